This is an optimization exercise on Yosys and OpenROAD, whose aim is small area, not a production implementation. Where RTL was checked, it was by simulation tests only, not by an equivalence proof against the original. Runs are listed by start time; runs that overlapped did not see each other's results, and the first one shown may already differ from the original design. The series may have gaps, and a smaller design here may also do less where the tests do not look. For runs 2 to 6, only the layout was checked, not whether the RTL still works. The clock cells of runs 10 to 12 come from the design's own scripts or RTL, not from TritonCTS. The clock input has no modelled driver; a real chip could not lean on it and would need a root buffer or a full tree.

## flow/design.v

```verilog
module uart_1r1w(
	input clk,
	input [2:0] ram_radr,
	output [7:0] ram_rdata,
	input [2:0] ram_wadr,
	input [7:0] ram_wdata,
	input ram_wen
	);
reg[7:0] ram[0:7];
always @ (posedge clk) begin
	if (ram_wen)
		ram[ram_wadr] <= ram_wdata;
end
assign ram_rdata = ram[ram_radr];
endmodule
module uart_if(
	input clk,
	input rst_n,
	input rx,
	output tx,
	input rx_rden,
	output [7:0] rx_rdata,
	output rx_fifo_full,
	output rx_fifo_dvalid,
	output rx_fifo_overrun,
	output rx_fifo_underrun,
	input [7:0] tx_wdata,
	input tx_wten,
	output tx_fifo_full,
	output tx_fifo_overrun,
	output tx_fifo_underrun
	);
reg rx1;
reg rx2;
reg s0;
reg s1;
reg s2;
reg s3;
reg s4;
always @ (posedge clk or negedge rst_n) begin
	if (~rst_n) begin
		rx1 <= 1'b1;
		rx2 <= 1'b1;
		s0 <= 1'b1;
		s1 <= 1'b1;
		s2 <= 1'b1;
		s3 <= 1'b1;
		s4 <= 1'b1;
	end
	else begin
		rx1 <= rx;
		rx2 <= rx1;
		s0 <= rx2;
		s1 <= s0;
		s2 <= s1;
		s3 <= s2;
		s4 <= s3;
	end
end
wire edge_rx = ~rx2 & s0;
wire sample_trg;
reg [3:0] rx_state;
wire [3:0] bit_cnt = {2'd0, s0} +  {2'd0, s1} +  {2'd0, s2} +  {2'd0, s3} +  {2'd0, s4}; 
wire bit_data = (bit_cnt >= 3'd3);
wire start_ok = ~bit_data & sample_trg & (rx_state == 4'd1);
wire start_ng =  bit_data & sample_trg & (rx_state == 4'd1);
wire end_ok   =  bit_data & sample_trg & (rx_state == 4'd10);
wire end_ng   = ~bit_data & sample_trg & (rx_state == 4'd10);
wire get_bit =  sample_trg & (rx_state != 4'd10) & sample_trg & (rx_state != 4'd10);
wire start_trg = edge_rx & (rx_state == 4'd0);
reg [12:0] sample_cntr;
always @ (posedge clk or negedge rst_n) begin
	if (~rst_n)
		sample_cntr <= 13'd0;
	else if (start_trg)
		sample_cntr <= 2500;
	else if (start_ok | get_bit)
		sample_cntr <= 5000;
	else if (sample_cntr == 13'd0)
		sample_cntr <= 13'd0;
	else
		sample_cntr <= sample_cntr - 13'd1;
end
assign sample_trg = (sample_cntr == 13'd1);
function [3:0] rx_state_machine;
input [3:0] rx_state;
input edge_rx;
input start_ok;
input start_ng;
input get_bit;
input end_ok;
input end_ng;
begin
	case(rx_state)
		4'd0: if (edge_rx) rx_state_machine = 4'd1;
				  else rx_state_machine = 4'd0;
		4'd1: if (start_ok)  rx_state_machine = 4'd2;
		          else if (start_ng) rx_state_machine = 4'd0;
				  else rx_state_machine = 4'd1;
		4'd2: if (get_bit) rx_state_machine = 4'd3;
				  else  rx_state_machine = 4'd2;
		4'd3: if (get_bit) rx_state_machine = 4'd4;
				  else  rx_state_machine = 4'd3;
		4'd4: if (get_bit) rx_state_machine = 4'd5;
				  else  rx_state_machine = 4'd4;
		4'd5: if (get_bit) rx_state_machine = 4'd6;
				  else  rx_state_machine = 4'd5;
		4'd6: if (get_bit) rx_state_machine = 4'd7;
				  else  rx_state_machine = 4'd6;
		4'd7: if (get_bit) rx_state_machine = 4'd8;
				  else  rx_state_machine = 4'd7;
		4'd8: if (get_bit) rx_state_machine = 4'd9;
				  else  rx_state_machine = 4'd8;
		4'd9: if (get_bit) rx_state_machine = 4'd10;
				  else  rx_state_machine = 4'd9;
		4'd10: if (end_ok)  rx_state_machine = 4'd0;
		          else if (end_ng) rx_state_machine = 4'd0;
				  else rx_state_machine = 4'd10;
		default : rx_state_machine = 4'd0;
	endcase
end
endfunction
wire [3:0] next_rx_state = rx_state_machine( rx_state,
											 edge_rx,
											 start_ok,
											 start_ng,
											 get_bit,
											 end_ok,
											 end_ng);
always @ (posedge clk or negedge rst_n) begin
	if (~rst_n)
		rx_state <= 4'd0;
	else
		rx_state <= next_rx_state;
end
reg [7:0] byte_data;
always @ (posedge clk or negedge rst_n) begin
	if (~rst_n)
		byte_data <= 8'd0;
	else if (start_ok)
		byte_data <= 8'd0;
	else if (get_bit)
		byte_data <= { byte_data[6:0], bit_data } ;
end
reg [2:0] rx_fifo_wcntr;
reg [2:0] rx_fifo_rcntr;
reg [3:0] rx_fifo_dcntr;
always @ (posedge clk or negedge rst_n) begin
	if (~rst_n)
		rx_fifo_wcntr <= 3'd0;
	else if (end_ok)
		rx_fifo_wcntr <= rx_fifo_wcntr + 3'd1;
end
always @ (posedge clk or negedge rst_n) begin
	if (~rst_n)
		rx_fifo_rcntr <= 3'd0;
	else if (rx_rden)
		rx_fifo_rcntr <= rx_fifo_rcntr + 3'd1;
end
always @ (posedge clk or negedge rst_n) begin
	if (~rst_n)
		rx_fifo_dcntr <= 4'd0;
	else if (end_ok & rx_rden)
		rx_fifo_dcntr <= rx_fifo_dcntr;		
	else if (end_ok)
		rx_fifo_dcntr <= rx_fifo_dcntr + 4'd1;
	else if (rx_rden)
		rx_fifo_dcntr <= rx_fifo_dcntr - 4'd1;
end
assign rx_fifo_full = (rx_fifo_dcntr == 4'd8);
assign rx_fifo_dvalid = ~(rx_fifo_dcntr == 4'd0);
assign rx_fifo_overrun = rx_fifo_full & end_ok;
assign rx_fifo_underrun = ~rx_fifo_dvalid & rx_rden;
uart_1r1w rx_fifo (
	.clk(clk),
	.ram_radr(rx_fifo_rcntr),
	.ram_rdata(rx_rdata),
	.ram_wadr(rx_fifo_wcntr),
	.ram_wdata(byte_data),
	.ram_wen(end_ok)
	);
reg [2:0] tx_fifo_wcntr;
reg [2:0] tx_fifo_rcntr;
reg [3:0] tx_fifo_dcntr;
wire tx_rden;
wire tx_wr = tx_wten & ~tx_fifo_full;
always @ (posedge clk or negedge rst_n) begin
	if (~rst_n)
		tx_fifo_wcntr <= 3'd0;
	else if (tx_wr)
		tx_fifo_wcntr <= tx_fifo_wcntr + 3'd1;
end
always @ (posedge clk or negedge rst_n) begin
	if (~rst_n)
		tx_fifo_rcntr <= 3'd0;
	else if (tx_rden)
		tx_fifo_rcntr <= tx_fifo_rcntr + 3'd1;
end
always @ (posedge clk or negedge rst_n) begin
	if (~rst_n)
		tx_fifo_dcntr <= 4'd0;
	else if (tx_wr & tx_rden)
		tx_fifo_dcntr <= tx_fifo_dcntr;		
	else if (tx_wr)
		tx_fifo_dcntr <= tx_fifo_dcntr + 4'd1;
	else if (tx_rden)
		tx_fifo_dcntr <= tx_fifo_dcntr - 4'd1;
end
assign tx_fifo_full = (tx_fifo_dcntr == 4'd8);
wire   tx_fifo_dvalid = ~(tx_fifo_dcntr == 4'd0);
assign tx_fifo_overrun = tx_fifo_full & tx_wten;
assign tx_fifo_underrun = ~tx_fifo_dvalid & tx_rden;
wire [7:0] tx_rdata;
 uart_1r1w tx_fifo(
	.clk(clk),
	.ram_radr(tx_fifo_rcntr),
	.ram_rdata(tx_rdata),
	.ram_wadr(tx_fifo_wcntr),
	.ram_wdata(tx_wdata),
	.ram_wen(tx_wr)
	);
reg [3:0] tx_out_cntr;
wire tx_cycle_end;
reg tx_state;
wire tx_cntr_start = tx_fifo_dvalid & (tx_state == 1'b0);
always @ (posedge clk or negedge rst_n) begin
	if (~rst_n)
		tx_out_cntr <= 4'd0;
	else if (tx_cntr_start)
		tx_out_cntr <= 4'd10;
	else if (tx_out_cntr == 4'd0)
		tx_out_cntr <= 4'd0;
	else if (tx_cycle_end)
		tx_out_cntr <= tx_out_cntr - 4'd1;
end
reg [12:0] tx_cycle_cntr;
wire tx_cntr_next;
wire tx_start_cycle = tx_cntr_start | tx_cntr_next;
always @ (posedge clk or negedge rst_n) begin
	if (~rst_n)
		tx_cycle_cntr <= 13'd0;
	else if (tx_start_cycle)
		tx_cycle_cntr <= 5000;
	else if (tx_cycle_cntr == 13'd0)
		tx_cycle_cntr <= 13'd0;
	else
		tx_cycle_cntr <= tx_cycle_cntr - 13'd1;
end
assign tx_cycle_end = (tx_cycle_cntr == 13'd1);
assign tx_cntr_next = tx_cycle_end & (tx_out_cntr != 4'd0);
wire tx_cntr_finish = tx_cycle_end & (tx_out_cntr == 4'd0);
assign tx_rden = tx_cntr_finish;
function tx_state_machine;
input tx_state;
input tx_fifo_dvalid;
input tx_cntr_finish;
begin
	case(tx_state)
		1'b0: if (tx_fifo_dvalid) tx_state_machine = 1'b1;
				  else tx_state_machine = 1'b0;
		1'b1: if (tx_cntr_finish) tx_state_machine = 1'b0;
				  else tx_state_machine = 1'b1;
		default : tx_state_machine = 1'b0;
	endcase
end
endfunction
wire next_tx_state = tx_state_machine( tx_state, tx_fifo_dvalid, tx_cntr_finish);
always @ (posedge clk or negedge rst_n) begin
	if (~rst_n)
		tx_state <= 1'b0;
	else
		tx_state <= next_tx_state;
end
reg [9:0] tx_out_data;
always @ (posedge clk or negedge rst_n) begin
	if (~rst_n)
		tx_out_data <= 9'd1;
	else if (tx_cntr_start)
		tx_out_data <= { 1'b0, tx_rdata, 1'b1 };
	else if (tx_cntr_next)
		tx_out_data <= { tx_out_data[8:0], 1'b1 };
end
assign tx = tx_out_data[9] | (tx_state == 1'b0);
endmodule
module uart_loop (
    input clk,
    input rst_n,
	output rx_rden,
	input [7:0] rx_rdata,
	input rx_fifo_full,
	input rx_fifo_dvalid,
	input rx_fifo_overrun,
	input rx_fifo_underrun,
	output [7:0] tx_wdata,
	output reg tx_wten,
	input tx_fifo_full,
	input tx_fifo_overrun,
	input tx_fifo_underrun
);
assign rx_rden = rx_fifo_dvalid;
reg [7:0] rx_data_l;
always @ (posedge clk or negedge rst_n) begin
    if (~rst_n)
        rx_data_l <= 8'd0 ;
    else if (rx_fifo_dvalid)
        rx_data_l <= rx_rdata ;
end
always @ (posedge clk or negedge rst_n) begin
    if (~rst_n)
        tx_wten <= 1'b0 ;
    else
        tx_wten <= rx_fifo_dvalid ;
end
assign tx_wdata = rx_data_l;
endmodule
module led
	(
		input clk,
		input rst_n,
		input next,
		output [2:0]rgb_led
	);
reg [2:0] led_value;
always @ (posedge clk or negedge rst_n) begin
    if (~rst_n)
        led_value <= 3'd0 ;
	else if ( next )
		led_value <= led_value + 3'd1 ;
end
assign rgb_led = led_value;
endmodule
module uart_top (
	input clkin,
	input rst_n,
	input rx,
	output tx,
	output [2:0] rgb_led
	);
wire rx_fifo_dvalid;
wire rx_fifo_full;
wire rx_fifo_overrun;
wire rx_fifo_underrun;
wire rx_rden;
wire tx_fifo_full;
wire tx_fifo_overrun;
wire tx_fifo_underrun;
wire tx_wten;
wire [7:0] rx_rdata;
wire [7:0] tx_wdata;
wire clk = clkin;
led led (
	.clk(clk),
	.rst_n(rst_n),
	.next(tx_wten),
	.rgb_led(rgb_led)
	);
uart_if uart_if (
	.clk(clk),
	.rst_n(rst_n),
	.rx(rx),
	.tx(tx),
	.rx_rden(rx_rden),
	.rx_rdata(rx_rdata),
	.rx_fifo_full(rx_fifo_full),
	.rx_fifo_dvalid(rx_fifo_dvalid),
	.rx_fifo_overrun(rx_fifo_overrun),
	.rx_fifo_underrun(rx_fifo_underrun),
	.tx_wdata(tx_wdata),
	.tx_wten(tx_wten),
	.tx_fifo_full(tx_fifo_full),
	.tx_fifo_overrun(tx_fifo_overrun),
	.tx_fifo_underrun(tx_fifo_underrun)
	);
uart_loop uart_loop (
	.clk(clk),
	.rst_n(rst_n),
	.rx_rden(rx_rden),
	.rx_rdata(rx_rdata),
	.rx_fifo_full(rx_fifo_full),
	.rx_fifo_dvalid(rx_fifo_dvalid),
	.rx_fifo_overrun(rx_fifo_overrun),
	.rx_fifo_underrun(rx_fifo_underrun),
	.tx_wdata(tx_wdata),
	.tx_wten(tx_wten),
	.tx_fifo_full(tx_fifo_full),
	.tx_fifo_overrun(tx_fifo_overrun),
	.tx_fifo_underrun(tx_fifo_underrun)
	);
endmodule
```

## flow/run.sh

```bash
#!/bin/bash
# synth_recipe.tcl (not shown) runs the flow's synth.tcl, then flattens the netlist and writes it again
# the make line also repeats each setting of config.mk as NAME=value (left out here)
make -C /OpenROAD-flow-scripts/flow DESIGN_CONFIG=/design/flow/config.mk WORK_HOME=/design/flow/orfs CLKGATE_MAP_FILE= SYNTH_SCRIPT=/design/flow/synth_recipe.tcl finish
```

## flow/config.mk

```make
export PLATFORM = sky130hd
export DESIGN_NAME = uart_top
export DESIGN_NICKNAME = uart_top
export VERILOG_FILES = /design/flow/design.v
export SDC_FILE = /design/flow/constraint.sdc
export NUM_CORES = 4
export LEC_CHECK = 0
export CAP_MARGIN = 20
export CORE_MARGIN = 2
export CORE_UTILIZATION = 40
export SLEW_MARGIN = 20
```

## flow/constraint.sdc

```tcl
create_clock -name core_clock -period 20.8 [get_ports {clkin}]
set_input_delay 4.1600 -clock core_clock [delete_from_list [all_inputs] [get_ports {clkin}]]
set_output_delay 4.1600 -clock core_clock [all_outputs]
set_load 0.01 [all_outputs]
```

==> flow_summary.rst, run 1 <==
.. list-table::
   :header-rows: 1

   * - Metric
     - Value
   * - Run status
     - timing/DRC/antenna clean
   * - CP max FO
     - 4
   * - Yosys top cell area share
     - 41.1%
   * - GR Overflow Total
     - 0
   * - Cell count after synthesis
     - 637
   * - Top delay family on crit path
     - buffers and inverters
   * - Root Driver
     - clkbuf_16
   * - Category of the most critical setup path
     - flip-flop to primary output
   * - Vias per Instance
     - 5.24
   * - Violation count after the first detailed-routing iteration
     - 328
   * - Most common cell after layout, fill and taps aside
     - edfxtp_1
   * - Via count of the routed design
     - 5155
   * - Worst path slowest cell
     - clkdlybuf4s50_1
   * - Combined buffer and inverter count along the critical path
     - 1
   * - Clock Skews
     - 0.00983 ns
   * - Synthesized cell area
     - 9350 um^2
   * - TritonRoute pass-1 iters
     - 5
   * - Largest registers ranked by flip-flop count
     - uart_if.rx_fifo.ram: 64 flops, uart_if.tx_fifo.ram: 64 flops
   * - Syn Area/Cell
     - 14.7 um^2
   * - Cell type with the highest aggregate area in the netlist
     - edfxtp_1
   * - Quantity of I/O buffers inserted on ports
     - 6
   * - Number of DRC violations after detailed routing
     - 0
   * - Final HPWL from detailed placement
     - 11.2 mm
   * - Total die area
     - 24600 um^2
   * - Final WS setup
     - 15.08 ns
   * - CTS max path bufs
     - 3
   * - Crit path launch type
     - flip-flop
   * - Detailed-route wire length per cell
     - 17.2 um
   * - Worst-Skew Late Latency
     - 0.50 ns
   * - Post-synthesis cell type count
     - 66
   * - Warning count from the yosys run
     - 4
   * - Pre-CTS setup slack
     - 15.52 ns
   * - Setup TNS after final layout
     - 0 ns
   * - Critical path, cell by cell
     - nand2b_1 > clkdlybuf4s50_1
   * - Least-Margin Pin Slew
     - 1.01 ns
   * - Most used flip-flop cell after synthesis
     - edfxtp_1
   * - Sequential cell area fraction in the yosys report
     - 65.6%
   * - Crit. Startpoint
     - uart_if.tx_state
   * - Mapped Nets
     - 659
   * - # placed instances
     - 942
   * - Fmax
     - 0.175 GHz
   * - Count of flip-flops with a built-in enable after synthesis
     - 128
   * - Minimum period implied by the final worst setup slack
     - 5.72 ns
   * - Count of antenna-violating nets left after detailed routing
     - 0
   * - Setup fix buffers added after clock tree synthesis
     - 0
   * - Count of H-tree levels built during CTS
     - 1
   * - Part of the cycle the worst path needs
     - 27.5%
   * - Number of ports placed on the die boundary
     - 7
   * - DRT Wirelength
     - 16.9 mm
   * - Setup-violating endpoint count in the final report
     - 0
   * - Number of global-route vias before repair
     - 5093
   * - Hold path start
     - uart_if.rx1
   * - Gp weighted congestion
     - 0.834
   * - Area of the multi-input gates
     - 3070 um^2
   * - Relative slew slack
     - 32.2%
   * - CTS hold repair buffers
     - 0
   * - Worst hold path type
     - flip-flop to flip-flop
   * - Share of async-settable or async-resettable flops after synthesis
     - 41.6%
   * - FP Rows
     - 55
   * - Total Routing Usage GR
     - 14.2%
   * - FILL cells
     - 1953
   * - Die Width
     - 157 um
   * - TritonCTS clock tree
     - built
   * - Synth-to-layout area growth
     - 12.2%
   * - Final Hold Viols
     - 0
   * - Max incr delay on CP
     - 0.53 ns
   * - Critical Path AT
     - 1.56 ns
   * - First-pass GRT wire length
     - 27.4 mm
   * - Post-cts gate resize count
     - 0
   * - Final slew viol count
     - 0
   * - Max Cap Violations
     - 0
   * - Clock transition at the registers of the reported paths
     - 0.06 ns
   * - Critical R2R Launch
     - uart_if.s0
   * - Initial antenna violation count
     - 0
   * - Setup crit end kind
     - primary output
   * - Non-filler cells, final
     - 984
   * - Core region area
     - 22800 um^2
   * - Setup repair after global routing missed its margin
     - false
   * - Required time worst endpoint
     - 16.64 ns
   * - Area contributors post-synth
     - edfxtp_1, dfrtp_1, mux4_2
   * - Pin count of the biggest net entering global routing
     - 59
   * - # nets final
     - 676
   * - Number of clock buffers inserted by TritonCTS
     - 23
   * - Share of layout cells above drive strength 1
     - 16.7%
   * - Flip-flop and latch area
     - 6130 um^2
   * - Yosys reg bits
     - 219
   * - Count of inserted antenna diode cells
     - 0
   * - Commonest cells after routing, fill and taps aside
     - edfxtp_1, dfrtp_1, nand2_1
   * - Die span in y
     - 157 um
   * - Clk sinks
     - 219
   * - Fraction of the core area covered by cells at the end of the flow
     - 46.0%
   * - Starting utilization of the core area
     - 41.0%
[worst register-to-register path, cell delays in order (launching register included)]
cell	delay (ns)
dfstp_2	0.54
ha_1	0.22
inv_1	0.07
fa_1	0.40
inv_1	0.06
ha_1	0.13
inv_1	0.05
fa_1	0.43
nand2b_1	0.22
a21o_1	0.26
nor2_4	0.21
inv_2	0.18
nor4b_2	0.86
[cell usage after synthesis, types with 6 or more instances]
| master | instances |
|---|---|
| inv_1 | 15 |
| o21ai_0 | 39 |
| clkbuf_1 | 11 |
| ha_1 | 16 |
| a21oi_1 | 18 |
| nor4_1 | 6 |
| or3_1 | 6 |
| dfstp_2 | 7 |
| nor3_1 | 18 |
| buf_2 | 6 |
| mux2i_1 | 18 |
| xnor2_1 | 20 |
| edfxtp_1 | 128 |
| nand2b_1 | 6 |
| mux4_2 | 32 |
| xor2_1 | 14 |
| nand2_1 | 77 |
| nor3b_1 | 7 |
| dfrtp_1 | 84 |
| nand3_1 | 6 |
| nor2_1 | 35 |
[worst paths after layout]
kind | to | slack (ns) | depth (start not counted)
setup / recovery | tx | 15.08 | 2
hold / removal | uart_if.rx2 | 0.35 | 0
setup reg to reg | uart_if.rx_fifo.ram[4][6] | 16.76 | 12
hold reg to reg | uart_if.rx2 | 0.35 | 0
max in group asynchronous | uart_if.rx_state[0] | 16.11 | 2
min in group asynchronous | uart_if.tx_cycle_cntr[12] | 3.59 | 1
[cell type report]
cell class / count / share of cell area, %
Multi-Input combinational cell: 376 / 29.3
Tap cell: 313 / 3.73
Clock inverter: 9 / 0.668
Inverter: 17 / 0.608
Sequential cell: 219 / 58.5
Clock buffer: 33 / 5.94
Timing Repair Buffer: 17 / 1.34
[stage by stage]
step / instance area [um^2] / hold slack (ns)
3_3_place_gp: 9770 / 0.346
6_report: 10500 / 0.354
2_1_floorplan: 9350 / 0.345
3_5_place_dp: 9790 / 0.347
4_1_cts: 10500 / 0.355
5_1_grt: 10500 / 0.362
[per-layer routing]
| layer | wire length [um] | GRT usage, % | vias to the layer above |
|---|---|---|---|
| li1 | - | - | 2403 |
| met5 | 0 | 0 | - |
| met1 | 7700 | 19.3 | 2639 |
| met2 | 8280 | 24.0 | 90 |
| met4 | 319 | 3.76 | 0 |
| met3 | 581 | 2.24 | 23 |
[cell families (layout without fill, tap and decap cells)]
family	Yosys count	after routing	synth area share, %
buffers and inverters	42	76	1.93
AND/OR/NAND/NOR	186	186	10.9
AO/OA/AOI/OAI	82	82	5.29
XOR/XNOR	35	35	3.36
multiplexers	54	54	10.1
adder cells (fa/ha/maj)	19	19	2.78
flip-flops	219	219	65.6
Power of run 1 is not shown: the default activity estimate is doubtful for this run.
==> run 2: changes to the inputs <==
==> flow/design.v (replaced) <==
module uart_top (
	input clkin,
	input rst_n,
	input rx,
	output tx,
	output [2:0] rgb_led
	);
wire clk = clkin;
localparam T_END  = 13'b1111100011011;
localparam T_HARF = 13'b0101101101100;
localparam T_TERM = 13'b0101100101100;
reg rx1, rx2;
reg s0, s1, s2, s3, s4;
always @(posedge clk or negedge rst_n) begin
	if (~rst_n) begin
		rx1 <= 1'b1;
		rx2 <= 1'b1;
	end else begin
		rx1 <= rx;
		rx2 <= rx1;
	end
end
always @(posedge clk) begin
	s0 <= rx2;
	s1 <= s0;
	s2 <= s1;
	s3 <= s2;
	s4 <= s3;
end
wire edge_rx = ~rx2 & s0;
wire [2:0] bit_cnt = s0 + s1 + s2 + s3 + s4;
wire bit_data = (bit_cnt >= 3'd3);
localparam RX_IDLE = 2'd0;
localparam RX_ACPT = 2'd1;    
localparam RX_STAR = 2'd2;
localparam RX_DATA = 2'd3;    
reg [1:0] rx_state;
reg [12:0] sample_cntr;
reg [8:0] rb;                 
wire sample_trg = (sample_cntr == T_END);
wire rx_idle = ~rx_state[1];
wire start_trg = edge_rx & rx_idle;
wire in_stop = rb[8];
always @(posedge clk) begin
	if (start_trg)
		sample_cntr <= T_HARF;
	else if (sample_trg)
		sample_cntr <= T_TERM;
	else
		sample_cntr <= {sample_cntr[11:0], sample_cntr[12] ^ sample_cntr[2]};
end
always @(posedge clk or negedge rst_n) begin
	if (~rst_n)
		rx_state <= RX_IDLE;
	else case (rx_state)
		RX_IDLE, RX_ACPT:
			rx_state <= edge_rx ? RX_STAR : RX_IDLE;
		RX_STAR:
			if (sample_trg) rx_state <= bit_data ? RX_IDLE : RX_DATA;
		RX_DATA:
			if (sample_trg & in_stop) rx_state <= bit_data ? RX_ACPT : RX_IDLE;
	endcase
end
always @(posedge clk) begin
	if (sample_trg & (rx_state == RX_STAR))
		rb <= 9'd1;
	else if (sample_trg & (rx_state == RX_DATA) & ~in_stop)
		rb <= {rb[7:0], bit_data};
end
reg tx_wten;
reg [2:0] led_value;
always @(posedge clk or negedge rst_n) begin
	if (~rst_n) begin
		tx_wten <= 1'b0;
		led_value <= 3'd0;
	end else begin
		tx_wten <= (rx_state == RX_ACPT);
		if (tx_wten)
			led_value <= led_value + 3'd1;
	end
end
assign rgb_led = led_value;
reg [3:0] wp, rp;
wire empty = (wp == rp);
wire full = (wp[2:0] == rp[2:0]) & (wp[3] ^ rp[3]);
wire tx_wr = tx_wten & ~full;
reg [5:0] ph;
reg [63:0] ring;
reg pend;
always @(posedge clk)
	ph <= ph + 6'd1;
wire [2:0] wbit = ph[2:0] - 3'd3;
wire wen = pend & (ph[5:3] == wp[2:0]);
always @(posedge clk)
	ring <= {ring[62:0], wen ? rb[wbit] : ring[63]};
always @(posedge clk) begin
	if (tx_wr)
		pend <= 1'b1;
	else if (sample_trg)
		pend <= 1'b0;
end
reg busy;
reg [3:0] bc;
reg [12:0] tx_cycle_cntr;
reg nxt;
reg tx_reg;
wire cycle_end = (tx_cycle_cntr == T_END);
wire tx_start = ~busy & ~empty;
wire tx_next = busy & cycle_end & (bc != 4'd0);
wire tx_finish = busy & cycle_end & (bc == 4'd0);
always @(posedge clk) begin
	if (tx_start | tx_next)
		tx_cycle_cntr <= T_TERM;
	else
		tx_cycle_cntr <= {tx_cycle_cntr[11:0], tx_cycle_cntr[12] ^ tx_cycle_cntr[2]};
end
always @(posedge clk) begin
	if (ph == {rp[2:0], bc[2:0]})
		nxt <= ring[55];
end
always @(posedge clk or negedge rst_n) begin
	if (~rst_n) begin
		wp <= 4'd0;
		rp <= 4'd0;
		busy <= 1'b0;
		bc <= 4'd0;
		tx_reg <= 1'b1;
	end else begin
		if (tx_wr)
			wp <= wp + 4'd1;
		if (tx_finish)
			rp <= rp + 4'd1;
		if (tx_start)
			busy <= 1'b1;
		else if (tx_finish)
			busy <= 1'b0;
		if (tx_start)
			bc <= 4'd10;
		else if (tx_next)
			bc <= bc - 4'd1;
		if (tx_start)
			tx_reg <= 1'b0;
		else if (tx_next)
			tx_reg <= (bc >= 4'd3) ? nxt : 1'b1;
	end
end
assign tx = tx_reg;
endmodule
==> run 2 against run 1 <==
- critical path type unchanged
- sequential share of layout area up 0.38 points
- largest cell class unchanged
- highest routed layer unchanged
- final cell count down 52%
- global-route usage down 2.4 points
- via count down 59%
- first-iteration DRC count down 75%
- cell area down 55%
- clock skew down 0.0061 ns
- maximum frequency up 0.15%
- critical path depth down 1
==> flow_summary.rst, run 2 <==
.. list-table::
   :header-rows: 1

   * - Metric
     - Value
   * - GR Overflow Total
     - 0
   * - CTS max path bufs
     - 2
   * - CTS hold repair buffers
     - 0
   * - Post-synthesis cell type count
     - 41
   * - First-pass GRT wire length
     - 9.94 mm
   * - Number of flip-flops under the largest register name
     - 64
   * - Part of the cycle the worst path needs
     - 27.5%
   * - CP max FO
     - 2
   * - Number of ports placed on the die boundary
     - 7
   * - Setup repair after global routing missed its margin
     - false
   * - Synth-to-layout area growth
     - 18.4%
   * - DRT Wirelength
     - 5.67 mm
   * - Pin count of the biggest net entering global routing
     - 23
   * - Critical Path AT
     - 1.55 ns
   * - Most frequent cells after synthesis
     - dfxtp_1, dfrtp_1, xnor2_1
   * - Initial antenna violation count
     - 0
   * - Required time worst endpoint
     - 16.64 ns
   * - Synthesized cell area
     - 4030 um^2
   * - FILL cells
     - 876
   * - Core region area
     - 9770 um^2
   * - Warning count from the yosys run
     - 1
   * - Share of async-settable or async-resettable flops after synthesis
     - 16.4%
   * - Crit path launch type
     - flip-flop
   * - Max Cap Violations
     - 0
   * - Most instantiated library cell after synthesis
     - dfxtp_1
   * - Quantity of I/O buffers inserted on ports
     - 6
   * - Flop2flop setup slack
     - 18.53 ns
   * - Clk sinks
     - 134
   * - Detailed-route wire length per cell
     - 12.0 um
   * - Most flops, register
     - ring
   * - Sequential cell area fraction in the yosys report
     - 69.7%
   * - Fraction of the core area covered by cells at the end of the flow
     - 48.8%
   * - Max incr delay on CP
     - 0.52 ns
   * - Die Width
     - 104 um
   * - # nets final
     - 342
   * - Die span in y
     - 104 um
   * - Worst hold path type
     - flip-flop to flip-flop
   * - Clock transition at the registers of the reported paths
     - 0.06 ns
   * - Via count of the routed design
     - 2126
   * - Pre-CTS setup slack
     - 15.39 ns
   * - Total Routing Usage GR
     - 11.9%
   * - Post-cts gate resize count
     - 0
   * - Critical R2R Launch
     - s0
   * - Final HPWL from detailed placement
     - 3.39 mm
   * - Count of flip-flops with a built-in enable after synthesis
     - 1
   * - Minimum period implied by the final worst setup slack
     - 5.71 ns
   * - Combined buffer and inverter count along the critical path
     - 1
   * - Flip-flop and latch area
     - 2810 um^2
   * - Run status
     - timing/DRC/antenna clean
   * - Crit. Startpoint
     - tx_reg
   * - TritonCTS clock tree
     - built
   * - Number of global-route vias before repair
     - 2127
   * - Setup-violating endpoint count in the final report
     - 0
   * - Count of H-tree levels built during CTS
     - 4
   * - Relative slew slack
     - 48.4%
   * - Final slew viol count
     - 0
   * - Final Hold Viols
     - 0
   * - Critical path, cell by cell
     - clkdlybuf4s50_1
   * - Mapped Nets
     - 321
   * - Violation count after the first detailed-routing iteration
     - 82
   * - Setup fix buffers added after clock tree synthesis
     - 0
   * - Setup TNS after final layout
     - 0 ns
   * - Worst-Skew Late Latency
     - 0.51 ns
   * - Cell count after synthesis
     - 307
   * - Area contributors post-synth
     - dfxtp_1, dfrtp_1, xnor2_1
   * - Starting utilization of the core area
     - 41.2%
   * - Final WS setup
     - 15.09 ns
   * - Number of clock buffers inserted by TritonCTS
     - 17
   * - Least-Margin Pin Slew
     - 0.773 ns
   * - Worst path slowest cell
     - dfstp_2
   * - Most used flip-flop cell after synthesis
     - dfxtp_1
   * - Gp weighted congestion
     - 0.787
   * - Fmax
     - 0.175 GHz
   * - TritonRoute pass-1 iters
     - 4
   * - Share of layout cells above drive strength 1
     - 12.9%
   * - Vias per Instance
     - 4.49
   * - Worst reg2reg path depth
     - 8
   * - Yosys reg bits
     - 134
   * - Root Driver
     - clkbuf_8
   * - Commonest cells after routing, fill and taps aside
     - dfxtp_1, dfrtp_1, xnor2_1
   * - Cells on Worst Hold Path
     - 0
   * - Endpoint of the worst register-to-register path
     - rx_state[1]
   * - Most common cell after layout, fill and taps aside
     - dfxtp_1
   * - Number of DRC violations after detailed routing
     - 0
   * - Yosys top cell area share
     - 55.2%
   * - Largest registers ranked by flip-flop count
     - ring: 64 flops, sample_cntr: 13 flops, tx_cycle_cntr: 13 flops
   * - Syn Area/Cell
     - 13.1 um^2
   * - Area of the multi-input gates
     - 1150 um^2
   * - Setup crit end kind
     - primary output
   * - Count of inserted antenna diode cells
     - 0
   * - FP Rows
     - 36
   * - Cell type with the highest aggregate area in the netlist
     - dfxtp_1
   * - Crit path depth
     - 1
   * - Count of antenna-violating nets left after detailed routing
     - 0
   * - Clock Skews
     - 0.00371 ns
   * - Top delay family on crit path
     - flip-flops
   * - Termination of the worst setup path
     - tx
   * - Category of the most critical setup path
     - flip-flop to primary output
   * - Total die area
     - 10900 um^2
==> run 2: stage by stage <==
step                cell area [um^2]  cells  hold slack (ns)
CTS                             4770    473            0.323
floorplan                       4030    307            0.310
global route                    4770    473            0.325
global placement                4250    442            0.312
detailed placement              4250    442            0.312
finish                          4770    473            0.321
==> run 2: per-layer routing <==
layer / vias to the layer above / GRT usage, % / part of all wire [%]
li1: 1076 / - / -
met1: 1002 / 15.2 / 51
met2: 33 / 16.2 / 42
met3: 15 / 5.51 / 4.0
met4: 0 / 6.76 / 2.6
met5: - / 0 / 0
==> run 2: logic make-up (layout without fill, tap and decap cells) <==
family,after synthesis,count (layout),share of synthesized area [%]
DFF,134,134,69.7
and+or+nand+nor,81,81,11.7
xor gates and xnor gates,28,28,6.09
AOI/OAI and AO/OA,27,27,4.63
buffers and inverters,20,53,1.89
adders and majority gates,11,11,3.79
muxes,6,6,2.20
==> run 2: worst min path at each step <==
| stage | startpoint | to | slack [ns] |
|---|---|---|---|
| after floorplan | ring[9] | ring[10] | 0.31 |
| after global placement | ring[22] | ring[23] | 0.31 |
| after detailed placement | ring[13] | ring[14] | 0.31 |
| after CTS | ring[1] | ring[2] | 0.32 |
| after global routing | ring[1] | ring[2] | 0.32 |
| final | ring[34] | ring[35] | 0.32 |
==> run 2: final cells by class <==
| type | instances | area share [%] |
|---|---|---|
| timing repair buffer | 8 | 1.47 |
| inverter | 14 | 1.10 |
| sequential | 134 | 58.8 |
| clock buffer | 24 | 10.1 |
| multi-input combinational | 153 | 24.0 |
| clock inverter | 7 | 0.971 |
| tap | 133 | 3.49 |
Power of run 2 is not shown: the default activity estimate is doubtful for this run.
==> run 3: changes to the inputs <==
--- a/flow/config.mk
+++ b/flow/config.mk
@@ -8,4 +8,5 @@
 export CAP_MARGIN = 20
 export CORE_MARGIN = 2
 export CORE_UTILIZATION = 40
+export CTS_BUF_LIST = sky130_fd_sc_hd__clkbuf_4 sky130_fd_sc_hd__clkbuf_2
 export SLEW_MARGIN = 20
==> run 3 against run 2 <==
- non-clock buffer count stayed put
- sequential cell count stayed put
- global-route usage is 0.26 points lower
==> flow_summary.rst, run 3 <==
.. list-table::
   :header-rows: 1

   * - Metric
     - Value
   * - Run status
     - timing/DRC/antenna clean
   * - Yosys reg bits
     - 134
   * - Clock Skews
     - 0.0140 ns
   * - Setup crit end kind
     - primary output
   * - Count of flip-flops with a built-in enable after synthesis
     - 1
   * - Met1 Usage GRT
     - 15.1%
   * - Total die area
     - 10900 um^2
   * - Fmax
     - 0.175 GHz
   * - Critical Path AT
     - 1.56 ns
   * - TritonCTS clock tree
     - built
   * - Quantity of I/O buffers inserted on ports
     - 6
   * - Part of the cycle the worst path needs
     - 27.5%
   * - Final Hold Viols
     - 0
   * - Synth-to-layout area growth
     - 11.3%
   * - Vias per Instance
     - 4.48
   * - CTS hold repair buffers
     - 0
   * - Top delay family on crit path
     - flip-flops
   * - Count of antenna-violating nets left after detailed routing
     - 0
   * - CTS max path bufs
     - 2
   * - Xor-xnor portion of the synthesized cell area
     - 6.09%
   * - Worst-Skew Late Latency
     - 0.50 ns
   * - First-pass GRT wire length
     - 9.74 mm
   * - Arithmetic-cell share of the synthesized area counting full adders, half adders and majority gates
     - 3.79%
   * - Core region area
     - 9770 um^2
   * - TritonRoute pass-1 iters
     - 4
   * - Worst reg2reg path depth
     - 8
   * - Max incr delay on CP
     - 0.54 ns
   * - Setup fix buffers added after clock tree synthesis
     - 0
   * - CP max FO
     - 2
   * - Most frequent cells after synthesis
     - dfxtp_1, dfrtp_1, xnor2_1
   * - Syn Area/Cell
     - 13.1 um^2
   * - Mapped Nets
     - 321
   * - Combined buffer and inverter count along the critical path
     - 1
   * - Critical R2R Launch
     - s0
   * - Pin count of the biggest net entering global routing
     - 23
   * - Root Driver
     - clkbuf_4
   * - Setup TNS after final layout
     - 0 ns
   * - Synthesized cell area
     - 4030 um^2
   * - Final slew viol count
     - 0
   * - Global Route met3 Usage
     - 5.89%
   * - Flop2flop setup slack
     - 18.53 ns
   * - Share of async-settable or async-resettable flops after synthesis
     - 16.4%
   * - Fraction of synthesized area in multiplexers
     - 2.20%
   * - Compound-gate portion of the synthesized area
     - 4.63%
   * - Number of flip-flops under the largest register name
     - 64
   * - Detailed-route wire length per cell
     - 11.5 um
   * - Count of inserted antenna diode cells
     - 0
   * - Number of clock buffers inserted by TritonCTS
     - 17
   * - Warning count from the yosys run
     - 1
   * - Sequential cell area fraction in the yosys report
     - 69.7%
   * - Critical path, cell by cell
     - clkdlybuf4s50_1
   * - Total Routing Usage GR
     - 11.6%
   * - DRT Wirelength
     - 5.46 mm
   * - Worst path slowest cell
     - dfstp_2
   * - Number of global-route vias before repair
     - 2106
   * - Number of DRC violations after detailed routing
     - 0
   * - Die span in y
     - 104 um
   * - Crit path depth
     - 1
   * - Yosys top cell area share
     - 55.2%
   * - Number of ports placed on the die boundary
     - 7
   * - Area contributors post-synth
     - dfxtp_1, dfrtp_1, xnor2_1
   * - Commonest cells after routing, fill and taps aside
     - dfxtp_1, clkbuf_4, dfrtp_1
   * - Clock transition at the registers of the reported paths
     - 0.10 ns
   * - Endpoint of the worst register-to-register path
     - rx_state[1]
   * - GR Overflow Total
     - 0
   * - Count of H-tree levels built during CTS
     - 4
   * - Relative slew slack
     - 47.9%
   * - Violation count after the first detailed-routing iteration
     - 59
   * - GR Layer Usage met2
     - 15.5%
   * - Max Cap Violations
     - 0
   * - Post-synthesis cell type count
     - 41
   * - Most used flip-flop cell after synthesis
     - dfxtp_1
   * - Clk sinks
     - 134
   * - Die Width
     - 104 um
   * - Final HPWL from detailed placement
     - 3.39 mm
   * - Dominant combinational cell family by area after synthesis
     - simple AND/OR/NAND/NOR gates
   * - Post-cts gate resize count
     - 0
   * - # nets final
     - 342
   * - Setup-violating endpoint count in the final report
     - 0
   * - Crit path launch type
     - flip-flop
   * - Worst hold path type
     - flip-flop to flip-flop
   * - Destination of the worst hold path
     - ring[2]
   * - FP Rows
     - 36
   * - Post-synthesis share of cell area spent on and, or, nand and nor gates
     - 11.7%
   * - Largest registers ranked by flip-flop count
     - ring: 64 flops, sample_cntr: 13 flops, tx_cycle_cntr: 13 flops
   * - Minimum period implied by the final worst setup slack
     - 5.72 ns
   * - Required time worst endpoint
     - 16.64 ns
   * - Share of layout cells above drive strength 1
     - 13.5%
   * - Most flops, register
     - ring
   * - Initial antenna violation count
     - 0
   * - Cells on Worst Hold Path
     - 0
   * - Most instantiated library cell after synthesis
     - dfxtp_1
   * - Least-Margin Pin Slew
     - 0.781 ns
   * - Setup repair after global routing missed its margin
     - false
   * - Category of the most critical setup path
     - flip-flop to primary output
   * - Cell type with the highest aggregate area in the netlist
     - dfxtp_1
   * - Busiest metal layer after global routing
     - met2
   * - Hold path start
     - ring[1]
   * - Cell count after synthesis
     - 307
   * - Gp weighted congestion
     - 0.787
   * - Starting utilization of the core area
     - 41.2%
   * - Via count of the routed design
     - 2119
   * - Most common cell after layout, fill and taps aside
     - dfxtp_1
==> run 3: logic make-up (layout without fill, tap and decap cells) <==
kind of cell	count (synthesis)	count (layout)
AO/OA/AOI/OAI	27	27
buffers and inverters	20	53
multiplexers	6	6
AND/OR/NAND/NOR	81	81
adder cells (fa/ha/maj)	11	11
XOR/XNOR	28	28
flip-flops	134	134
==> run 3: how the worst max path moves through the flow <==
stage / to / from / slack, ns
after floorplan: tx / tx_reg / 16.11
after global placement: led_value[0] / rst_n / 15.42
after detailed placement: bc[0] / rst_n / 15.39
after CTS: tx / tx_reg / 15.03
after global routing: tx / tx_reg / 14.98
final: tx / tx_reg / 15.08
==> run 3: routing by layer <==
| metal | wire (um) | share of wire (%) |
|---|---|---|
| met1 | 2870 | 53 |
| met2 | 2260 | 41 |
| met3 | 242 | 4.4 |
| met4 | 89 | 1.6 |
| met5 | 0 | 0 |
==> run 3: cell type report <==
type,count,area (um^2)
fill,911,5290
sequential,134,2810
multi-input combinational,153,1150
tap,133,166
clock buffer,21,158
clock inverter,10,83.8
timing repair buffer,8,70.1
inverter,14,52.6
==> run 3: through the flow <==
step | area [um^2] | hold WS [ns] | cells | setup slack [ns] | util [%]
2_1_floorplan | 4030 | 0.310 | 307 | 16.11 | -
3_3_place_gp | 4250 | 0.312 | 442 | 15.42 | 43.4
3_5_place_dp | 4250 | 0.312 | 442 | 15.39 | 43.4
4_1_cts | 4490 | 0.326 | 473 | 15.03 | 45.9
5_1_grt | 4480 | 0.322 | 473 | 14.98 | 45.9
6_report | 4480 | 0.324 | 473 | 15.08 | 45.9
Power of run 3 is not shown: the default activity estimate is doubtful for this run.
==> run 4: changes to the inputs <==
--- a/flow/config.mk
+++ b/flow/config.mk
@@ -5,8 +5,9 @@
 export SDC_FILE = /design/flow/constraint.sdc
 export NUM_CORES = 4
 export LEC_CHECK = 0
+export ABC_AREA = 1
 export CAP_MARGIN = 20
 export CORE_MARGIN = 2
-export CORE_UTILIZATION = 40
+export CORE_UTILIZATION = 70
 export CTS_BUF_LIST = sky130_fd_sc_hd__clkbuf_4 sky130_fd_sc_hd__clkbuf_2
 export SLEW_MARGIN = 20
==> run 4 against run 3 <==
- maximum frequency is essentially flat
- clock skew is essentially flat
- setup slack is essentially flat
- register-to-register slack gained 0.15 ns
- global-route usage grew 11 points
- critical path depth is the same
- non-clock buffer count shrank 2
- critical endpoint unchanged
- still clean on timing, DRC and antenna
- clock-buffer cell count shrank 3
==> flow_summary.rst, run 4 <==
.. list-table::
   :header-rows: 1

   * - Metric
     - Value
   * - Global Route met3 Usage
     - 8.15%
   * - Met1 Usage GRT
     - 27.8%
   * - Minimum period implied by the final worst setup slack
     - 5.72 ns
   * - Most flops, register
     - ring
   * - Post-detailed-placement cell area
     - 4520 um^2
   * - Endpoint of the worst register-to-register path
     - rx_state[0]
   * - Setup repair after global routing missed its margin
     - false
   * - Setup-violating endpoint count in the final report
     - 0
   * - TritonRoute pass-1 iters
     - 4
   * - Initial antenna violation count
     - 0
   * - FP Rows
     - 28
   * - Combined buffer and inverter count along the critical path
     - 1
   * - TritonCTS clock tree
     - built
   * - Via count of the routed design
     - 2787
   * - Die span in y
     - 83.3 um
   * - Share of layout cells above drive strength 1
     - 9.65%
   * - Most common cell after layout, fill and taps aside
     - dfxtp_1
   * - Vias per Instance
     - 4.96
   * - CP max FO
     - 2
   * - Critical Path AT
     - 1.56 ns
   * - Setup fix buffers added after clock tree synthesis
     - 0
   * - Fraction of the core area covered by cells at the end of the flow
     - 80.7%
   * - Syn Area/Cell
     - 9.66 um^2
   * - Worst hold path type
     - flip-flop to flip-flop
   * - Starting utilization of the core area
     - 73.6%
   * - Clock transition at the registers of the reported paths
     - 0.11 ns
   * - Category of the most critical setup path
     - flip-flop to primary output
   * - Count of inserted antenna diode cells
     - 0
   * - Least-Margin Pin Slew
     - 0.525 ns
   * - Most frequent cells after synthesis
     - dfxtp_1, nand2_1, inv_1
   * - Area contributors post-synth
     - dfxtp_1, dfrtp_1, nand2_1
   * - Worst-Skew Late Latency
     - 0.49 ns
   * - Die Width
     - 83.3 um
   * - Destination of the worst hold path
     - ring[44]
   * - Detailed-route wire length per cell
     - 11.9 um
   * - Final slew viol count
     - 0
   * - Clk sinks
     - 134
   * - Post-cts gate resize count
     - 0
   * - Violation count after the first detailed-routing iteration
     - 135
   * - Flop2flop setup slack
     - 18.68 ns
   * - Final HPWL from detailed placement
     - 4.42 mm
   * - Setup crit end kind
     - primary output
   * - Part of the cycle the worst path needs
     - 27.5%
   * - Count of H-tree levels built during CTS
     - 4
   * - Clock Skews
     - 0.0141 ns
   * - Final Hold Viols
     - 0
   * - # nets final
     - 490
   * - Required time worst endpoint
     - 16.64 ns
   * - Gp weighted congestion
     - 0.774
   * - Count of flip-flops with a built-in enable after synthesis
     - 1
   * - Crit path launch type
     - flip-flop
   * - Cell type with the highest aggregate area in the netlist
     - dfxtp_1
   * - Count of antenna-violating nets left after detailed routing
     - 0
   * - Synth-to-layout area growth
     - 9.65%
   * - Hold path start
     - ring[43]
   * - Cells on Worst Hold Path
     - 0
   * - Number of global-route vias before repair
     - 2716
   * - Number of clock buffers inserted by TritonCTS
     - 17
   * - Core region area
     - 5990 um^2
   * - CTS max path bufs
     - 2
   * - Top delay family on crit path
     - flip-flops
   * - Critical R2R Launch
     - s0
   * - Post-synthesis cell type count
     - 35
   * - Run status
     - timing/DRC/antenna clean
   * - Relative slew slack
     - 65.0%
   * - GR Layer Usage met2
     - 34.6%
   * - Worst path slowest cell
     - dfstp_2
   * - Commonest cells after routing, fill and taps aside
     - dfxtp_1, nand2_1, inv_1
   * - Busiest metal layer after global routing
     - met2
   * - DRT Wirelength
     - 6.70 mm
   * - Most instantiated library cell after synthesis
     - dfxtp_1
   * - Number of flip-flops under the largest register name
     - 64
   * - Max Cap Violations
     - 0
   * - Max incr delay on CP
     - 0.55 ns
   * - Fmax
     - 0.175 GHz
   * - Quantity of I/O buffers inserted on ports
     - 6
   * - Largest registers ranked by flip-flop count
     - ring: 64 flops, sample_cntr: 13 flops, tx_cycle_cntr: 13 flops
   * - Cell count after synthesis
     - 456
   * - Number of DRC violations after detailed routing
     - 0
   * - Pin count of the biggest net entering global routing
     - 23
   * - Total Routing Usage GR
     - 22.1%
   * - Share of async-settable or async-resettable flops after synthesis
     - 16.4%
   * - Yosys reg bits
     - 134
   * - Root Driver
     - clkbuf_4
   * - Most used flip-flop cell after synthesis
     - dfxtp_1
   * - Critical path, cell by cell
     - clkdlybuf4s50_1
   * - Setup TNS after final layout
     - 0 ns
   * - CTS hold repair buffers
     - 0
   * - First-pass GRT wire length
     - 12.0 mm
   * - Warning count from the yosys run
     - 1
   * - Worst reg2reg path depth
     - 11
   * - Number of ports placed on the die boundary
     - 7
   * - GR Overflow Total
     - 0
   * - Synthesized cell area
     - 4410 um^2
   * - Post-route cell area
     - 4830 um^2
   * - Total die area
     - 6950 um^2
   * - Mapped Nets
     - 470
   * - Yosys top cell area share
     - 50.4%
   * - Sequential cell area fraction in the yosys report
     - 63.7%
-- run 4: cell count changes in the layout (fill, tap and decap cells not counted), sizes merged, moves of 5 or more --
cell / delta
inv: +57
nand4: +5
and2: -12
a22o: -7
nand2b: -9
or3: -5
nand3: +26
nand2: +96
nor2: +39
xnor2: -15
-- run 4: final cells by class --
type | count | area [um^2]
tap | 75 | 93.8
inverter | 70 | 263
clock inverter | 12 | 178
sequential | 134 | 2810
multi-input combinational | 247 | 1300
clock buffer | 18 | 135
fill | 372 | 1160
timing repair buffer | 6 | 55.1
-- run 4: cell families after synthesis --
family          count (synthesis)  synth area share [%]
compound gates                 12                  1.68
xor+xnor                       14                  2.78
fa+ha+maj                      11                  3.46
buf+inv                        75                  6.79
flops                         134                  63.7
mux                             1                 0.256
simple gates                  209                  21.4
-- run 4: worst max-delay path by stage --
stage,start,end,cells after the start
after floorplan,tx_reg,tx,0
after global placement,rst_n,bc[0],1
after detailed placement,rst_n,bc[2],1
after CTS,tx_reg,tx,1
after global routing,tx_reg,tx,1
final,tx_reg,tx,1
-- run 4: metal layers --
layer	share of wire (%)	wire, um
met1	48	3190
met2	48	3230
met3	3.1	206
met4	1.2	79
met5	0	0
-- run 4: stage by stage --
stage                     instances  hold WS [ns]  setup WS [ns]
after detailed placement        532         0.312          15.36
after global routing            562         0.335          14.97
final                           562         0.329          15.08
after CTS                       562         0.332          15.01
after floorplan                 456         0.310          16.11
after global placement          532         0.313          15.40
Power of run 4 is not shown: the default activity estimate is doubtful for this run.
==> run 5: changes to the inputs <==
--- a/flow/config.mk
+++ b/flow/config.mk
@@ -8,6 +8,8 @@
 export ABC_AREA = 1
 export CAP_MARGIN = 20
 export CORE_MARGIN = 2
-export CORE_UTILIZATION = 70
-export CTS_BUF_LIST = sky130_fd_sc_hd__clkbuf_4 sky130_fd_sc_hd__clkbuf_2
+export CORE_UTILIZATION = 40
+export CTS_BUF_LIST = sky130_fd_sc_hd__clkbuf_8
+export CTS_CLUSTER_DIAMETER = 200
+export CTS_CLUSTER_SIZE = 50
 export SLEW_MARGIN = 20
==> run 5 against run 4 <==
- die area is 71% higher
- area after synthesis unchanged
- clock-buffer cell count up 1
- setup slack better by 0.046 ns
- register-to-register slack improved by 0.02 ns
- final cell count increased by 12%
- hold slack lost 0.0086 ns
- maximum frequency rose by 0.82%
- non-clock buffer count did not move
==> flow_summary.rst, run 5 <==
.. list-table::
   :header-rows: 1

   * - Metric
     - Value
   * - Clock Skews
     - 0.0134 ns
   * - Share of layout cells above drive strength 1
     - 10.0%
   * - Setup fix buffers added after clock tree synthesis
     - 0
   * - Fraction of the core area covered by cells at the end of the flow
     - 46.9%
   * - Area of the multi-input gates
     - 1300 um^2
   * - Cells on Worst Hold Path
     - 0
   * - Cell type with the highest aggregate area in the netlist
     - dfxtp_1
   * - Most flops, register
     - ring
   * - Destination of the worst hold path
     - ring[29]
   * - Fmax
     - 0.176 GHz
   * - Final HPWL from detailed placement
     - 4.24 mm
   * - Cell count after synthesis
     - 456
   * - Hold path start
     - ring[28]
   * - Yosys reg bits
     - 134
   * - Required time worst endpoint
     - 16.64 ns
   * - TritonCTS clock tree
     - built
   * - Worst path slowest cell
     - clkdlybuf4s50_1
   * - Largest registers ranked by flip-flop count
     - ring: 64 flops, sample_cntr: 13 flops, tx_cycle_cntr: 13 flops
   * - Post-synthesis cell type count
     - 35
   * - Number of clock buffers inserted by TritonCTS
     - 17
   * - FP Rows
     - 38
   * - Number of ports placed on the die boundary
     - 7
   * - Post-cts gate resize count
     - 0
   * - Setup crit end kind
     - primary output
   * - Max incr delay on CP
     - 0.55 ns
   * - Synth-to-layout area growth
     - 14.8%
   * - TritonRoute pass-1 iters
     - 4
   * - Worst hold path type
     - flip-flop to flip-flop
   * - Most used flip-flop cell after synthesis
     - dfxtp_1
   * - Vias per Instance
     - 4.29
   * - Area contributors post-synth
     - dfxtp_1, dfrtp_1, nand2_1
   * - Quantity of I/O buffers inserted on ports
     - 6
   * - Yosys top cell area share
     - 50.4%
   * - Die span in y
     - 109 um
   * - Part of the cycle the worst path needs
     - 27.3%
   * - Relative slew slack
     - 67.1%
   * - Final Hold Viols
     - 0
   * - Clk sinks
     - 134
   * - Initial antenna violation count
     - 0
   * - Root Driver
     - clkbuf_8
   * - Flop2flop setup slack
     - 18.70 ns
   * - Combined buffer and inverter count along the critical path
     - 1
   * - Critical R2R Launch
     - s0
   * - Count of antenna-violating nets left after detailed routing
     - 0
   * - CTS max path bufs
     - 2
   * - Category of the most critical setup path
     - flip-flop to primary output
   * - # nets final
     - 490
   * - Count of flip-flops with a built-in enable after synthesis
     - 1
   * - Mapped Nets
     - 470
   * - Syn Area/Cell
     - 9.66 um^2
   * - Sequential cell area fraction in the yosys report
     - 63.7%
   * - Most instantiated library cell after synthesis
     - dfxtp_1
   * - Setup repair after global routing missed its margin
     - false
   * - Endpoint of the worst register-to-register path
     - rx_state[0]
   * - DRT Wirelength
     - 6.50 mm
   * - First-pass GRT wire length
     - 11.4 mm
   * - Setup-violating endpoint count in the final report
     - 0
   * - Top delay family on crit path
     - buffers and inverters
   * - Setup TNS after final layout
     - 0 ns
   * - Total die area
     - 11900 um^2
   * - Die Width
     - 109 um
   * - Critical path, cell by cell
     - clkdlybuf4s50_1
   * - Violation count after the first detailed-routing iteration
     - 146
   * - Worst reg2reg path depth
     - 11
   * - Number of flip-flops under the largest register name
     - 64
   * - Count of H-tree levels built during CTS
     - 4
   * - Most common cell after layout, fill and taps aside
     - dfxtp_1
   * - Starting utilization of the core area
     - 40.8%
   * - Max Cap Violations
     - 0
   * - Total Routing Usage GR
     - 12.9%
   * - Least-Margin Pin Slew
     - 0.494 ns
   * - Gp weighted congestion
     - 0.766
   * - Core region area
     - 10800 um^2
   * - CP max FO
     - 2
   * - Pre-CTS setup slack
     - 15.38 ns
   * - Worst hold slack
     - 0.321 ns
   * - FILL cells
     - 1017
   * - Flip-flop and latch area
     - 2810 um^2
   * - Crit path launch type
     - flip-flop
   * - Number of DRC violations after detailed routing
     - 0
   * - Pin count of the biggest net entering global routing
     - 23
   * - Share of async-settable or async-resettable flops after synthesis
     - 16.4%
   * - Critical Path AT
     - 1.52 ns
   * - Number of global-route vias before repair
     - 2570
   * - Clock transition at the registers of the reported paths
     - 0.08 ns
   * - Final WS setup
     - 15.12 ns
   * - Minimum period implied by the final worst setup slack
     - 5.68 ns
   * - Worst-Skew Late Latency
     - 0.44 ns
   * - Final slew viol count
     - 0
   * - GR Overflow Total
     - 0
   * - Synthesized cell area
     - 4410 um^2
   * - Most frequent cells after synthesis
     - dfxtp_1, nand2_1, inv_1
   * - CTS hold repair buffers
     - 0
   * - Detailed-route wire length per cell
     - 10.3 um
   * - Warning count from the yosys run
     - 1
   * - Via count of the routed design
     - 2697
   * - Commonest cells after routing, fill and taps aside
     - dfxtp_1, nand2_1, inv_1
   * - Count of inserted antenna diode cells
     - 0
   * - Run status
     - timing/DRC/antenna clean
## run 5: cell counts after synthesis
Identical to the previous run, type by type.
## run 5: metal layers
metal  global-route usage, %  vias to the layer above  part of all wire, %
met5                       0                        -                    0
li1                        -                     1442                    -
met4                    8.24                        0                  2.3
met3                    4.84                       12                  3.2
met1                    16.1                     1219                   53
met2                    18.6                       24                   42
## run 5: cell families (layout without fill, tap and decap cells)
| logic type | count (synthesis) | in the layout | synth area share [%] |
|---|---|---|---|
| flip-flops | 134 | 134 | 63.7 |
| buffers and inverters | 75 | 108 | 6.79 |
| multiplexers | 1 | 1 | 0.256 |
| AND/OR/NAND/NOR | 209 | 209 | 21.4 |
| AO/OA/AOI/OAI | 12 | 12 | 1.68 |
| adder cells (fa/ha/maj) | 11 | 11 | 3.46 |
| XOR/XNOR | 14 | 14 | 2.78 |
## run 5: metrics by stage
step           cells  area (um^2)
5_1_grt          629         5060
2_1_floorplan    456         4410
4_1_cts          629         5060
3_5_place_dp     597         4610
3_3_place_gp     597         4610
6_report         629         5060
## run 5: worst reg2reg max path: stages, from the launching register on
cell and delay, ns:
dfxtp_1 0.33, inv_1 0.07, fa_1 0.50, fa_1 0.37, inv_1 0.08, ha_1 0.22
nand3b_1 0.10, nand2_1 0.08, nand2_1 0.06, nand2_1 0.04, nand3_1 0.07, nand2_1 0.06
## run 5: how the worst max path moves through the flow
| stage | end | startpoint | cells after the start |
|---|---|---|---|
| after floorplan | tx | tx_reg | 0 |
| after global placement | bc[0] | rst_n | 1 |
| after detailed placement | bc[0] | rst_n | 1 |
| after CTS | tx | tx_reg | 1 |
| after global routing | tx | tx_reg | 1 |
| final | tx | tx_reg | 1 |
## run 5: layout make-up
class,count,share of cell area [%]
timing repair buffer,6,1.09
inverter,70,5.20
multi-input combinational,247,25.7
tap,140,3.46
clock inverter,13,3.86
sequential,134,55.5
clock buffer,19,5.17
Power of run 5 is not shown: the default activity estimate is doubtful for this run.
==> run 6: changes to the inputs <==
==> flow/config.mk (replaced) <==
export PLATFORM = sky130hd
export DESIGN_NAME = uart_top
export DESIGN_NICKNAME = uart_top
export VERILOG_FILES = /design/flow/design.v
export SDC_FILE = /design/flow/constraint.sdc
export NUM_CORES = 4
export LEC_CHECK = 0
export CAP_MARGIN = 20
export CORE_MARGIN = 2
export CORE_UTILIZATION = 40
export CTS_BUF_LIST = sky130_fd_sc_hd__clkbuf_4 sky130_fd_sc_hd__clkbuf_2
export CTS_CLUSTER_DIAMETER = 100
export CTS_CLUSTER_SIZE = 30
export SLEW_MARGIN = 20
==> run 6 against run 5 <==
- still clean
- non-clock buffer count grew 2
- core utilization shrank 0.99 points
- cell area shrank 11%
- critical path type unchanged
- critical endpoint unchanged
- largest cell class unchanged
- highest routed layer unchanged
==> flow_summary.rst, run 6 <==
.. list-table::
   :header-rows: 1

   * - Metric
     - Value
   * - Count of flip-flops with a built-in enable after synthesis
     - 1
   * - Starting utilization of the core area
     - 41.2%
   * - Worst hold slack
     - 0.324 ns
   * - Most frequent cells after synthesis
     - dfxtp_1, dfrtp_1, xnor2_1
   * - Die span in y
     - 104 um
   * - Crit path depth
     - 1
   * - Top delay family on crit path
     - flip-flops
   * - First-pass GRT wire length
     - 9.74 mm
   * - Root Driver
     - clkbuf_4
   * - # nets final
     - 342
   * - Post-cts gate resize count
     - 0
   * - Clock transition at the registers of the reported paths
     - 0.10 ns
   * - TritonCTS clock tree
     - built
   * - Max incr delay on CP
     - 0.54 ns
   * - Worst-Skew Late Latency
     - 0.50 ns
   * - Most flops, register
     - ring
   * - Part of the cycle the worst path needs
     - 27.5%
   * - Violation count after the first detailed-routing iteration
     - 59
   * - Post-detailed-placement cell area
     - 4250 um^2
   * - Category of the most critical setup path
     - flip-flop to primary output
   * - Crit path launch type
     - flip-flop
   * - Mapped Nets
     - 321
   * - CTS max path bufs
     - 2
   * - Share of async-settable or async-resettable flops after synthesis
     - 16.4%
   * - Via count of the routed design
     - 2119
   * - Clock Skews
     - 0.0140 ns
   * - Count of antenna-violating nets left after detailed routing
     - 0
   * - Most common cell after layout, fill and taps aside
     - dfxtp_1
   * - Commonest cells after routing, fill and taps aside
     - dfxtp_1, clkbuf_4, dfrtp_1
   * - Setup TNS after final layout
     - 0 ns
   * - Final HPWL from detailed placement
     - 3.39 mm
   * - Area of the multi-input gates
     - 1150 um^2
   * - Number of ports placed on the die boundary
     - 7
   * - Total Routing Usage GR
     - 11.6%
   * - FILL cells
     - 911
   * - CP max FO
     - 2
   * - Combined buffer and inverter count along the critical path
     - 1
   * - Count of inserted antenna diode cells
     - 0
   * - Area contributors post-synth
     - dfxtp_1, dfrtp_1, xnor2_1
   * - Setup crit end kind
     - primary output
   * - Largest registers ranked by flip-flop count
     - ring: 64 flops, sample_cntr: 13 flops, tx_cycle_cntr: 13 flops
   * - Total die area
     - 10900 um^2
   * - TritonRoute pass-1 iters
     - 4
   * - Setup-violating endpoint count in the final report
     - 0
   * - Vias per Instance
     - 4.48
   * - Final slew viol count
     - 0
   * - Clk sinks
     - 134
   * - Number of clock buffers inserted by TritonCTS
     - 17
   * - Cell type with the highest aggregate area in the netlist
     - dfxtp_1
   * - Syn Area/Cell
     - 13.1 um^2
   * - Quantity of I/O buffers inserted on ports
     - 6
   * - Critical Path AT
     - 1.56 ns
   * - FP Rows
     - 36
   * - Setup fix buffers added after clock tree synthesis
     - 0
   * - Pin count of the biggest net entering global routing
     - 23
   * - DRT Wirelength
     - 5.46 mm
   * - Synthesized cell area
     - 4030 um^2
   * - Required time worst endpoint
     - 16.64 ns
   * - Worst reg2reg path depth
     - 8
   * - Yosys top cell area share
     - 55.2%
   * - Setup repair after global routing missed its margin
     - false
   * - Number of global-route vias before repair
     - 2106
   * - Flip-flop and latch area
     - 2810 um^2
   * - Worst path slowest cell
     - dfstp_2
   * - Worst hold path type
     - flip-flop to flip-flop
   * - Crit. Startpoint
     - tx_reg
   * - Final Hold Viols
     - 0
   * - Detailed-route wire length per cell
     - 11.5 um
   * - Flop2flop setup slack
     - 18.53 ns
   * - Most used flip-flop cell after synthesis
     - dfxtp_1
   * - Critical R2R Launch
     - s0
   * - Least-Margin Pin Slew
     - 0.781 ns
   * - Synth-to-layout area growth
     - 11.3%
   * - Core region area
     - 9770 um^2
   * - Minimum period implied by the final worst setup slack
     - 5.72 ns
   * - Sequential cell area fraction in the yosys report
     - 69.7%
   * - Post-synthesis cell type count
     - 41
   * - Termination of the worst setup path
     - tx
   * - GR Overflow Total
     - 0
   * - Run status
     - timing/DRC/antenna clean
   * - CTS hold repair buffers
     - 0
   * - Cell count after synthesis
     - 307
   * - Relative slew slack
     - 47.9%
   * - Critical path, cell by cell
     - clkdlybuf4s50_1
   * - Gp weighted congestion
     - 0.787
   * - Share of layout cells above drive strength 1
     - 13.5%
   * - Number of DRC violations after detailed routing
     - 0
   * - Warning count from the yosys run
     - 1
   * - Die Width
     - 104 um
   * - Max Cap Violations
     - 0
   * - Most instantiated library cell after synthesis
     - dfxtp_1
   * - Post-route cell area
     - 4480 um^2
   * - Initial antenna violation count
     - 0
   * - Count of H-tree levels built during CTS
     - 4
   * - Yosys reg bits
     - 134
   * - Fmax
     - 0.175 GHz
   * - Number of flip-flops under the largest register name
     - 64
   * - Endpoint of the worst register-to-register path
     - rx_state[1]
[run 6: worst min-delay path by stage]
stage | to | depth (start not counted) | from | slack, ns
global placement | ring[23] | 0 | ring[22] | 0.31
detailed placement | ring[14] | 0 | ring[13] | 0.31
global route | ring[2] | 0 | ring[1] | 0.32
CTS | ring[2] | 0 | ring[1] | 0.33
finish | ring[2] | 0 | ring[1] | 0.32
floorplan | ring[10] | 0 | ring[9] | 0.31
[run 6: per-layer routing]
layer  GRT usage [%]  wire length (um)
met1            15.1              2870
met5               0                 0
met4            6.27                89
met2            15.5              2260
met3            5.89               242
[run 6: area by class of cell]
| type | count | share of cell area, % |
|---|---|---|
| tap | 133 | 3.71 |
| sequential | 134 | 62.6 |
| clock buffer | 21 | 3.52 |
| inverter | 14 | 1.17 |
| timing repair buffer | 8 | 1.56 |
| multi-input combinational | 153 | 25.6 |
| clock inverter | 10 | 1.87 |
[run 6: logic make-up (layout without fill, tap and decap cells)]
kind of cell	Yosys count	count (layout)	synth area share, %
fa+ha+maj	11	11	3.79
flops	134	134	69.7
mux	6	6	2.20
buf+inv	20	53	1.89
xor+xnor	28	28	6.09
simple gates	81	81	11.7
compound gates	27	27	4.63
[run 6: metrics by stage]
stage	setup slack [ns]	util, %	cells
2_1_floorplan	16.11	-	307
3_3_place_gp	15.42	43.4	442
3_5_place_dp	15.39	43.4	442
4_1_cts	15.03	45.9	473
5_1_grt	14.98	45.9	473
6_report	15.08	45.9	473
Power of run 6 is not shown: the default activity estimate is doubtful for this run.
==> run 7: changes to the inputs <==
==> flow/design.v (replaced) <==
module uart_top (
	input clkin,
	input rst_n,
	input rx,
	output tx,
	output [2:0] rgb_led
	);
wire clk = clkin;
localparam T_END  = 13'b1111100011011;
localparam T_HARF = 13'b0101101101100;
localparam T_TERM = 13'b0101100101100;
reg rx1, rx2;
reg s0, s1, s2, s3, s4;
always @(posedge clk or negedge rst_n) begin
	if (~rst_n) begin
		rx1 <= 1'b1;
		rx2 <= 1'b1;
	end else begin
		rx1 <= rx;
		rx2 <= rx1;
	end
end
always @(posedge clk) begin
	s0 <= rx2;
	s1 <= s0;
	s2 <= s1;
	s3 <= s2;
	s4 <= s3;
end
wire edge_rx = ~rx2 & s0;
wire [2:0] bit_cnt = s0 + s1 + s2 + s3 + s4;
wire bit_data = (bit_cnt >= 3'd3);
localparam RX_IDLE = 4'b0000;
localparam RX_ACPT = 4'b0001;    
localparam RX_STAR = 4'b0010;
localparam RX_BIT0 = 4'b0011;
localparam RX_STOP = 4'b1000;
reg [3:0] rx_state;
reg [12:0] sample_cntr;
reg hb;                          
wire sample_trg = (sample_cntr == T_END);
wire rx_idle = (rx_state == RX_IDLE) | (rx_state == RX_ACPT);
wire start_trg = edge_rx & rx_idle;
always @(posedge clk) begin
	if (start_trg)
		sample_cntr <= T_HARF;
	else if (sample_trg)
		sample_cntr <= T_TERM;
	else
		sample_cntr <= {sample_cntr[11:0], sample_cntr[12] ^ sample_cntr[2]};
end
always @(posedge clk or negedge rst_n) begin
	if (~rst_n)
		rx_state <= RX_IDLE;
	else if (rx_idle)
		rx_state <= edge_rx ? RX_STAR : RX_IDLE;
	else if (sample_trg) begin
		if (rx_state == RX_STAR)
			rx_state <= bit_data ? RX_IDLE : RX_BIT0;
		else if (rx_state == RX_BIT0)
			rx_state <= 4'b1001;
		else if (rx_state == RX_STOP)
			rx_state <= bit_data ? RX_ACPT : RX_IDLE;
		else
			rx_state <= {1'b1, rx_state[2:0] + 3'd1};
	end
end
always @(posedge clk) begin
	if (sample_trg)
		hb <= bit_data;
end
reg tx_wten;
reg [2:0] led_value;
always @(posedge clk or negedge rst_n) begin
	if (~rst_n) begin
		tx_wten <= 1'b0;
		led_value <= 3'd0;
	end else begin
		tx_wten <= (rx_state == RX_ACPT);
		if (tx_wten)
			led_value <= led_value + 3'd1;
	end
end
assign rgb_led = led_value;
reg [3:0] wp, rp;
wire empty = (wp == rp);
wire full = (wp[2:0] == rp[2:0]) & (wp[3] ^ rp[3]);
wire tx_wr = tx_wten & ~full;
reg [5:0] ph;
reg [63:0] ring;
always @(posedge clk)
	ph <= ph + 6'd1;
reg [3:0] tv;
wire wen = rx_state[3] & (ph == {wp[2:0], rx_state[2:0]});
always @(posedge clk)
	ring <= {ring[62:0], wen ? hb : ring[63]};
reg [12:0] tx_cycle_cntr;
reg nxt;
reg tx_reg;
wire busy = (tv != 4'd0);
wire cycle_end = (tx_cycle_cntr == T_END);
wire tx_start = ~busy & ~empty;
wire tx_next = busy & cycle_end & (tv != 4'd11);
wire tx_finish = cycle_end & (tv == 4'd11);
always @(posedge clk) begin
	if (tx_start | tx_next)
		tx_cycle_cntr <= T_TERM;
	else
		tx_cycle_cntr <= {tx_cycle_cntr[11:0], tx_cycle_cntr[12] ^ tx_cycle_cntr[2]};
end
always @(posedge clk) begin
	if (ph == {rp[2:0], tv[2:0]})
		nxt <= ring[63];
end
always @(posedge clk or negedge rst_n) begin
	if (~rst_n) begin
		wp <= 4'd0;
		rp <= 4'd0;
		tv <= 4'd0;
		tx_reg <= 1'b1;
	end else begin
		if (tx_wr)
			wp <= wp + 4'd1;
		if (tx_finish)
			rp <= rp + 4'd1;
		if (tx_start)
			tv <= 4'd1;
		else if (tx_finish)
			tv <= 4'd0;
		else if (tx_next)
			tv <= tv + 4'd1;
		if (tx_start)
			tx_reg <= 1'b0;
		else if (tx_next)
			tx_reg <= (tv <= 4'd8) ? nxt : 1'b1;
	end
end
assign tx = tx_reg;
endmodule
--- a/flow/config.mk
+++ b/flow/config.mk
@@ -9,6 +9,4 @@
 export CORE_MARGIN = 2
 export CORE_UTILIZATION = 40
 export CTS_BUF_LIST = sky130_fd_sc_hd__clkbuf_4 sky130_fd_sc_hd__clkbuf_2
-export CTS_CLUSTER_DIAMETER = 100
-export CTS_CLUSTER_SIZE = 30
 export SLEW_MARGIN = 20
==> run 7 against run 6 <==
- routed wire length decreased by 2.5%
- cell area fell by 0.75%
- first-iteration DRC count is 29% higher
- final cell count decreased by 1.1%
- critical path type unchanged
- clock-buffer cell count down 4
- global-route usage is 0.28 points higher
- clock skew increased by 0.0015 ns
- sequential share of layout area is 2.8 points lower
- synthesized cell count is 1.3% lower
- hold slack improved by 0.0039 ns
- critical path depth unchanged
==> flow_summary.rst, run 7 <==
.. list-table::
   :header-rows: 1

   * - Metric
     - Value
   * - Dominant combinational cell family by area after synthesis
     - simple AND/OR/NAND/NOR gates
   * - Root Driver
     - clkbuf_4
   * - Most instantiated library cell after synthesis
     - dfxtp_1
   * - Gp weighted congestion
     - 0.779
   * - Required time worst endpoint
     - 16.64 ns
   * - Setup fix buffers added after clock tree synthesis
     - 0
   * - Critical Path AT
     - 1.55 ns
   * - Starting utilization of the core area
     - 40.9%
   * - Syn Area/Cell
     - 13.1 um^2
   * - Clock Skews
     - 0.0155 ns
   * - Arithmetic-cell share of the synthesized area counting full adders, half adders and majority gates
     - 4.81%
   * - Die Width
     - 103 um
   * - Count of H-tree levels built during CTS
     - 4
   * - Worst-Skew Late Latency
     - 0.49 ns
   * - Most common cell after layout, fill and taps aside
     - dfxtp_1
   * - FILL cells
     - 914
   * - Final WS setup
     - 15.09 ns
   * - Yosys top cell area share
     - 51.1%
   * - Crit path depth
     - 1
   * - First-pass GRT wire length
     - 9.27 mm
   * - Most frequent cells after synthesis
     - dfxtp_1, dfrtp_1, xnor2_1, xor2_1, inv_1
   * - Combined buffer and inverter count along the critical path
     - 1
   * - Sequential cell area fraction in the yosys report
     - 67.2%
   * - Post-synthesis cell type count
     - 51
   * - Count of flip-flops with a built-in enable after synthesis
     - 2
   * - Clk sinks
     - 126
   * - Violation count after the first detailed-routing iteration
     - 76
   * - Share of layout cells above drive strength 1
     - 17.0%
   * - Cell count after synthesis
     - 303
   * - CP max FO
     - 2
   * - Initial antenna violation count
     - 0
   * - Worst path slowest cell
     - dfstp_2
   * - TritonRoute pass-1 iters
     - 4
   * - Xor-xnor portion of the synthesized cell area
     - 7.08%
   * - Commonest cells after routing, fill and taps aside
     - dfxtp_1, dfrtp_1, clkbuf_4
   * - Number of global-route vias before repair
     - 2011
   * - Number of flip-flops under the largest register name
     - 64
   * - Setup TNS after final layout
     - 0 ns
   * - Minimum period implied by the final worst setup slack
     - 5.71 ns
   * - Least-Margin Pin Slew
     - 0.837 ns
   * - Number of ports placed on the die boundary
     - 7
   * - Post-synthesis share of cell area spent on and, or, nand and nor gates
     - 12.4%
   * - Flop2flop setup slack
     - 18.35 ns
   * - Critical path, cell by cell
     - clkdlybuf4s50_1
   * - Via count of the routed design
     - 2065
   * - Total Routing Usage GR
     - 11.9%
   * - Max Cap Violations
     - 0
   * - Final slew viol count
     - 0
   * - Post-cts gate resize count
     - 0
   * - Worst reg2reg path depth
     - 9
   * - Warning count from the yosys run
     - 1
   * - Fraction of synthesized area in multiplexers
     - 1.39%
   * - Crit path launch type
     - flip-flop
   * - Synth-to-layout area growth
     - 12.4%
   * - Vias per Instance
     - 4.41
   * - Fmax
     - 0.175 GHz
   * - Die span in y
     - 103 um
   * - Relative slew slack
     - 44.0%
   * - DRT Wirelength
     - 5.33 mm
   * - Final HPWL from detailed placement
     - 3.41 mm
   * - Run status
     - timing/DRC/antenna clean
   * - Part of the cycle the worst path needs
     - 27.4%
   * - Detailed-route wire length per cell
     - 11.4 um
   * - CTS hold repair buffers
     - 0
   * - # nets final
     - 339
   * - Synthesized cell area
     - 3960 um^2
   * - Most used flip-flop cell after synthesis
     - dfxtp_1
   * - GR Overflow Total
     - 0
   * - Core region area
     - 9680 um^2
   * - Final Hold Viols
     - 0
   * - Total die area
     - 10700 um^2
   * - Yosys reg bits
     - 126
   * - Quantity of I/O buffers inserted on ports
     - 6
   * - Count of antenna-violating nets left after detailed routing
     - 0
   * - Setup-violating endpoint count in the final report
     - 0
   * - Number of clock buffers inserted by TritonCTS
     - 17
   * - Cell type with the highest aggregate area in the netlist
     - dfxtp_1
   * - FP Rows
     - 36
   * - Compound-gate portion of the synthesized area
     - 5.03%
   * - Number of DRC violations after detailed routing
     - 0
   * - Setup crit end kind
     - primary output
   * - Cells on Worst Hold Path
     - 0
   * - Largest registers ranked by flip-flop count
     - ring: 64 flops, sample_cntr: 13 flops, tx_cycle_cntr: 13 flops
   * - Max incr delay on CP
     - 0.54 ns
   * - Category of the most critical setup path
     - flip-flop to primary output
   * - Count of inserted antenna diode cells
     - 0
   * - Share of async-settable or async-resettable flops after synthesis
     - 18.3%
   * - Mapped Nets
     - 320
   * - Pin count of the biggest net entering global routing
     - 24
   * - Setup repair after global routing missed its margin
     - false
   * - CTS max path bufs
     - 2
   * - Worst hold path type
     - flip-flop to flip-flop
   * - Clock transition at the registers of the reported paths
     - 0.12 ns
   * - Pre-CTS setup slack
     - 15.27 ns
   * - Top delay family on crit path
     - flip-flops
   * - Area contributors post-synth
     - dfxtp_1, dfrtp_1, ha_1
   * - TritonCTS clock tree
     - built
   * - Most flops, register
     - ring
-- run 7: cell count changes after synthesis, sizes merged, moves of 3 or more --
cell and change:
a31oi -4, ha +3, xor2 +6, dfxtp -10, a21oi -3, a22o -5, or2 +3, or3 -3
nor3 -5, nor2 +3
-- run 7: metal layers --
| layer | up-vias | share of wire (%) | wire length (um) | global-route usage [%] |
|---|---|---|---|---|
| li1 | 1049 | - | - | - |
| met1 | 995 | 53 | 2840 | 15.6 |
| met2 | 16 | 42 | 2250 | 16.1 |
| met3 | 5 | 3.4 | 179 | 5.85 |
| met4 | 0 | 1.1 | 57 | 6.07 |
| met5 | - | 0 | 0 | 0 |
-- run 7: path summary, 6_finish.rpt --
path / from / endpoint
max: tx_reg / tx
min: ring[36] / ring[37]
max reg2reg: s0 / rx_state[1]
min reg2reg: ring[36] / ring[37]
max in group asynchronous: rst_n / tx_reg
min in group asynchronous: rst_n / rp[3]
-- run 7: worst register-to-register path: stages (launching register included) --
cell and delay [ns]:
dfxtp_1 0.34, inv_1 0.07, fa_1 0.49, fa_1 0.37, inv_1 0.08, ha_1 0.22
nor3b_1 0.14, or2_2 0.31, o211a_1 0.23, o21bai_1 0.12
-- run 7: kinds of logic after synthesis --
| family | after synthesis |
|---|---|
| multiplexers | 5 |
| AND/OR/NAND/NOR | 81 |
| flip-flops | 126 |
| AO/OA/AOI/OAI | 24 |
| adder cells (fa/ha/maj) | 14 |
| buffers and inverters | 21 |
| XOR/XNOR | 32 |
-- run 7: metrics by stage --
| step | hold slack (ns) | instance area [um^2] | utilization, % | instances |
|---|---|---|---|---|
| after floorplan | 0.310 | 3960 | - | 303 |
| after global placement | 0.312 | 4160 | 43.0 | 435 |
| after detailed placement | 0.312 | 4170 | 43.0 | 436 |
| after CTS | 0.332 | 4450 | 46.0 | 468 |
| after global routing | 0.338 | 4450 | 45.9 | 468 |
| final | 0.328 | 4450 | 45.9 | 468 |
-- run 7: final cells by class --
type | instances | area [um^2] | area share (%)
clock buffer | 17 | 128 | 2.87
tap | 133 | 166 | 3.74
timing repair buffer | 7 | 60.1 | 1.35
multi-input combinational | 156 | 1220 | 27.4
clock inverter | 15 | 161 | 3.63
inverter | 14 | 52.6 | 1.18
sequential | 126 | 2660 | 59.8
Power of run 7 is not shown: the default activity estimate is doubtful for this run.
==> run 8: changes to the inputs <==
--- a/flow/design.v
+++ b/flow/design.v
@@ -28,8 +28,10 @@
 	s4 <= s3;
 end
 wire edge_rx = ~rx2 & s0;
-wire [2:0] bit_cnt = s0 + s1 + s2 + s3 + s4;
-wire bit_data = (bit_cnt >= 3'd3);
+wire m3 = (s0 & s1) | (s2 & (s0 | s1));
+wire o3 = s0 | s1 | s2;
+wire a3 = s0 & s1 & s2;
+wire bit_data = a3 | (m3 & (s3 | s4)) | (o3 & s3 & s4);
 localparam RX_IDLE = 4'b0000;
 localparam RX_ACPT = 4'b0001;    
 localparam RX_STAR = 4'b0010;
@@ -62,7 +64,7 @@
 		else if (rx_state == RX_STOP)
 			rx_state <= bit_data ? RX_ACPT : RX_IDLE;
 		else
-			rx_state <= {1'b1, rx_state[2:0] + 3'd1};
+			rx_state <= {1'b1, rx_state[2] ^ (rx_state[1] & rx_state[0]), rx_state[1] ^ rx_state[0], ~rx_state[0]};
 	end
 end
 always @(posedge clk) begin
@@ -78,18 +80,21 @@
 	end else begin
 		tx_wten <= (rx_state == RX_ACPT);
 		if (tx_wten)
-			led_value <= led_value + 3'd1;
+			led_value <= {led_value[2] ^ (led_value[1] & led_value[0]), led_value[1] ^ led_value[0], ~led_value[0]};
 	end
 end
 assign rgb_led = led_value;
 reg [3:0] wp, rp;
+function [3:0] inc4(input [3:0] a);
+	inc4 = {a[3] ^ (a[2] & a[1] & a[0]), a[2] ^ (a[1] & a[0]), a[1] ^ a[0], ~a[0]};
+endfunction
 wire empty = (wp == rp);
 wire full = (wp[2:0] == rp[2:0]) & (wp[3] ^ rp[3]);
 wire tx_wr = tx_wten & ~full;
 reg [5:0] ph;
 reg [63:0] ring;
 always @(posedge clk)
-	ph <= ph + 6'd1;
+	ph <= {ph[4:0], ph[5] ^ ph[4] ^ (ph[4:0] == 5'd0)};
 reg [3:0] tv;
 wire wen = rx_state[3] & (ph == {wp[2:0], rx_state[2:0]});
 always @(posedge clk)
@@ -120,15 +125,15 @@
 		tx_reg <= 1'b1;
 	end else begin
 		if (tx_wr)
-			wp <= wp + 4'd1;
+			wp <= inc4(wp);
 		if (tx_finish)
-			rp <= rp + 4'd1;
+			rp <= inc4(rp);
 		if (tx_start)
 			tv <= 4'd1;
 		else if (tx_finish)
 			tv <= 4'd0;
 		else if (tx_next)
-			tv <= tv + 4'd1;
+			tv <= inc4(tv);
 		if (tx_start)
 			tx_reg <= 1'b0;
 		else if (tx_next)
==> flow/flow/run.sh (new file) <==
#!/bin/bash
# Standard ORFS layout with a lighter clock tree: fewer, larger sink clusters
# and no dummy loads.  Each tool's output goes to its own log in this folder.
set -euo pipefail
export CTS_ARGS="-sink_clustering_enable -repair_clock_nets -sink_clustering_size 40 -sink_clustering_max_diameter 200 -buf_list sky130_fd_sc_hd__clkbuf_8 -root_buf sky130_fd_sc_hd__clkbuf_8 -dont_use_dummy_load"
bash standard.sh finish > orfs_make.log 2>&1
==> flow/standard.sh (new file) <==
#!/bin/bash
# synth_recipe.tcl (not shown) runs the flow's synth.tcl, then flattens the netlist and writes it again
# the make line also repeats each setting of config.mk as NAME=value (left out here)
make -C /OpenROAD-flow-scripts/flow DESIGN_CONFIG=/design/flow/config.mk WORK_HOME=/design/flow/orfs CLKGATE_MAP_FILE= SYNTH_SCRIPT=/design/flow/synth_recipe.tcl "${@:-finish}"
--- a/flow/config.mk
+++ b/flow/config.mk
@@ -8,5 +8,4 @@
 export CAP_MARGIN = 20
 export CORE_MARGIN = 2
 export CORE_UTILIZATION = 40
-export CTS_BUF_LIST = sky130_fd_sc_hd__clkbuf_4 sky130_fd_sc_hd__clkbuf_2
 export SLEW_MARGIN = 20
removed: flow/run.sh
==> run 8 against run 7 <==
- still clean
- non-clock buffer count increased by 1
- maximum frequency up 1.8%
- highest routed layer unchanged
- clock-buffer cell count unchanged
- critical path type unchanged
- first-iteration DRC count decreased by 29%
- final cell count down 13%
- area after synthesis shrank 5.3%
==> flow_summary.rst, run 8 <==
.. list-table::
   :header-rows: 1

   * - Metric
     - Value
   * - Clock transition at the registers of the reported paths
     - 0.06 ns
   * - Worst path slowest cell
     - clkdlybuf4s50_1
   * - Synthesized cell area
     - 3750 um^2
   * - Critical path, cell by cell
     - clkdlybuf4s50_1
   * - Worst hold path type
     - flip-flop to flip-flop
   * - Sequential cell area fraction in the yosys report
     - 71.0%
   * - Die span in y
     - 101 um
   * - Cell count after synthesis
     - 275
   * - Setup TNS after final layout
     - 0 ns
   * - Warning count from the yosys run
     - 1
   * - CTS hold repair buffers
     - 0
   * - Clk sinks
     - 126
   * - Post-synthesis cell type count
     - 47
   * - TritonCTS clock tree
     - built
   * - Final slew viol count
     - 0
   * - FP Rows
     - 35
   * - Quantity of I/O buffers inserted on ports
     - 6
   * - Run status
     - timing/DRC/antenna clean
   * - Max incr delay on CP
     - 0.53 ns
   * - Number of flip-flops under the largest register name
     - 64
   * - Most used flip-flop cell after synthesis
     - dfxtp_1
   * - GR Overflow Total
     - 0
   * - CP max FO
     - 2
   * - Vias per Instance
     - 4.61
   * - # nets final
     - 309
   * - Top delay family on crit path
     - buffers and inverters
   * - Post-cts gate resize count
     - 0
   * - Core region area
     - 9150 um^2
   * - Setup-violating endpoint count in the final report
     - 0
   * - Gp weighted congestion
     - 0.767
   * - Violation count after the first detailed-routing iteration
     - 54
   * - CTS max path bufs
     - 2
   * - Final WS setup
     - 15.19 ns
   * - Yosys top cell area share
     - 54.0%
   * - Global Route met3 Usage
     - 4.79%
   * - Part of the cycle the worst path needs
     - 27.0%
   * - Root Driver
     - clkbuf_8
   * - Critical Path AT
     - 1.45 ns
   * - Required time worst endpoint
     - 16.64 ns
   * - Count of inserted antenna diode cells
     - 0
   * - Share of async-settable or async-resettable flops after synthesis
     - 18.3%
   * - Category of the most critical setup path
     - flip-flop to primary output
   * - Setup crit end kind
     - primary output
   * - Pre-CTS setup slack
     - 15.34 ns
   * - Largest registers ranked by flip-flop count
     - ring: 64 flops, sample_cntr: 13 flops, tx_cycle_cntr: 13 flops
   * - Max Cap Violations
     - 0
   * - Count of antenna-violating nets left after detailed routing
     - 0
   * - Cell type with the highest aggregate area in the netlist
     - dfxtp_1
   * - FILL cells
     - 831
   * - TritonRoute pass-1 iters
     - 4
   * - Via count of the routed design
     - 1870
   * - Met1 Usage GRT
     - 15.8%
   * - Number of ports placed on the die boundary
     - 7
   * - Syn Area/Cell
     - 13.6 um^2
   * - Total Routing Usage GR
     - 11.6%
   * - Area contributors post-synth
     - dfxtp_1, dfrtp_1, xnor2_1
   * - Starting utilization of the core area
     - 40.9%
   * - Least-Margin Pin Slew
     - 0.517 ns
   * - Clock Skews
     - 0.0223 ns
   * - Most instantiated library cell after synthesis
     - dfxtp_1
   * - Share of layout cells above drive strength 1
     - 13.2%
   * - Yosys reg bits
     - 126
   * - Final Hold Viols
     - 0
   * - Number of DRC violations after detailed routing
     - 0
   * - Initial antenna violation count
     - 0
   * - Final HPWL from detailed placement
     - 3.08 mm
   * - Busiest metal layer after global routing
     - met1
   * - Die Width
     - 101 um
   * - Setup repair after global routing missed its margin
     - false
   * - Minimum period implied by the final worst setup slack
     - 5.61 ns
   * - Synth-to-layout area growth
     - 11.0%
   * - Number of clock buffers inserted by TritonCTS
     - 17
   * - Detailed-route wire length per cell
     - 12.3 um
   * - GR Layer Usage met2
     - 15.2%
   * - Count of H-tree levels built during CTS
     - 4
   * - Most frequent cells after synthesis
     - dfxtp_1, dfrtp_1, xnor2_1
   * - Number of global-route vias before repair
     - 1882
   * - Count of flip-flops with a built-in enable after synthesis
     - 2
   * - Fmax
     - 0.178 GHz
   * - DRT Wirelength
     - 5.00 mm
   * - Relative slew slack
     - 65.5%
   * - Crit path launch type
     - flip-flop
   * - Total die area
     - 10200 um^2
   * - First-pass GRT wire length
     - 8.85 mm
   * - Worst-Skew Late Latency
     - 0.40 ns
   * - Most flops, register
     - ring
   * - Setup fix buffers added after clock tree synthesis
     - 0
   * - Combined buffer and inverter count along the critical path
     - 1
   * - Pin count of the biggest net entering global routing
     - 24
   * - Commonest cells after routing, fill and taps aside
     - dfxtp_1, dfrtp_1, xnor2_1
   * - Mapped Nets
     - 287
   * - Most common cell after layout, fill and taps aside
     - dfxtp_1
## run 8: cell types whose count changed in the layout (fill, tap and decap cells not counted), moves of 3 or more
| cell | previous run | this run |
|---|---|---|
| clkbuf_4 | 17 | 0 |
| clkbuf_8 | 0 | 17 |
| inv_1 | 14 | 5 |
| nand3_1 | 10 | 2 |
| nand2b_1 | 8 | 1 |
| or3_1 | 2 | 8 |
| clkinv_4 | 5 | 0 |
| xor2_1 | 16 | 11 |
| a21oi_1 | 3 | 6 |
| clkinv_2 | 3 | 0 |
| ha_1 | 12 | 9 |
## run 8: worst register-to-register path, stage by stage, from the launching register on
cell and delay (ns):
dfxtp_1 0.33, nand4bb_1 0.20, nor4_2 0.36, o21a_1 0.44
nor2_1 0.18, and2_1 0.19
## run 8: kinds of logic (layout without fill, tap and decap cells)
kind of cell	after synthesis	count (layout)	share of synthesized area, %
flip-flops	126	126	71.0
AND/OR/NAND/NOR	72	72	11.7
XOR/XNOR	30	30	7.21
AO/OA/AOI/OAI	22	22	4.01
adder cells (fa/ha/maj)	10	10	3.27
buffers and inverters	10	30	1.37
multiplexers	5	5	1.47
## run 8: path summary, 6_finish.rpt
check,endpoint,slack [ns],startpoint,cells after the start
setup / recovery,tx,15.19,tx_reg,1
hold / removal,ring[2],0.31,ring[1],0
setup reg to reg,tx_cycle_cntr[12],19.00,tx_cycle_cntr[2],5
hold reg to reg,ring[2],0.31,ring[1],0
max in group asynchronous,rx1,16.70,rst_n,1
min in group asynchronous,rp[2],3.72,rst_n,1
## run 8: metal layers
metal / part of all wire (%) / wire (um)
met1: 55 / 2740
met3: 3.4 / 171
met4: 1.4 / 69
met5: 0 / 0
met2: 40 / 2020
## run 8: final cells by class
| type | count | area, um^2 | area share [%] |
|---|---|---|---|
| repair buffers | 8 | 70.1 | 1.69 |
| multi-input cells | 139 | 1030 | 24.9 |
| clock buffers | 17 | 234 | 5.63 |
| inverters | 5 | 18.8 | 0.451 |
| flip-flops and latches | 126 | 2660 | 64.0 |
| well taps | 111 | 139 | 3.34 |
## run 8: stage by stage
stage	hold slack [ns]	std cells	utilization, %	instance area (um^2)
2_1_floorplan	0.310	275	-	3750
3_3_place_gp	0.313	389	42.9	3930
3_5_place_dp	0.312	389	42.9	3930
4_1_cts	0.315	406	45.5	4160
5_1_grt	0.316	406	45.4	4160
6_report	0.310	406	45.4	4160
Power of run 8 is not shown: the default activity estimate is doubtful for this run.
==> run 9: changes to the inputs <==
==> flow/flow/run.sh (replaced) <==
#!/bin/bash
# Standard ORFS layout with a lighter clock tree: fewer, larger sink clusters
# and no dummy loads.  Each tool's output goes to its own log in this folder.
set -euo pipefail
export CTS_ARGS="-sink_clustering_enable -repair_clock_nets -sink_clustering_size 25 -sink_clustering_max_diameter 150 -buf_list {sky130_fd_sc_hd__clkbuf_4 sky130_fd_sc_hd__clkbuf_8} -root_buf sky130_fd_sc_hd__clkbuf_8 -dont_use_dummy_load"
bash standard.sh finish > orfs_make.log 2>&1
==> run 9 against run 8 <==
- first-iteration DRC count stayed put
- sequential share of layout area stayed put
- clock skew stayed put
==> flow_summary.rst, run 9 <==
.. list-table::
   :header-rows: 1

   * - Metric
     - Value
   * - Run status
     - timing/DRC/antenna clean
   * - Post-synthesis cell type count
     - 47
   * - Vias per Instance
     - 4.61
   * - Setup-violating endpoint count in the final report
     - 0
   * - DRT Wirelength
     - 5.00 mm
   * - # nets final
     - 309
   * - Critical Path AT
     - 1.45 ns
   * - Share of async-settable or async-resettable flops after synthesis
     - 18.3%
   * - Setup repair after global routing missed its margin
     - false
   * - Violation count after the first detailed-routing iteration
     - 54
   * - Quantity of I/O buffers inserted on ports
     - 6
   * - Relative slew slack
     - 65.5%
   * - First-pass GRT wire length
     - 8.85 mm
   * - Die span in y
     - 101 um
   * - GR Overflow Total
     - 0
   * - Yosys top cell area share
     - 54.0%
   * - Xor-xnor portion of the synthesized cell area
     - 7.21%
   * - Critical R2R Launch
     - tx_cycle_cntr[2]
   * - CP max FO
     - 2
   * - Worst hold path type
     - flip-flop to flip-flop
   * - Number of flip-flops under the largest register name
     - 64
   * - Most instantiated library cell after synthesis
     - dfxtp_1
   * - Final HPWL from detailed placement
     - 3.08 mm
   * - Post-detailed-placement cell area
     - 3930 um^2
   * - Least-Margin Pin Slew
     - 0.517 ns
   * - Area contributors post-synth
     - dfxtp_1, dfrtp_1, xnor2_1
   * - Count of inserted antenna diode cells
     - 0
   * - Max Cap Violations
     - 0
   * - Die Width
     - 101 um
   * - Clock Skews
     - 0.0223 ns
   * - Max incr delay on CP
     - 0.53 ns
   * - Most common cell after layout, fill and taps aside
     - dfxtp_1
   * - Mapped Nets
     - 287
   * - Post-synthesis share of cell area spent on and, or, nand and nor gates
     - 11.7%
   * - Synth-to-layout area growth
     - 11.0%
   * - TritonRoute pass-1 iters
     - 4
   * - Root Driver
     - clkbuf_8
   * - Crit path launch type
     - flip-flop
   * - Most flops, register
     - ring
   * - Yosys reg bits
     - 126
   * - Detailed-route wire length per cell
     - 12.3 um
   * - Clk sinks
     - 126
   * - Initial antenna violation count
     - 0
   * - Most used flip-flop cell after synthesis
     - dfxtp_1
   * - Part of the cycle the worst path needs
     - 27.0%
   * - Cell count after synthesis
     - 275
   * - Synthesized cell area
     - 3750 um^2
   * - Syn Area/Cell
     - 13.6 um^2
   * - Number of DRC violations after detailed routing
     - 0
   * - TritonCTS clock tree
     - built
   * - Total die area
     - 10200 um^2
   * - Count of H-tree levels built during CTS
     - 4
   * - Gp weighted congestion
     - 0.767
   * - Pin count of the biggest net entering global routing
     - 24
   * - Hold path start
     - ring[1]
   * - FP Rows
     - 35
   * - Fraction of the core area covered by cells at the end of the flow
     - 45.4%
   * - Core region area
     - 9150 um^2
   * - Clock transition at the registers of the reported paths
     - 0.06 ns
   * - Number of clock buffers inserted by TritonCTS
     - 17
   * - Required time worst endpoint
     - 16.64 ns
   * - Count of flip-flops with a built-in enable after synthesis
     - 2
   * - Post-route cell area
     - 4160 um^2
   * - Commonest cells after routing, fill and taps aside
     - dfxtp_1, dfrtp_1, xnor2_1
   * - Worst path slowest cell
     - clkdlybuf4s50_1
   * - Total Routing Usage GR
     - 11.6%
   * - Final slew viol count
     - 0
   * - Sequential cell area fraction in the yosys report
     - 71.0%
   * - Minimum period implied by the final worst setup slack
     - 5.61 ns
   * - Setup TNS after final layout
     - 0 ns
   * - Worst-Skew Late Latency
     - 0.40 ns
   * - Setup fix buffers added after clock tree synthesis
     - 0
   * - Crit. Startpoint
     - tx_reg
   * - Number of ports placed on the die boundary
     - 7
   * - Arithmetic-cell share of the synthesized area counting full adders, half adders and majority gates
     - 3.27%
   * - Combined buffer and inverter count along the critical path
     - 1
   * - Number of global-route vias before repair
     - 1882
   * - Starting utilization of the core area
     - 40.9%
   * - Share of layout cells above drive strength 1
     - 13.2%
   * - Critical path, cell by cell
     - clkdlybuf4s50_1
   * - CTS hold repair buffers
     - 0
   * - FILL cells
     - 831
   * - Cell type with the highest aggregate area in the netlist
     - dfxtp_1
   * - Warning count from the yosys run
     - 1
   * - Largest registers ranked by flip-flop count
     - ring: 64 flops, sample_cntr: 13 flops, tx_cycle_cntr: 13 flops
   * - Final Hold Viols
     - 0
   * - Top delay family on crit path
     - buffers and inverters
   * - CTS max path bufs
     - 2
   * - Setup crit end kind
     - primary output
   * - Most frequent cells after synthesis
     - dfxtp_1, dfrtp_1, xnor2_1
   * - Fraction of synthesized area in multiplexers
     - 1.47%
   * - Fmax
     - 0.178 GHz
   * - Via count of the routed design
     - 1870
   * - Count of antenna-violating nets left after detailed routing
     - 0
   * - Compound-gate portion of the synthesized area
     - 4.01%
   * - Post-cts gate resize count
     - 0
   * - Flop2flop setup slack
     - 19.00 ns
   * - Dominant combinational cell family by area after synthesis
     - simple AND/OR/NAND/NOR gates
   * - Category of the most critical setup path
     - flip-flop to primary output
run 9: cell families (layout without fill, tap and decap cells):
| family | count (synthesis) | in the layout |
|---|---|---|
| buffers and inverters | 10 | 30 |
| muxes | 5 | 5 |
| and+or+nand+nor | 72 | 72 |
| xor gates and xnor gates | 30 | 30 |
| adders and majority gates | 10 | 10 |
| AOI/OAI and AO/OA | 22 | 22 |
| DFF | 126 | 126 |
run 9: area by class of cell:
| class | instances | area, um^2 | area share [%] |
|---|---|---|---|
| clock buffers | 17 | 234 | 5.63 |
| inverters | 5 | 18.8 | 0.451 |
| multi-input cells | 139 | 1030 | 24.9 |
| flip-flops and latches | 126 | 2660 | 64.0 |
| well taps | 111 | 139 | 3.34 |
| repair buffers | 8 | 70.1 | 1.69 |
run 9: through the flow:
step	instances	hold slack (ns)	setup WS (ns)
finish	406	0.310	15.19
global route	406	0.316	15.13
CTS	406	0.315	15.16
detailed placement	389	0.312	15.34
global placement	389	0.313	15.35
floorplan	275	0.310	16.11
run 9: per-layer routing:
layer / up-vias / part of all wire (%) / track usage, %
li1: 963 / - / -
met1: 878 / 55 / 15.8
met2: 23 / 40 / 15.2
met3: 6 / 3.4 / 4.79
met4: 0 / 1.4 / 7.27
met5: - / 0 / 0
run 9: path summary, 6_finish.rpt:
check | cells after the start | endpoint
max reg2reg | 5 | tx_cycle_cntr[12]
min in group asynchronous | 1 | rp[2]
min reg2reg | 0 | ring[2]
min | 0 | ring[2]
max | 1 | tx
max in group asynchronous | 1 | rx1
Power of run 9 is not shown: the default activity estimate is doubtful for this run.
==> run 10: changes to the inputs <==
==> flow/flow/run.sh (replaced) <==
#!/bin/bash
# Standard ORFS layout, except that the clock tree is built by flow/cts_step.tcl:
# the clock port drives four clkbuf_16, each placed at the centre of a cluster
# of flip-flops.  Each tool's output goes to a log file of its own here.
set -euo pipefail
bash standard.sh synth floorplan place > orfs_make_to_place.log 2>&1
RES=orfs/results/sky130hd/uart_top/base
export RESULTS=$RES
export LIBFILE=$FLOW_HOME/platforms/sky130hd/lib/sky130_fd_sc_hd__tt_025C_1v80.lib
export PLATFORM_DIR=$FLOW_HOME/platforms/sky130hd
export NLEAF=4 LEAFBUF=sky130_fd_sc_hd__clkbuf_16 ROOTBUF= CLKNET=clkin
openroad -no_init -exit flow/cts_step.tcl > cts_step.log 2>&1
cp $RES/3_place.sdc $RES/4_cts.sdc
bash standard.sh finish > orfs_make_finish.log 2>&1
==> flow/flow/cts_step.tcl (new file) <==
# Replaces ORFS's CTS step: reads the placed design, builds the clock tree
# with mycts.tcl, legalises the placement and writes the CTS step's results.
set res $::env(RESULTS)
read_db $res/3_place.odb
read_liberty $::env(LIBFILE)
read_sdc $res/3_place.sdc
source $::env(PLATFORM_DIR)/setRC.tcl
source [file dirname [info script]]/mycts.tcl
detailed_placement
check_placement -verbose
set_propagated_clock [all_clocks]
estimate_parasitics -placement
report_clock_skew
report_worst_slack -min
report_worst_slack -max
write_db $res/4_1_cts.odb
==> flow/flow/mycts.tcl (new file) <==
# Manual clock tree: the clock port drives NLEAF clock buffers directly, each
# placed at the centre of a k-means cluster of the flip-flops' clock pins.
set K $::env(NLEAF)
set bufname $::env(LEAFBUF)
set block [ord::get_db_block]
set db [ord::get_db]
set master [$db findMaster $bufname]
set clknet [$block findNet $::env(CLKNET)]
set rootnet $clknet
set sinks {}
foreach it [$clknet getITerms] {
  set inst [$it getInst]
  set loc [$inst getLocation]
  lappend sinks [list $it [lindex $loc 0] [lindex $loc 1]]
}
set n [llength $sinks]
puts "clock sinks: $n"
# initial centres: spread along sorted x then y
set sorted [lsort -real -index 1 $sinks]
set cx {}; set cy {}
for {set k 0} {$k < $K} {incr k} {
  set s [lindex $sorted [expr {int(($k + 0.5) * $n / $K)}]]
  lappend cx [lindex $s 1]; lappend cy [lindex $s 2]
}
for {set iter 0} {$iter < 30} {incr iter} {
  set sx [lrepeat $K 0.0]; set sy [lrepeat $K 0.0]; set cnt [lrepeat $K 0]
  set assign {}
  foreach s $sinks {
    set best 0; set bd 1e30
    for {set k 0} {$k < $K} {incr k} {
      set d [expr {abs([lindex $s 1] - [lindex $cx $k]) + abs([lindex $s 2] - [lindex $cy $k])}]
      if {$d < $bd} { set bd $d; set best $k }
    }
    lappend assign $best
    lset sx $best [expr {[lindex $sx $best] + [lindex $s 1]}]
    lset sy $best [expr {[lindex $sy $best] + [lindex $s 2]}]
    lset cnt $best [expr {[lindex $cnt $best] + 1}]
  }
  for {set k 0} {$k < $K} {incr k} {
    if {[lindex $cnt $k] > 0} {
      lset cx $k [expr {[lindex $sx $k] / [lindex $cnt $k]}]
      lset cy $k [expr {[lindex $sy $k] / [lindex $cnt $k]}]
    }
  }
}
puts "cluster sizes: $cnt"
if {[info exists ::env(ROOTBUF)] && $::env(ROOTBUF) ne ""} {
  set rm [$db findMaster $::env(ROOTBUF)]
  set r [odb::dbInst_create $block $rm "clkroot"]
  set mx 0.0; set my 0.0
  for {set k 0} {$k < $K} {incr k} { set mx [expr {$mx + [lindex $cx $k]}]; set my [expr {$my + [lindex $cy $k]}] }
  $r setLocation [expr {int($mx / $K)}] [expr {int($my / $K)}]
  $r setPlacementStatus PLACED
  set rootnet [odb::dbNet_create $block "clknet_root"]
  $rootnet setSigType CLOCK
  foreach mt [$rm getMTerms] {
    set io [$mt getIoType]; set sig [$mt getSigType]
    if {$sig eq "POWER" || $sig eq "GROUND"} { continue }
    if {$io eq "INPUT"} { [$r findITerm [$mt getName]] connect $clknet }
    if {$io eq "OUTPUT"} { [$r findITerm [$mt getName]] connect $rootnet }
  }
}
for {set k 0} {$k < $K} {incr k} {
  set b [odb::dbInst_create $block $master "clkleaf_$k"]
  $b setLocation [expr {int([lindex $cx $k])}] [expr {int([lindex $cy $k])}]
  $b setPlacementStatus PLACED
  set net [odb::dbNet_create $block "clknet_leaf_$k"]
  $net setSigType CLOCK
  foreach mt [$master getMTerms] {
    set io [$mt getIoType]
    set sig [$mt getSigType]
    if {$sig eq "POWER" || $sig eq "GROUND"} { continue }
    if {$io eq "INPUT"} { [$b findITerm [$mt getName]] connect $rootnet }
    if {$io eq "OUTPUT"} { [$b findITerm [$mt getName]] connect $net }
  }
  set i 0
  foreach s $sinks {
    if {[lindex $assign $i] == $k} {
      set it [lindex $s 0]
      $it disconnect
      $it connect $net
    }
    incr i
  }
}
$clknet setSigType CLOCK
--- a/flow/config.mk
+++ b/flow/config.mk
@@ -7,5 +7,5 @@
 export LEC_CHECK = 0
 export CAP_MARGIN = 20
 export CORE_MARGIN = 2
-export CORE_UTILIZATION = 40
+export CORE_UTILIZATION = 60
 export SLEW_MARGIN = 20
==> run 10 against run 9 <==
- die area down 32%
- cell area down 4.3%
- routed wire length down 2.5%
- first-iteration DRC count up 11%
- sequential cell count unchanged
- register-to-register slack worse by 0.05 ns
- critical path depth unchanged
- still clean
- global-route usage up 2.6 points
- sequential share of layout area up 2.9 points
- maximum frequency up 4.3%
- area after synthesis unchanged
- highest routed layer unchanged
==> flow_summary.rst, run 10 <==
.. list-table::
   :header-rows: 1

   * - Metric
     - Value
   * - Combined buffer and inverter count along the critical path
     - 1
   * - GR Overflow Total
     - 0
   * - Count of inserted antenna diode cells
     - 0
   * - Yosys reg bits
     - 126
   * - Detailed-route wire length per cell
     - 13.6 um
   * - Share of async-settable or async-resettable flops after synthesis
     - 18.3%
   * - Count of flip-flops with a built-in enable after synthesis
     - 2
   * - Setup repair after global routing missed its margin
     - false
   * - Least-Margin Pin Slew
     - 0.520 ns
   * - Critical path, cell by cell
     - clkdlybuf4s50_1
   * - Pin count of the biggest net entering global routing
     - 38
   * - Worst hold path type
     - flip-flop to flip-flop
   * - Total die area
     - 6890 um^2
   * - Via count of the routed design
     - 1851
   * - First-pass GRT wire length
     - 8.58 mm
   * - Area contributors post-synth
     - dfxtp_1, dfrtp_1, xnor2_1
   * - Largest registers ranked by flip-flop count
     - ring: 64 flops, sample_cntr: 13 flops, tx_cycle_cntr: 13 flops
   * - Warning count from the yosys run
     - 1
   * - Quantity of I/O buffers inserted on ports
     - 6
   * - Most used flip-flop cell after synthesis
     - dfxtp_1
   * - Most common cell after layout, fill and taps aside
     - dfxtp_1
   * - Commonest cells after routing, fill and taps aside
     - dfxtp_1, dfrtp_1, xnor2_1
   * - Die span in y
     - 83.0 um
   * - Die Width
     - 83.0 um
   * - Count of antenna-violating nets left after detailed routing
     - 0
   * - Vias per Instance
     - 5.18
   * - Met1 Usage GRT
     - 21.1%
   * - Fmax
     - 0.186 GHz
   * - Setup crit end kind
     - primary output
   * - Max incr delay on CP
     - 0.54 ns
   * - Crit path launch type
     - flip-flop
   * - Synthesized cell area
     - 3750 um^2
   * - DRT Wirelength
     - 4.87 mm
   * - Worst path slowest cell
     - dfstp_2
   * - Run status
     - timing/DRC/antenna clean
   * - Required time worst endpoint
     - 16.64 ns
   * - Syn Area/Cell
     - 13.6 um^2
   * - Number of flip-flops under the largest register name
     - 64
   * - Final slew viol count
     - 0
   * - Number of DRC violations after detailed routing
     - 0
   * - Most frequent cells after synthesis
     - dfxtp_1, dfrtp_1, xnor2_1
   * - Most flops, register
     - ring
   * - FILL cells
     - 445
   * - Final HPWL from detailed placement
     - 3.17 mm
   * - Global Route met3 Usage
     - 0.994%
   * - Busiest metal layer after global routing
     - met2
   * - TritonRoute pass-1 iters
     - 4
   * - Max Cap Violations
     - 0
   * - Violation count after the first detailed-routing iteration
     - 60
   * - Final Hold Viols
     - 0
   * - Share of layout cells above drive strength 1
     - 9.22%
   * - Setup TNS after final layout
     - 0 ns
   * - # nets final
     - 296
   * - Worst-Skew Late Latency
     - 0.17 ns
   * - Minimum period implied by the final worst setup slack
     - 5.37 ns
   * - Relative slew slack
     - 65.3%
   * - Yosys top cell area share
     - 54.0%
   * - Number of ports placed on the die boundary
     - 7
   * - Setup-violating endpoint count in the final report
     - 0
   * - Clock Skews
     - 0.0153 ns
   * - Starting utilization of the core area
     - 62.6%
   * - Mapped Nets
     - 287
   * - GR Layer Usage met2
     - 24.1%
   * - Initial antenna violation count
     - 0
   * - Most instantiated library cell after synthesis
     - dfxtp_1
   * - Synth-to-layout area growth
     - 6.18%
   * - FP Rows
     - 28
   * - Critical Path AT
     - 1.21 ns
   * - Sequential cell area fraction in the yosys report
     - 71.0%
   * - Post-synthesis cell type count
     - 47
   * - Part of the cycle the worst path needs
     - 25.8%
   * - Cell type with the highest aggregate area in the netlist
     - dfxtp_1
   * - Gp weighted congestion
     - 0.779
   * - Number of global-route vias before repair
     - 1815
   * - Clock transition at the registers of the reported paths
     - 0.12 ns
   * - Top delay family on crit path
     - flip-flops
   * - Cell count after synthesis
     - 275
   * - Fraction of the core area covered by cells at the end of the flow
     - 66.4%
   * - Total Routing Usage GR
     - 14.3%
   * - Core region area
     - 5990 um^2
   * - Category of the most critical setup path
     - flip-flop to primary output
   * - CP max FO
     - 2
==> run 10: cell counts after synthesis <==
Identical to the previous run, type by type.
==> run 10: logic make-up (layout without fill, tap and decap cells) <==
group / Yosys count / in the layout / synth area share (%)
buffers and inverters: 10 / 17 / 1.37
AND/OR/NAND/NOR: 72 / 72 / 11.7
AO/OA/AOI/OAI: 22 / 22 / 4.01
multiplexers: 5 / 5 / 1.47
adder cells (fa/ha/maj): 10 / 10 / 3.27
XOR/XNOR: 30 / 30 / 7.21
flip-flops: 126 / 126 / 71.0
==> run 10: cell type report <==
cell class	instances	area, um^2	share of cell area [%]
Sequential cell	126	2660	66.9
Multi-Input combinational cell	139	1030	26.0
Buffer	4	100	2.52
Tap cell	75	93.8	2.36
Timing Repair Buffer	8	70.1	1.76
Inverter	5	18.8	0.472
==> run 10: worst paths after layout <==
path	from	to	slack, ns	cells past startpoint
worst max-delay path	tx_reg	tx	15.43	1
worst max register to register	rx_state[0]	sample_cntr[10]	18.95	6
worst min register to register	ring[12]	ring[13]	0.34	0
max in group asynchronous	rst_n	tx_reg	16.47	1
min in group asynchronous	rst_n	tv[1]	3.96	1
worst min-delay path	ring[12]	ring[13]	0.34	0
==> run 10: stage by stage <==
| stage | setup slack (ns) | hold slack (ns) | area [um^2] | cells |
|---|---|---|---|---|
| finish | 15.43 | 0.337 | 3980 | 357 |
| global route | 15.40 | 0.345 | 3980 | 357 |
| detailed placement | 15.33 | 0.312 | 3880 | 353 |
| global placement | 15.39 | 0.310 | 3880 | 353 |
| floorplan | 16.11 | 0.310 | 3750 | 275 |
==> run 10: routing by layer <==
layer	share of wire, %	vias up
met5	0	-
met4	1.1	0
met3	1.9	6
met2	45	17
met1	52	892
li1	-	936
Power of run 10 is not shown: the default activity estimate is doubtful for this run.
==> run 11: changes to the inputs <==
--- a/flow/config.mk
+++ b/flow/config.mk
@@ -7,5 +7,5 @@
 export LEC_CHECK = 0
 export CAP_MARGIN = 20
 export CORE_MARGIN = 2
-export CORE_UTILIZATION = 60
+export CORE_UTILIZATION = 40
 export SLEW_MARGIN = 20
==> run 11 against run 10 <==
- hold slack worse by 0.0065 ns
- via count fell by 1.2%
- cell area up 1.1%
- area after synthesis is the same
- sequential share of layout area decreased by 0.75 points
- synthesized cell count unchanged
- clock skew decreased by 0.0039 ns
- core utilization decreased by 22 points
- sequential cell count did not move
- global-route usage down 4.5 points
- critical endpoint unchanged
- highest routed layer unchanged
- critical path depth is the same
- die area increased by 47%
==> flow_summary.rst, run 11 <==
.. list-table::
   :header-rows: 1

   * - Metric
     - Value
   * - Run status
     - timing/DRC/antenna clean
   * - Critical path, cell by cell
     - clkdlybuf4s50_1
   * - Via count of the routed design
     - 1828
   * - Most instantiated library cell after synthesis
     - dfxtp_1
   * - # nets final
     - 296
   * - Flip-flop and latch area
     - 2660 um^2
   * - Share of layout cells above drive strength 1
     - 9.22%
   * - CP max FO
     - 2
   * - Final Hold Viols
     - 0
   * - Setup TNS after final layout
     - 0 ns
   * - Count of flip-flops with a built-in enable after synthesis
     - 2
   * - Most frequent cells after synthesis
     - dfxtp_1, dfrtp_1, xnor2_1
   * - Share of async-settable or async-resettable flops after synthesis
     - 18.3%
   * - Top delay family on crit path
     - flip-flops
   * - Commonest cells after routing, fill and taps aside
     - dfxtp_1, dfrtp_1, xnor2_1
   * - Final HPWL from detailed placement
     - 3.08 mm
   * - Most used flip-flop cell after synthesis
     - dfxtp_1
   * - Initial antenna violation count
     - 0
   * - Post-synthesis cell type count
     - 47
   * - Minimum period implied by the final worst setup slack
     - 5.39 ns
   * - Least-Margin Pin Slew
     - 0.514 ns
   * - Sequential cell area fraction in the yosys report
     - 71.0%
   * - Starting utilization of the core area
     - 40.9%
   * - # placed instances
     - 389
   * - Final slew viol count
     - 0
   * - Warning count from the yosys run
     - 1
   * - Cell count after synthesis
     - 275
   * - Non-filler cells, final
     - 393
   * - FP Rows
     - 35
   * - Worst hold slack
     - 0.330 ns
   * - Worst path slowest cell
     - dfstp_2
   * - Clock transition at the registers of the reported paths
     - 0.11 ns
   * - Cell type with the highest aggregate area in the netlist
     - dfxtp_1
   * - GR Overflow Total
     - 0
   * - Total Routing Usage GR
     - 9.79%
   * - Number of ports placed on the die boundary
     - 7
   * - Fmax
     - 0.186 GHz
   * - FILL cells
     - 837
   * - Violation count after the first detailed-routing iteration
     - 71
   * - Gp weighted congestion
     - 0.767
   * - First-pass GRT wire length
     - 8.47 mm
   * - Synthesized cell area
     - 3750 um^2
   * - Destination of the worst hold path
     - ring[2]
   * - Required time worst endpoint
     - 16.64 ns
   * - Largest registers ranked by flip-flop count
     - ring: 64 flops, sample_cntr: 13 flops, tx_cycle_cntr: 13 flops
   * - Vias per Instance
     - 4.65
   * - Post-detailed-placement cell area
     - 3930 um^2
   * - Die span in y
     - 101 um
   * - Count of inserted antenna diode cells
     - 0
   * - Setup crit end kind
     - primary output
   * - Area contributors post-synth
     - dfxtp_1, dfrtp_1, xnor2_1
   * - Total die area
     - 10200 um^2
   * - Max incr delay on CP
     - 0.54 ns
   * - Syn Area/Cell
     - 13.6 um^2
   * - Number of flip-flops under the largest register name
     - 64
   * - Mapped Nets
     - 287
   * - Critical Path AT
     - 1.23 ns
   * - Die Width
     - 101 um
   * - Endpoint of the worst register-to-register path
     - tx_cycle_cntr[7]
   * - DRT Wirelength
     - 4.71 mm
   * - Relative slew slack
     - 65.7%
   * - Yosys top cell area share
     - 54.0%
   * - Pin count of the biggest net entering global routing
     - 36
   * - Area of the multi-input gates
     - 1030 um^2
   * - Critical R2R Launch
     - tx_cycle_cntr[2]
   * - Count of antenna-violating nets left after detailed routing
     - 0
   * - Flop2flop setup slack
     - 18.97 ns
   * - Core region area
     - 9150 um^2
   * - Clock Skews
     - 0.0114 ns
   * - Synth-to-layout area growth
     - 7.38%
   * - Crit path launch type
     - flip-flop
   * - Hold path start
     - ring[1]
   * - Part of the cycle the worst path needs
     - 25.9%
   * - Setup-violating endpoint count in the final report
     - 0
   * - Worst hold path type
     - flip-flop to flip-flop
   * - Quantity of I/O buffers inserted on ports
     - 6
   * - Combined buffer and inverter count along the critical path
     - 1
   * - Number of DRC violations after detailed routing
     - 0
   * - Worst reg2reg path depth
     - 5
   * - Yosys reg bits
     - 126
   * - Worst-Skew Late Latency
     - 0.17 ns
   * - Cells on Worst Hold Path
     - 0
   * - Post-route cell area
     - 4020 um^2
   * - Max Cap Violations
     - 0
   * - Detailed-route wire length per cell
     - 12.0 um
   * - Number of global-route vias before repair
     - 1760
   * - TritonRoute pass-1 iters
     - 4
   * - Most common cell after layout, fill and taps aside
     - dfxtp_1
   * - Setup repair after global routing missed its margin
     - false
   * - Category of the most critical setup path
     - flip-flop to primary output
   * - Most flops, register
     - ring
## run 11: cell counts in the layout (fill, tap and decap cells not counted)
No cell type changed its count.
## run 11: worst max path at each step
stage | cells past startpoint | endpoint | startpoint
detailed placement | 1 | rx_state[1] | rst_n
global placement | 1 | rx_state[1] | rst_n
global route | 1 | tx | tx_reg
finish | 1 | tx | tx_reg
floorplan | 0 | tx | tx_reg
## run 11: layout make-up
type,count,share of cell area (%)
buffer,4,2.49
inverter,5,0.466
multi-input combinational,139,25.7
sequential,126,66.1
tap,111,3.45
timing repair buffer,8,1.74
## run 11: kinds of logic (layout without fill, tap and decap cells)
group / Yosys count / count (layout) / share of synthesized area [%]
AO/OA/AOI/OAI: 22 / 22 / 4.01
multiplexers: 5 / 5 / 1.47
buffers and inverters: 10 / 17 / 1.37
XOR/XNOR: 30 / 30 / 7.21
AND/OR/NAND/NOR: 72 / 72 / 11.7
flip-flops: 126 / 126 / 71.0
adder cells (fa/ha/maj): 10 / 10 / 3.27
## run 11: worst register-to-register path: stages, from the launching register on
cell and delay (ns):
dfxtp_1 0.35, nand4bb_1 0.20, nor4_2 0.37, o21a_1 0.45
nor2_1 0.18, and2_1 0.19
## run 11: routing by layer
layer | routed length [um] | GRT usage, % | vias to the layer above
met5 | 0 | 0 | -
met4 | 93 | 1.37 | 0
met3 | 117 | 0.763 | 8
met2 | 1880 | 14.7 | 23
met1 | 2620 | 15.7 | 859
li1 | - | - | 938
## run 11: stage by stage
stage	util [%]	setup WS (ns)
2_1_floorplan	-	16.11
3_3_place_gp	42.9	15.35
3_5_place_dp	42.9	15.34
5_1_grt	44.0	15.36
6_report	44.0	15.41
Power of run 11 is not shown: the default activity estimate is doubtful for this run.
==> run 12: changes to the inputs <==
--- a/flow/flow/cts_step.tcl
+++ b/flow/flow/cts_step.tcl
@@ -6,6 +6,13 @@
 read_sdc $res/3_place.sdc
 source $::env(PLATFORM_DIR)/setRC.tcl
 source [file dirname [info script]]/mycts.tcl
+# the port buffers: the smallest buffer is enough for one pin or the output load
+foreach inst [[ord::get_db_block] getInsts] {
+  if {[regexp {^(input|output)[0-9]+$} [$inst getName]] &&
+      [[$inst getMaster] getName] eq "sky130_fd_sc_hd__clkdlybuf4s50_1"} {
+    replace_cell [get_cells [$inst getName]] sky130_fd_sc_hd__buf_1
+  }
+}
 detailed_placement
 check_placement -verbose
 set_propagated_clock [all_clocks]
--- a/flow/config.mk
+++ b/flow/config.mk
@@ -5,7 +5,7 @@
 export SDC_FILE = /design/flow/constraint.sdc
 export NUM_CORES = 4
 export LEC_CHECK = 0
-export CAP_MARGIN = 20
+export CAP_MARGIN = 0
 export CORE_MARGIN = 2
 export CORE_UTILIZATION = 40
-export SLEW_MARGIN = 20
+export SLEW_MARGIN = 0
==> run 12 against run 11 <==
- setup slack better by 0.38 ns
- die area unchanged
- critical endpoint unchanged
- still clean
- register-to-register slack about the same
- sequential share of layout area up 0.52 points
- global-route usage about the same
- area after synthesis unchanged
- critical path depth unchanged
==> flow_summary.rst, run 12 <==
.. list-table::
   :header-rows: 1

   * - Metric
     - Value
   * - Final Hold Viols
     - 0
   * - # nets final
     - 296
   * - FP Rows
     - 35
   * - Share of async-settable or async-resettable flops after synthesis
     - 18.3%
   * - Number of DRC violations after detailed routing
     - 0
   * - Arithmetic-cell share of the synthesized area counting full adders, half adders and majority gates
     - 3.27%
   * - GR Overflow Total
     - 0
   * - Yosys reg bits
     - 126
   * - Post-synthesis share of cell area spent on and, or, nand and nor gates
     - 11.7%
   * - Syn Area/Cell
     - 13.6 um^2
   * - DRT Wirelength
     - 4.72 mm
   * - Part of the cycle the worst path needs
     - 24.1%
   * - Yosys top cell area share
     - 54.0%
   * - Gp weighted congestion
     - 0.767
   * - Die Width
     - 101 um
   * - Core region area
     - 9150 um^2
   * - Relative slew slack
     - 61.5%
   * - Setup repair after global routing missed its margin
     - false
   * - Least-Margin Pin Slew
     - 0.578 ns
   * - Area contributors post-synth
     - dfxtp_1, dfrtp_1, xnor2_1
   * - Most flops, register
     - ring
   * - Worst-Skew Late Latency
     - 0.17 ns
   * - Via count of the routed design
     - 1822
   * - Number of flip-flops under the largest register name
     - 64
   * - Warning count from the yosys run
     - 1
   * - Fmax
     - 0.200 GHz
   * - Number of global-route vias before repair
     - 1763
   * - Die span in y
     - 101 um
   * - Critical path, cell by cell
     - buf_1
   * - Pin count of the biggest net entering global routing
     - 36
   * - Setup TNS after final layout
     - 0 ns
   * - Total Routing Usage GR
     - 9.82%
   * - Compound-gate portion of the synthesized area
     - 4.01%
   * - Crit path launch type
     - flip-flop
   * - TritonRoute pass-1 iters
     - 4
   * - Dominant combinational cell family by area after synthesis
     - simple AND/OR/NAND/NOR gates
   * - Final HPWL from detailed placement
     - 3.08 mm
   * - Setup-violating endpoint count in the final report
     - 0
   * - Worst path slowest cell
     - dfstp_2
   * - Synth-to-layout area growth
     - 6.54%
   * - Max incr delay on CP
     - 0.54 ns
   * - Worst hold path type
     - flip-flop to flip-flop
   * - Commonest cells after routing, fill and taps aside
     - dfxtp_1, dfrtp_1, xnor2_1
   * - Top delay family on crit path
     - flip-flops
   * - Combined buffer and inverter count along the critical path
     - 1
   * - Sequential cell area fraction in the yosys report
     - 71.0%
   * - Clock transition at the registers of the reported paths
     - 0.11 ns
   * - Setup crit end kind
     - primary output
   * - Fraction of synthesized area in multiplexers
     - 1.47%
   * - Starting utilization of the core area
     - 40.9%
   * - Vias per Instance
     - 4.64
   * - Most common cell after layout, fill and taps aside
     - dfxtp_1
   * - Required time worst endpoint
     - 16.64 ns
   * - Share of layout cells above drive strength 1
     - 9.22%
   * - Most frequent cells after synthesis
     - dfxtp_1, dfrtp_1, xnor2_1
   * - Minimum period implied by the final worst setup slack
     - 5.01 ns
   * - Mapped Nets
     - 287
   * - Critical Path AT
     - 0.85 ns
   * - Largest registers ranked by flip-flop count
     - ring: 64 flops, sample_cntr: 13 flops, tx_cycle_cntr: 13 flops
   * - Clock Skews
     - 0.0113 ns
   * - Run status
     - timing/DRC/antenna clean
   * - Initial antenna violation count
     - 0
   * - Synthesized cell area
     - 3750 um^2
   * - Cell count after synthesis
     - 275
   * - FILL cells
     - 842
   * - Violation count after the first detailed-routing iteration
     - 58
   * - Final slew viol count
     - 0
   * - Category of the most critical setup path
     - flip-flop to primary output
   * - First-pass GRT wire length
     - 8.50 mm
   * - CP max FO
     - 2
   * - Number of ports placed on the die boundary
     - 7
   * - Count of antenna-violating nets left after detailed routing
     - 0
   * - Total die area
     - 10200 um^2
   * - Cell type with the highest aggregate area in the netlist
     - dfxtp_1
   * - Detailed-route wire length per cell
     - 12.0 um
   * - Count of flip-flops with a built-in enable after synthesis
     - 2
   * - Post-synthesis cell type count
     - 47
   * - Count of inserted antenna diode cells
     - 0
   * - Most used flip-flop cell after synthesis
     - dfxtp_1
   * - Most instantiated library cell after synthesis
     - dfxtp_1
   * - Max Cap Violations
     - 0
   * - Quantity of I/O buffers inserted on ports
     - 6
   * - Xor-xnor portion of the synthesized cell area
     - 7.21%
[run 12: cell counts after synthesis]
No cell type changed its count.
[run 12: cell type report]
cell class                      instances  area, um^2  area share (%)
Timing Repair Buffer                    8        38.8           0.971
Buffer                                  4         100            2.51
Sequential cell                       126        2660            66.7
Inverter                                5        18.8           0.470
Tap cell                              111         139            3.48
Multi-Input combinational cell        139        1030            25.9
[run 12: per-stage QoR]
| step | setup slack (ns) | cells | area, um^2 | util, % | hold WS (ns) |
|---|---|---|---|---|---|
| global placement | 15.35 | 389 | 3930 | 42.9 | 0.313 |
| floorplan | 16.11 | 275 | 3750 | - | 0.310 |
| global route | 15.74 | 393 | 3990 | 43.6 | 0.330 |
| finish | 15.79 | 393 | 3990 | 43.6 | 0.330 |
| detailed placement | 15.34 | 389 | 3930 | 42.9 | 0.312 |
[run 12: kinds of logic (layout without fill, tap and decap cells)]
kind of cell	after synthesis	in the layout
flops	126	126
fa+ha+maj	10	10
mux	5	5
xor+xnor	30	30
compound gates	22	22
buf+inv	10	17
simple gates	72	72
[run 12: metal layers]
| metal | part of all wire [%] | vias up | routed length [um] | global-route usage [%] |
|---|---|---|---|---|
| met5 | 0 | - | 0 | 0 |
| met4 | 2.0 | 0 | 93 | 1.37 |
| met3 | 2.6 | 8 | 122 | 0.763 |
| met2 | 40 | 23 | 1880 | 14.7 |
| met1 | 56 | 855 | 2620 | 15.8 |
| li1 | - | 936 | - | - |
[run 12: worst paths after layout]
| kind | depth (start not counted) | endpoint | start | slack, ns |
|---|---|---|---|---|
| worst max-delay path | 1 | tx | tx_reg | 15.79 |
| worst min-delay path | 0 | ring[2] | ring[1] | 0.33 |
| worst max register to register | 5 | tx_cycle_cntr[7] | tx_cycle_cntr[2] | 18.97 |
| worst min register to register | 0 | ring[2] | ring[1] | 0.33 |
| max in group asynchronous | 1 | rx1 | rst_n | 16.45 |
| min in group asynchronous | 1 | wp[3] | rst_n | 3.97 |
Power of run 12 is not shown: the default activity estimate is doubtful for this run.

==> separate check: timing with driven ports <==
In the flow no input, the clock included, has a driving cell. The finished layouts below were timed again as built, in two steps. Step 1 assumes that a clkbuf_16 drives the clock port and a buf_2 every other input. Step 2 also shifts input and output timing later by t, the mid clock arrival at the registers, as if the neighbouring blocks saw the same clock. Slacks: ideal / step 1 / step 2; pairs: ideal / step 1.
run | shift t [ns] | slack for setup (ns) | hold WS [ns] | worst register clock-pin slew, ns | worst data-port slew with drivers (ns)
run 1 | 0.538 | 15.077 / 15.034 / 15.572 | 0.354 / 0.354 / 0.354 | 0.06 / 0.06 | 0.03
run 2 | 0.536 | 15.086 / 15.055 / 15.591 | 0.321 / 0.321 / 0.321 | 0.06 / 0.06 | 0.03
run 3 | 0.522 | 15.077 / 15.049 / 15.571 | 0.324 / 0.324 / 0.324 | 0.11 / 0.11 | 0.03
run 4 | 0.508 | 15.076 / 15.051 / 15.559 | 0.329 / 0.329 / 0.329 | 0.11 / 0.11 | 0.03
run 5 | 0.465 | 15.123 / 15.090 / 15.555 | 0.321 / 0.321 / 0.321 | 0.09 / 0.09 | 0.03
run 6 | 0.522 | 15.077 / 15.049 / 15.571 | 0.324 / 0.324 / 0.324 | 0.11 / 0.11 | 0.03
run 7 | 0.513 | 15.094 / 15.066 / 15.579 | 0.328 / 0.328 / 0.328 | 0.12 / 0.12 | 0.03
run 8 | 0.424 | 15.194 / 15.165 / 15.589 | 0.310 / 0.310 / 0.310 | 0.07 / 0.07 | 0.03
run 9 | 0.424 | 15.194 / 15.165 / 15.589 | 0.310 / 0.310 / 0.310 | 0.07 / 0.07 | 0.03
run 10 | 0.233 | 15.426 / 15.356 / 15.590 | 0.337 / 0.337 / 0.337 | 0.12 / 0.12 | 0.03
run 11 | 0.237 | 15.413 / 15.340 / 15.577 | 0.330 / 0.330 / 0.330 | 0.11 / 0.11 | 0.03
run 12 | 0.237 | 15.791 / 15.718 / 15.955 | 0.330 / 0.330 / 0.330 | 0.11 / 0.11 | 0.03
After both steps every run listed still meets setup and hold.
